Source: an optimization exercise on an open RTL-to-GDS flow (aim: small area). Production flows keep margins and buffers that such runs may drop.
RTL that was checked went through simulation tests only; none was proved equivalent to the original.
Order is by start time. A run may have started before the one above it ended, and the first run may already hold edits.
The series may have gaps, and a smaller design here may also do less where the tests do not look.
Only the layout flow was run in runs 2, 3, 6 and 7; the RTL was not checked for function there.

--- flow/design.v ---
module segdriver(decimal_in, seg);
	output [6:0] seg;
	input [3:0] decimal_in;
	wire [15:0] m = 16'd1 << decimal_in;
	assign seg[0] = |(m & 16'b0010100000010010);
	assign seg[1] = |(m & 16'b1101100001100000);
	assign seg[2] = |(m & 16'b1101000000000100);
	assign seg[3] = |(m & 16'b1000011010010010);
	assign seg[4] = |(m & 16'b0000001010111010);
	assign seg[5] = |(m & 16'b0010000010001110);
	assign seg[6] = |(m & 16'b0001000010000011);
endmodule
module lcd(CLOCK_50, RESET, KEY0, ASCIIData, writeData,
	LCD_ON, LCD_BLON, LCD_EN, LCD_RS, LCD_DATA, LCD_RW);
input CLOCK_50;
input RESET;
input KEY0;
input [6:0] ASCIIData;
input writeData;
output LCD_ON;
output LCD_BLON;
output LCD_EN;
output LCD_RS;
output LCD_RW;
output [7:0] LCD_DATA;
assign LCD_ON = 1'b1;
assign LCD_BLON = 1'b1;
assign LCD_RW = 1'b0;
localparam COUNT = 2'b00, PEND2 = 2'b01, PARK = 2'b10, PEND1 = 2'b11;
reg [1:0] mode;
reg [19:0] C;
reg [1:0] state;
reg [2:0] idx;
reg hi;
reg [3:0] lo;
reg prevWriteData;
reg [7:0] data;
reg rs;
reg F;       
reg done;    
wire run = mode[1] & ~RESET;
wire [19:0] Cstep = {C[18:0], ~(C[19] ^ C[16])};
wire cEq1  = (C == 20'h00001);
wire cEq3  = (C == 20'h00007);
wire cEq21 = (C == 20'hFFFF1);
wire porEnd = (C == 20'hC0007);
wire delayEnd = (C == 20'h56C7C);
assign LCD_EN = F & (C[3] | C[4]);
assign LCD_RS = rs;
assign LCD_DATA = data;
wire wr = writeData & ~prevWriteData;
wire isChar = (ASCIIData >= 7'h20) && (ASCIIData != 7'h7F);
wire loadInst = (idx != 3'd5);
wire load = wr | loadInst;
wire exit1 = ~F | (cEq1 & done);
reg [7:0] instData;
always @* begin
	case (idx)
		3'd0: instData = 8'h38;
		3'd1: instData = 8'h0F;
		3'd2: instData = 8'h01;
		3'd3: instData = 8'h06;
		3'd4: instData = 8'h80;
		default: instData = 8'h00;
	endcase
end
always @(posedge CLOCK_50) begin
	if (RESET) begin
		mode <= COUNT;
		C <= 20'd0;
	end
	else case (mode)
		COUNT: begin
			if (porEnd) begin
				mode <= KEY0 ? PARK : PEND1;
				C <= 20'd0;
			end
			else
				C <= Cstep;
		end
		PEND2: begin
			mode <= COUNT;
			C <= 20'h00003;
		end
		default: begin
			if (mode == PEND1)
				mode <= PEND2;
			else if (!KEY0)
				mode <= PEND1;
			case (state)
				2'd0: C <= load ? Cstep : 20'd0;
				2'd1: C <= exit1 ? 20'h00003 : Cstep;
				2'd2: C <= delayEnd ? 20'd0 : Cstep;
				2'd3: C <= 20'd0;
			endcase
		end
	endcase
end
always @(posedge CLOCK_50) begin
	if (!run) begin
		state <= 2'd0;
		idx <= 3'd0;
		hi <= 1'b0;
		lo <= 4'd0;
		prevWriteData <= 1'b0;
		data <= 8'd0;
		rs <= 1'b0;
		F <= 1'b0;
		done <= 1'b0;
	end
	else begin
		prevWriteData <= writeData;
		if (F && cEq21) begin
			F <= 1'b0;
			done <= 1'b1;
		end
		case (state)
		2'd0: begin
			if (wr) begin
				if (isChar) begin
					data <= {1'b0, ASCIIData};
					rs <= 1'b1;
					if (lo != 4'hF) lo <= lo + 4'd1;
				end
				else begin
					rs <= 1'b0;
					case (ASCIIData)
					7'h11: begin
						hi <= 1'b0;
						data <= {4'b1000, lo};
					end
					7'h12: begin
						hi <= 1'b1;
						data <= {4'b1100, lo};
					end
					7'h13: begin
						if (lo != 4'h0) begin
							lo <= lo - 4'd1;
							data <= {1'b1, hi, 2'b00, lo - 4'd1};
						end
						else
							data <= {1'b1, hi, 2'b00, lo};
					end
					7'h14: begin
						if (lo != 4'hF) begin
							lo <= lo + 4'd1;
							data <= {1'b1, hi, 2'b00, lo + 4'd1};
						end
						else
							data <= {1'b1, hi, 2'b00, lo};
					end
					7'h0D: begin
						hi <= 1'b1;
						lo <= 4'd0;
						data <= 8'hC0;
					end
					7'h1B: begin
						hi <= 1'b0;
						lo <= 4'd0;
						data <= 8'h01;
					end
					default: data <= 8'h00;
					endcase
				end
			end
			else if (loadInst) begin
				data <= instData;
				rs <= 1'b0;
			end
			if (load) begin
				state <= 2'd1;
				F <= 1'b1;
			end
		end
		2'd1: if (exit1) state <= 2'd2;
		2'd2: if (delayEnd) state <= 2'd3;
		2'd3: begin
			if (idx != 3'd5) idx <= idx + 3'd1;
			state <= 2'd0;
		end
		endcase
	end
end
endmodule
module ps2(CLOCK_50, RESET, PS2_CLK, PS2_DAT, LCD_ON, LCD_BLON, LCD_EN,
	LCD_RS, LCD_DATA, LCD_RW, HEX0, HEX1, HEX4, HEX5, GPIO_1, LEDR, KEY);
input CLOCK_50, RESET, PS2_CLK, PS2_DAT;
input [1:0] KEY;
output wire [6:0] HEX0;
output wire [6:0] HEX1;
output wire [6:0] HEX4;
output wire [6:0] HEX5;
output [1:0] GPIO_1;
output [1:0] LEDR;
output LCD_ON;
output LCD_BLON;
output LCD_EN;
output LCD_RS;
output LCD_RW;
output [7:0] LCD_DATA;
reg [2:0] ps2ClkSync;
reg [1:0] ps2DatSync;
always @(posedge CLOCK_50) begin
	ps2ClkSync <= {ps2ClkSync[1:0], PS2_CLK};
	ps2DatSync <= {ps2DatSync[0], PS2_DAT};
end
wire ps2ClkRise = ps2ClkSync[1] & ~ps2ClkSync[2];
wire ps2Dat = ps2DatSync[1];
reg [22:0] porLfsr;
reg resetNeg;
always @(posedge CLOCK_50) begin
	if (RESET) begin
		porLfsr <= 23'd0;
		resetNeg <= 1'b0;
	end
	else begin
		porLfsr <= {porLfsr[21:0], ~(porLfsr[22] ^ porLfsr[17])};
		resetNeg <= resetNeg | (porLfsr == 23'h5FA021);
	end
end
reg [7:0] PS2Data;    
reg prevF0;           
reg [3:0] rxState;    
reg shiftOn;
reg writeData;
reg [6:0] ASCIIData;
wire shiftCode = (PS2Data == 8'h12) || (PS2Data == 8'h59);
wire isF0 = (PS2Data == 8'hF0);
wire brk = isF0 | prevF0;
reg [6:0] a;
wire sh = shiftOn;
always @* begin
	a = 7'h00;
	if (!PS2Data[7])
	case (PS2Data[6:0])
		7'h0E: a = sh ? 7'h7E : 7'h60;
		7'h15: a = sh ? 7'h51 : 7'h71;
		7'h16: a = sh ? 7'h21 : 7'h31;
		7'h1A: a = sh ? 7'h5A : 7'h7A;
		7'h1B: a = sh ? 7'h53 : 7'h73;
		7'h1C: a = sh ? 7'h41 : 7'h61;
		7'h1D: a = sh ? 7'h57 : 7'h77;
		7'h1E: a = sh ? 7'h40 : 7'h32;
		7'h21: a = sh ? 7'h43 : 7'h63;
		7'h22: a = sh ? 7'h58 : 7'h78;
		7'h23: a = sh ? 7'h44 : 7'h64;
		7'h24: a = sh ? 7'h45 : 7'h65;
		7'h25: a = sh ? 7'h24 : 7'h34;
		7'h26: a = sh ? 7'h23 : 7'h33;
		7'h29: a = 7'h20;
		7'h2A: a = sh ? 7'h56 : 7'h76;
		7'h2B: a = sh ? 7'h46 : 7'h66;
		7'h2C: a = sh ? 7'h54 : 7'h74;
		7'h2D: a = sh ? 7'h52 : 7'h72;
		7'h2E: a = sh ? 7'h25 : 7'h35;
		7'h31: a = sh ? 7'h4E : 7'h6E;
		7'h32: a = sh ? 7'h42 : 7'h62;
		7'h33: a = sh ? 7'h48 : 7'h68;
		7'h34: a = sh ? 7'h47 : 7'h67;
		7'h35: a = sh ? 7'h59 : 7'h79;
		7'h36: a = sh ? 7'h5E : 7'h36;
		7'h3A: a = sh ? 7'h4D : 7'h6D;
		7'h3B: a = sh ? 7'h4A : 7'h6A;
		7'h3C: a = sh ? 7'h55 : 7'h75;
		7'h3D: a = sh ? 7'h26 : 7'h37;
		7'h3E: a = sh ? 7'h2A : 7'h38;
		7'h41: a = sh ? 7'h3C : 7'h2C;
		7'h42: a = sh ? 7'h4B : 7'h6B;
		7'h43: a = sh ? 7'h49 : 7'h69;
		7'h44: a = sh ? 7'h4F : 7'h6F;
		7'h45: a = sh ? 7'h29 : 7'h30;
		7'h46: a = sh ? 7'h28 : 7'h39;
		7'h49: a = sh ? 7'h3E : 7'h2E;
		7'h4A: a = sh ? 7'h3F : 7'h2F;
		7'h4B: a = sh ? 7'h4C : 7'h6C;
		7'h4C: a = sh ? 7'h3A : 7'h3B;
		7'h4D: a = sh ? 7'h50 : 7'h70;
		7'h4E: a = sh ? 7'h5F : 7'h2D;
		7'h52: a = sh ? 7'h22 : 7'h27;
		7'h54: a = sh ? 7'h7B : 7'h5B;
		7'h55: a = sh ? 7'h2B : 7'h3D;
		7'h5A: a = 7'h0D;
		7'h5B: a = sh ? 7'h7D : 7'h5D;
		7'h5D: a = sh ? 7'h7C : 7'h60;
		7'h66: a = 7'h08;
		7'h6B: a = 7'h13;
		7'h71: a = 7'h7F;
		7'h72: a = 7'h12;
		7'h74: a = 7'h14;
		7'h75: a = 7'h11;
		7'h76: a = 7'h1B;
		default: a = 7'h00;
	endcase
end
always @(posedge CLOCK_50) begin
	if (RESET || !resetNeg) begin
		rxState <= 4'd0;
		shiftOn <= 1'b0;
		writeData <= 1'b0;
		PS2Data <= 8'd0;
		prevF0 <= 1'b0;
		ASCIIData <= 7'd0;
	end
	else if (ps2ClkRise) begin
		if (rxState == 4'd0) begin
			if (!ps2Dat) begin
				writeData <= 1'b0;
				rxState <= 4'd1;
			end
		end
		else if (rxState != 4'd9) begin
			PS2Data <= {ps2Dat, PS2Data[7:1]};
			rxState <= rxState + 4'd1;
		end
		else begin
			prevF0 <= isF0;
			rxState <= 4'd0;
			if (brk) begin
				if (shiftCode)
					shiftOn <= 1'b0;
			end
			else if (shiftCode)
				shiftOn <= 1'b1;
			else begin
				ASCIIData <= a;
				writeData <= 1'b1;
			end
		end
	end
end
assign GPIO_1[0] = PS2_DAT;
assign GPIO_1[1] = PS2_CLK;
assign LEDR[0] = shiftOn;
assign LEDR[1] = 1'b0;
segdriver make0(PS2Data[3:0], HEX0);
segdriver make1(PS2Data[7:4], HEX1);
segdriver ascii0(ASCIIData[3:0], HEX4);
segdriver ascii1({1'b0, ASCIIData[6:4]}, HEX5);
lcd lcd16x2(.CLOCK_50(CLOCK_50), .RESET(RESET), .KEY0(KEY[0]),
	.ASCIIData(ASCIIData), .writeData(writeData),
	.LCD_ON(LCD_ON), .LCD_BLON(LCD_BLON), .LCD_EN(LCD_EN),
	.LCD_RS(LCD_RS), .LCD_DATA(LCD_DATA), .LCD_RW(LCD_RW));
endmodule
--- flow/run.sh ---
#!/bin/bash
# synth_recipe.tcl (not shown) runs the flow's synth.tcl, then flattens the netlist and writes it again
# the make line also repeats each setting of config.mk as NAME=value (left out here)
make -C /OpenROAD-flow-scripts/flow DESIGN_CONFIG=/design/flow/config.mk WORK_HOME=/design/flow/orfs CLKGATE_MAP_FILE= SYNTH_SCRIPT=/design/flow/synth_recipe.tcl finish
--- flow/config.mk ---
export PLATFORM = sky130hd
export DESIGN_NAME = ps2
export DESIGN_NICKNAME = ps2
export VERILOG_FILES = /design/flow/design.v
export SDC_FILE = /design/flow/constraint.sdc
export NUM_CORES = 4
export LEC_CHECK = 0
export ABC_AREA = 1
export CAP_MARGIN = 20
export CORE_MARGIN = 2
export CORE_UTILIZATION = 40
export SLEW_MARGIN = 20
--- flow/constraint.sdc ---
create_clock -name core_clock -period 20.0 [get_ports {CLOCK_50}]
set_input_delay 4.0000 -clock core_clock [delete_from_list [all_inputs] [get_ports {CLOCK_50}]]
set_output_delay 4.0000 -clock core_clock [all_outputs]
set_load 0.01 [all_outputs]
==> summary.txt, run 1 <==
Outcome - no timing/DRC/antenna violations
Final setup vio count - 0
Mapped Area - 0.00600 mm²
DR WL/cell - 13.8 µm
Netlist cell types - 42
Layout cells sized above 1 - 0.0433
Register area share after synthesis - 0.317
Worst-path cell chain - clkdlybuf4s50_1 > clkdlybuf4s50_1
Worst-case clock buffer depth - 2
Critical path peak fanout - 2
IO Pins - 51
Slew Limit Fails - 0
Core footprint - 0.0146 mm²
Worst Reg-to-Reg Cells - 8
CP most frequent cell - clkdlybuf4s50_1
Final Skew - 0.00624 ns
GPL Wtd Cong - 0.973
Hold_buf cts - 0
Starting DRT DRC Count - 692
Ys Warns - 2
Layout area overhead - 14.3%
Setup CP Type - input port to primary output
Die span in y - 126 µm
Antenna viol nets, final - 0
Wire length on met2 - 7.53 mm
Max-cap viol count - 0
Post-layout net count - 1034
Rows - 44
Routed wire length - 16.6 mm
All-layer global routing usage - 0.210
Setup bufs post-CTS - 0
Placed inst area - 0.00654 mm²
Clock root buffer - clkbuf_16
Post-cts repair resize count - 0
Initial Utilization - 0.411
CTS Buf Count - 9
Synth top area share - 0.317
Post-synth top cells - nand2_1, nor2_1, inv_1
Crit start category - input port
RSZ-0062 raised after global routing - false
Clk slew on worst S/H paths - 0.06 ns
Initial antenna violation count - 0
Tmin final - 9.01 ns
Ys async rst share - 0
First-pass GRT wire length - 27.9 mm
Worst Setup End Kind - primary output
Overflow after GRT - 0
Pin count of the biggest net entering global routing - 34
HP Class - register to register
Delay-heaviest family, CP - buffers and inverters
Critical path arrival - 5.01 ns
Syn_area_per_cell - 6.10 µm²
Drt pass-1 iters - 5
M1 wire length - 7.69 mm
Vias per cell - 5.27
Die area - 0.0160 mm²
Post-DP HPWL - 12.8 mm
WP data required - 16.00 ns
DRC viols - 0
Via count - 6328
Final cycle utilization of the critical path - 0.451
Count leader, synth - nand2_1
WP depth - 2
Vias in the first global route - 5696
Post-synthesis cell count - 984
Clock Latency Late Sink - 0.34 ns
CP peak stage delay - 0.54 ns
Peak Freq - 111 MHz
CTS tree - done
Slew HR - 0.364
Final core utilization - 0.470
Setup TNS - 0 ns
Cell area after layout - 0.00686 mm²
WHS Path Cells - 0
Met3 wire len - 981 µm
Antenna Cells - 0
Chip width - 126 µm
Max Used Layer - met4
Slowest-stage cell, CP - clkdlybuf4s50_1
Worst Tran Pin Value - 0.953 ns
Depth of the CTS H-tree - 3
Port bufs - 45
Synthesis-stage register bit count - 95
Final Hold Vio Count - 0
Clk sink count - 95
Area leader, netlist - dfxtp_1
Post-synth EDFFs - 0
Synth area leaders - dfxtp_1, nand2_1, nor2_1
Ys flop type - dfxtp_1
CP bufs+invs - 2
worst paths after layout:
kind / from / to / slack [ns]
worst max-delay path: PS2_DAT / GPIO_1[0] / 10.99
worst min-delay path: ps2ClkSync[0] / ps2ClkSync[1] / 0.33
worst max register to register: shiftOn / ASCIIData[2] / 17.59
worst min register to register: ps2ClkSync[0] / ps2ClkSync[1] / 0.33
layout by cell type, fill, tap and decap left out, types with 2 or more instances in the layout:
master	synthesis	final
a211oi_1	2	2
a21oi_1	76	76
a31oi_1	7	7
bufinv_16	0	2
clkbuf_1	16	2
clkbuf_16	0	9
clkdlybuf4s50_1	0	45
conb_1	2	4
dfxtp_1	95	95
ha_1	15	15
inv_1	113	113
inv_2	9	9
nand2_1	233	233
nand3_1	50	50
nand3b_1	4	4
nand4_1	30	30
nor2_1	176	176
nor2_2	12	12
nor3_1	17	17
nor4_1	8	8
o2111ai_1	3	3
o211ai_1	7	7
o21ai_0	64	64
o21ai_1	2	2
o221ai_1	2	2
o22ai_1	4	4
or2_2	4	4
xor2_1	4	4
per-stage QoR:
| step | hold WS [ns] | instances | worst slack [ns] |
|---|---|---|---|
| finish | 0.326 | 1201 | 10.99 |
| CTS | 0.330 | 1201 | 10.98 |
| floorplan | 0.310 | 986 | 11.88 |
| detailed placement | 0.315 | 1186 | 10.98 |
| global route | 0.347 | 1201 | 10.97 |
| global placement | 0.311 | 1186 | 10.99 |
state kept, by name, indices dropped and copies added (netlist names), 3 cells and up:
name and count:
porLfsr 23, PS2Data 8, lcd16x2.data 8, rxState 4, lcd16x2.lo 4, lcd16x2.idx 3
ps2ClkSync 3, lcd16x2.C 20, ASCIIData 7
layer usage:
layer | GRT usage | up-vias
li1 | - | 3263
met1 | 0.287 | 2819
met2 | 0.334 | 203
met3 | 0.0405 | 43
met4 | 0.0698 | 0
met5 | 0 | -
cell families (layout without fill, tap and decap cells):
logic type      Yosys count  in the layout  share of synthesized area
xor+xnor                  5              5                    0.00730
flops                    95             95                      0.317
other cells               2              4                    0.00125
simple gates            539            539                      0.380
fa+ha+maj                15             15                     0.0313
buf+inv                 153            184                      0.102
compound gates          175            175                      0.161
final cells by class:
cell class                      instances  area, µm²
Multi-Input combinational cell        738       3490
Tap cell                              184        230
Clock inverter                          3       67.6
Inverter                              123        462
Timing Repair Buffer                   46        458
Clock buffer                           12        246
Fill cell                            1566       7730
Sequential cell                        95       1900
Power of run 1 is not shown: the default activity estimate is doubtful for this run.
==> run 2: changes to the inputs <==
==> flow/design.v (replaced) <==
module segdriver(decimal_in, seg);
	output [6:0] seg;
	input [3:0] decimal_in;
	wire [15:0] m = 16'd1 << decimal_in;
	assign seg[0] = |(m & 16'b0010100000010010);
	assign seg[1] = |(m & 16'b1101100001100000);
	assign seg[2] = |(m & 16'b1101000000000100);
	assign seg[3] = |(m & 16'b1000011010010010);
	assign seg[4] = |(m & 16'b0000001010111010);
	assign seg[5] = |(m & 16'b0010000010001110);
	assign seg[6] = |(m & 16'b0001000010000011);
endmodule
module lcd(CLOCK_50, RESET, KEY0, ASCIIData, writeData,
	LCD_ON, LCD_BLON, LCD_EN, LCD_RS, LCD_DATA, LCD_RW);
input CLOCK_50;
input RESET;
input KEY0;
input [6:0] ASCIIData;
input writeData;
output LCD_ON;
output LCD_BLON;
output LCD_EN;
output LCD_RS;
output LCD_RW;
output [7:0] LCD_DATA;
assign LCD_ON = 1'b1;
assign LCD_BLON = 1'b1;
assign LCD_RW = 1'b0;
localparam COUNT = 2'b00, PEND2 = 2'b01, PARK = 2'b10, PEND1 = 2'b11;
reg [1:0] mode;
reg [19:0] C;
reg [1:0] state;
reg [2:0] idx;
reg hi;
reg [3:0] lo;
reg prevWriteData;
reg [7:0] data;
reg rs;
reg F;       
wire run = mode[1] & ~RESET;
wire [19:0] Cstep = {~C[18:0], ~(C[19] ^ C[16])};
wire cEq1  = C[1] & C[3];
wire cEq21 = ~C[0] & ~C[2];
wire porEnd = (C == 20'hBFFFD);
wire delayEnd = (C == 20'h3242B);
assign LCD_EN = F & ~C[3] & (C[2] | ~C[0]);
assign LCD_RS = rs;
assign LCD_DATA = data;
wire wr = writeData & ~prevWriteData;
wire isChar = (ASCIIData >= 7'h20) && (ASCIIData != 7'h7F);
wire loadInst = (idx != 3'd5);
wire load = wr | loadInst;
wire exit1 = ~F | (cEq1 & (idx != 3'd0));
wire isUp = (ASCIIData == 7'h11);
wire isDown = (ASCIIData == 7'h12);
wire isLeft = (ASCIIData == 7'h13);
wire isRight = (ASCIIData == 7'h14);
wire isEnter = (ASCIIData == 7'h0D);
wire isEsc = (ASCIIData == 7'h1B);
wire isAddr = isUp | isDown | isLeft | isRight | isEnter;
wire incLo = (isChar | isRight) & (lo != 4'hF);
wire decLo = isLeft & (lo != 4'h0);
wire [3:0] newLo = (isEnter | isEsc) ? 4'h0 : incLo ? lo + 4'd1 : decLo ? lo - 4'd1 : lo;
wire newHi = (isDown | isEnter) ? 1'b1 : (isUp | isEsc) ? 1'b0 : hi;
reg [7:0] instData;
always @* begin
	case (idx)
		3'd0: instData = 8'h38;
		3'd1: instData = 8'h0F;
		3'd2: instData = 8'h01;
		3'd3: instData = 8'h06;
		3'd4: instData = 8'h80;
		default: instData = 8'h00;
	endcase
end
always @(posedge CLOCK_50) begin
	if (RESET) begin
		mode <= COUNT;
		C <= 20'd0;
	end
	else case (mode)
		COUNT: begin
			if (porEnd) begin
				mode <= KEY0 ? PARK : PEND1;
				C <= 20'd0;
			end
			else
				C <= Cstep;
		end
		PEND2: begin
			mode <= COUNT;
			C <= 20'h00001;
		end
		default: begin
			if (mode == PEND1)
				mode <= PEND2;
			else if (!KEY0)
				mode <= PEND1;
			case (state)
				2'd0: C <= load ? Cstep : 20'd0;
				2'd1: C <= exit1 ? 20'h00001 : Cstep;
				2'd2: C <= delayEnd ? 20'd0 : Cstep;
				2'd3: C <= 20'd0;
			endcase
		end
	endcase
end
always @(posedge CLOCK_50) begin
	if (!run) begin
		state <= 2'd0;
		idx <= 3'd0;
		hi <= 1'b0;
		lo <= 4'd0;
		prevWriteData <= 1'b0;
		data <= 8'd0;
		rs <= 1'b0;
		F <= 1'b0;
	end
	else begin
		prevWriteData <= writeData;
		if (F && cEq21)
			F <= 1'b0;
		case (state)
		2'd0: begin
			if (wr) begin
				hi <= newHi;
				lo <= newLo;
				rs <= isChar;
				data <= isChar ? {1'b0, ASCIIData} :
					isAddr ? {1'b1, newHi, 2'b00, newLo} :
					{7'd0, isEsc};
			end
			else if (loadInst) begin
				data <= instData;
				rs <= 1'b0;
			end
			if (load) begin
				state <= 2'd1;
				F <= 1'b1;
			end
		end
		2'd1: if (exit1) state <= 2'd2;
		2'd2: if (delayEnd) state <= 2'd3;
		2'd3: begin
			if (idx != 3'd5) idx <= idx + 3'd1;
			state <= 2'd0;
		end
		endcase
	end
end
endmodule
module ps2(CLOCK_50, RESET, PS2_CLK, PS2_DAT, LCD_ON, LCD_BLON, LCD_EN,
	LCD_RS, LCD_DATA, LCD_RW, HEX0, HEX1, HEX4, HEX5, GPIO_1, LEDR, KEY);
input CLOCK_50, RESET, PS2_CLK, PS2_DAT;
input [1:0] KEY;
output wire [6:0] HEX0;
output wire [6:0] HEX1;
output wire [6:0] HEX4;
output wire [6:0] HEX5;
output [1:0] GPIO_1;
output [1:0] LEDR;
output LCD_ON;
output LCD_BLON;
output LCD_EN;
output LCD_RS;
output LCD_RW;
output [7:0] LCD_DATA;
reg [2:0] ps2ClkSync;
reg [1:0] ps2DatSync;
always @(posedge CLOCK_50) begin
	ps2ClkSync <= {ps2ClkSync[1:0], PS2_CLK};
	ps2DatSync <= {ps2DatSync[0], PS2_DAT};
end
wire ps2ClkRise = ps2ClkSync[1] & ~ps2ClkSync[2];
wire ps2Dat = ps2DatSync[1];
reg [22:0] porLfsr;
reg resetNeg;
always @(posedge CLOCK_50) begin
	if (RESET) begin
		porLfsr <= 23'd0;
		resetNeg <= 1'b0;
	end
	else begin
		porLfsr <= {~porLfsr[21:0], ~(porLfsr[22] ^ porLfsr[17])};
		resetNeg <= resetNeg | (porLfsr == 23'h35601F);
	end
end
reg [7:0] PS2Data;    
reg prevF0;           
reg [3:0] rxState;    
reg shiftOn;
reg writeData;
reg [6:0] ASCIIData;
wire shiftCode = (PS2Data == 8'h12) || (PS2Data == 8'h59);
wire isF0 = (PS2Data == 8'hF0);
wire brk = isF0 | prevF0;
wire [6:0] a;
asciirom rom(.sh(shiftOn), .code(PS2Data), .q(a));
always @(posedge CLOCK_50) begin
	if (RESET || !resetNeg) begin
		rxState <= 4'd0;
		shiftOn <= 1'b0;
		writeData <= 1'b0;
		PS2Data <= 8'd0;
		prevF0 <= 1'b0;
		ASCIIData <= 7'd0;
	end
	else if (ps2ClkRise) begin
		if (rxState == 4'd0) begin
			if (!ps2Dat) begin
				writeData <= 1'b0;
				rxState <= 4'd1;
			end
		end
		else if (rxState != 4'd9) begin
			PS2Data <= {ps2Dat, PS2Data[7:1]};
			rxState <= rxState + 4'd1;
		end
		else begin
			prevF0 <= isF0;
			rxState <= 4'd0;
			if (brk) begin
				if (shiftCode)
					shiftOn <= 1'b0;
			end
			else if (shiftCode)
				shiftOn <= 1'b1;
			else begin
				ASCIIData <= a;
				writeData <= 1'b1;
			end
		end
	end
end
assign GPIO_1[0] = PS2_DAT;
assign GPIO_1[1] = PS2_CLK;
assign LEDR[0] = shiftOn;
assign LEDR[1] = 1'b0;
segdriver make0(PS2Data[3:0], HEX0);
segdriver make1(PS2Data[7:4], HEX1);
segdriver ascii0(ASCIIData[3:0], HEX4);
segdriver ascii1({1'b0, ASCIIData[6:4]}, HEX5);
lcd lcd16x2(.CLOCK_50(CLOCK_50), .RESET(RESET), .KEY0(KEY[0]),
	.ASCIIData(ASCIIData), .writeData(writeData),
	.LCD_ON(LCD_ON), .LCD_BLON(LCD_BLON), .LCD_EN(LCD_EN),
	.LCD_RS(LCD_RS), .LCD_DATA(LCD_DATA), .LCD_RW(LCD_RW));
endmodule
module asciirom(sh, code, q);
input sh;
input [7:0] code;
output [6:0] q;
wire c7=code[7], c6=code[6], c5=code[5], c4=code[4], c3=code[3], c2=code[2], c1=code[1], c0=code[0];
wire q6, q5, q4, q3, q2, q1, q0;
assign q = {q6, q5, q4, q3, q2, q1, q0};
wire n17, n18, n19, n20, n21, n22, n23, n24, n25, n26, n27, n28, n29, n30, n31, n32, n33, n34, n35, n36, n37, n38, n39, n40, n41, n42, n43, n44, n45, n46, n47, n48, n49, n50, n51, n52, n53, n54, n55, n56, n57, n58, n59, n60, n61, n62, n63, n64, n65, n66, n67, n68, n69, n70, n71, n72, n73, n74, n75, n76, n77, n78, n79, n80, n81, n82, n83, n84, n85, n86, n87, n88, n89, n90, n91, n92, n93, n94, n95, n96, n97, n98, n99, n100, n101, n102, n103, n104, n105, n106, n107, n108, n109, n110, n111, n112, n113, n114, n115, n116, n118, n119, n120, n121, n122, n124, n125, n126, n127, n128, n129, n130, n131, n132, n133, n134, n135, n136, n137, n138, n139, n140, n141, n142, n143, n144, n145, n146, n147, n148, n149, n150, n151, n152, n153, n155, n156, n157, n158, n159, n160, n161, n162, n163, n164, n165, n166, n167, n169, n170, n171, n172, n173, n174, n175, n176, n177, n178, n179, n180, n181, n182, n183, n184, n185, n186, n188, n189, n190, n191, n192, n193, n194, n195, n196, n197, n198, n199, n200, n201, n202, n203, n204, n205, n207, n208, n209, n210, n211, n212, n213, n214, n215, n216, n217, n218;
assign n17 = c2 & c0;
  assign n18 = ~c5 & ~c3;
  assign n19 = c0 & ~n18;
  assign n20 = ~c1 & ~n19;
  assign n21 = c1 & c0;
  assign n22 = c5 & ~c4;
  assign n23 = ~n21 & n22;
  assign n24 = c4 & c3;
  assign n25 = c6 & ~n24;
  assign n26 = ~n21 & n25;
  assign n27 = ~n22 & ~n26;
  assign n28 = ~n23 & ~n27;
  assign n29 = ~n20 & n28;
  assign n30 = c6 & ~c5;
  assign n31 = ~c6 & c5;
  assign n32 = ~n30 & ~n31;
  assign n33 = ~n21 & ~n32;
  assign n34 = ~c6 & ~c2;
  assign n35 = ~c4 & n34;
  assign n36 = c3 & c1;
  assign n37 = c4 & c2;
  assign n38 = n36 & ~n37;
  assign n39 = ~n35 & n38;
  assign n40 = n33 & n39;
  assign n41 = ~c4 & ~c2;
  assign n42 = n36 & ~n41;
  assign n43 = ~c3 & n19;
  assign n44 = ~n42 & ~n43;
  assign n45 = ~c5 & ~c4;
  assign n46 = c5 & c1;
  assign n47 = ~c2 & ~n46;
  assign n48 = ~n45 & ~n47;
  assign n49 = n44 & ~n48;
  assign n50 = ~c6 & ~n49;
  assign n51 = c2 & n28;
  assign n52 = ~n50 & ~n51;
  assign n53 = ~n40 & ~n52;
  assign n54 = ~n29 & ~n53;
  assign n55 = c4 & ~n54;
  assign n56 = ~c1 & n55;
  assign n57 = ~c6 & ~c1;
  assign n58 = c2 & n57;
  assign n59 = n21 & n35;
  assign n60 = ~n58 & ~n59;
  assign n61 = ~n40 & n60;
  assign n62 = ~n56 & n61;
  assign n63 = ~c4 & ~c3;
  assign n64 = ~n24 & ~n63;
  assign n65 = c5 & ~n64;
  assign n66 = ~n62 & ~n65;
  assign n67 = n17 & ~n66;
  assign n68 = ~n17 & n18;
  assign n69 = ~n62 & n68;
  assign n70 = n50 & ~n69;
  assign n71 = ~n67 & n70;
  assign n72 = c5 & c4;
  assign n73 = ~c3 & n72;
  assign n74 = ~n34 & ~n73;
  assign n75 = sh & c3;
  assign n76 = n45 & n75;
  assign n77 = n74 & ~n76;
  assign n78 = ~c0 & ~n77;
  assign n79 = ~c4 & c2;
  assign n80 = ~c5 & n24;
  assign n81 = ~n79 & ~n80;
  assign n82 = n78 & ~n81;
  assign n83 = ~n72 & ~n82;
  assign n84 = ~n44 & ~n83;
  assign n85 = c3 & c0;
  assign n86 = ~n63 & ~n85;
  assign n87 = ~c2 & ~n86;
  assign n88 = ~c3 & ~c0;
  assign n89 = ~n85 & ~n88;
  assign n90 = ~c1 & ~n89;
  assign n91 = ~n87 & ~n90;
  assign n92 = ~n84 & n91;
  assign n93 = ~c2 & ~c1;
  assign n94 = n30 & ~n93;
  assign n95 = ~n92 & n94;
  assign n96 = ~c4 & n95;
  assign n97 = ~n71 & ~n96;
  assign n98 = c4 & ~c2;
  assign n99 = ~c0 & ~n79;
  assign n100 = ~n98 & ~n99;
  assign n101 = n33 & n100;
  assign n102 = n97 & ~n101;
  assign n103 = ~n30 & ~n57;
  assign n104 = ~n80 & n103;
  assign n105 = n74 & n104;
  assign n106 = sh & ~n105;
  assign n107 = ~n97 & n106;
  assign n108 = ~n102 & ~n107;
  assign n109 = c2 & n108;
  assign n110 = c1 & ~n45;
  assign n111 = n109 & n110;
  assign n112 = c5 & ~n62;
  assign n113 = ~c2 & n112;
  assign n114 = ~n95 & ~n113;
  assign n115 = ~n71 & n114;
  assign n116 = ~c7 & ~n115;
  assign q6 = ~n111 & n116;
  assign n118 = sh & n95;
  assign n119 = n29 & n47;
  assign n120 = ~n118 & ~n119;
  assign n121 = n102 & n120;
  assign n122 = ~c7 & ~n107;
  assign q5 = ~n121 & n122;
  assign n124 = ~n22 & n34;
  assign n125 = n78 & ~n124;
  assign n126 = sh & n108;
  assign n127 = ~n52 & n126;
  assign n128 = c6 & n79;
  assign n129 = ~c5 & ~n128;
  assign n130 = ~n88 & ~n129;
  assign n131 = ~c2 & ~n130;
  assign n132 = n29 & ~n131;
  assign n133 = c5 & ~n132;
  assign n134 = n39 & ~n91;
  assign n135 = ~n72 & ~n134;
  assign n136 = ~n45 & ~n135;
  assign n137 = ~n133 & n136;
  assign n138 = n79 & n88;
  assign n139 = c1 & ~n138;
  assign n140 = ~n105 & ~n139;
  assign n141 = ~n82 & ~n140;
  assign n142 = ~n137 & n141;
  assign n143 = ~n111 & n142;
  assign n144 = ~n127 & ~n143;
  assign n145 = ~n125 & ~n144;
  assign n146 = ~c6 & ~n17;
  assign n147 = n55 & ~n146;
  assign n148 = n93 & n130;
  assign n149 = ~c1 & ~n130;
  assign n150 = ~n126 & n149;
  assign n151 = ~n148 & ~n150;
  assign n152 = ~n147 & ~n151;
  assign n153 = ~c7 & ~n152;
  assign q4 = ~n145 & n153;
  assign n155 = ~c2 & ~n36;
  assign n156 = n102 & n155;
  assign n157 = ~n17 & ~n37;
  assign n158 = ~n56 & ~n157;
  assign n159 = ~n126 & n158;
  assign n160 = n30 & ~n159;
  assign n161 = n46 & ~n98;
  assign n162 = n88 & n161;
  assign n163 = ~n109 & n162;
  assign n164 = ~n160 & ~n163;
  assign n165 = ~n156 & ~n164;
  assign n166 = n84 & ~n115;
  assign n167 = ~n165 & ~n166;
  assign q3 = ~c7 & ~n167;
  assign n169 = ~c3 & ~c1;
  assign n170 = ~sh & ~c0;
  assign n171 = ~n169 & ~n170;
  assign n172 = ~n93 & ~n171;
  assign n173 = n167 & n172;
  assign n174 = ~n102 & n149;
  assign n175 = ~n145 & n174;
  assign n176 = ~n36 & ~n175;
  assign n177 = ~n173 & n176;
  assign n178 = n160 & ~n177;
  assign n179 = n17 & n64;
  assign n180 = n112 & ~n179;
  assign n181 = n78 & ~n131;
  assign n182 = n56 & n85;
  assign n183 = ~n181 & ~n182;
  assign n184 = n50 & ~n183;
  assign n185 = ~n180 & ~n184;
  assign n186 = ~n178 & n185;
  assign q2 = ~c7 & ~n186;
  assign n188 = c0 & n62;
  assign n189 = ~sh & c4;
  assign n190 = ~n88 & n189;
  assign n191 = ~c1 & ~n190;
  assign n192 = c1 & n190;
  assign n193 = ~n191 & ~n192;
  assign n194 = ~n57 & ~n193;
  assign n195 = c5 & n194;
  assign n196 = ~n46 & ~n85;
  assign n197 = ~n78 & n196;
  assign n198 = ~n194 & n197;
  assign n199 = ~n195 & ~n198;
  assign n200 = ~n188 & n199;
  assign n201 = c2 & ~n200;
  assign n202 = ~n21 & ~n161;
  assign n203 = n155 & ~n202;
  assign n204 = ~c7 & ~n203;
  assign n205 = ~n54 & n204;
  assign q1 = ~n201 & n205;
  assign n207 = n160 & n172;
  assign n208 = n126 & n184;
  assign n209 = n97 & ~n184;
  assign n210 = n46 & ~n79;
  assign n211 = ~n37 & ~n63;
  assign n212 = ~n36 & ~n211;
  assign n213 = ~n210 & n212;
  assign n214 = ~n209 & n213;
  assign n215 = ~n208 & n214;
  assign n216 = ~n40 & ~n137;
  assign n217 = ~n215 & n216;
  assign n218 = ~n207 & n217;
  assign q0 = ~c7 & ~n218;
endmodule
==> run 2 against run 1 <==
  * Still clean on timing, DRC and antenna
  * Global-route usage shrank 1.9 points
  * Highest routed layer unchanged
  * Critical endpoint is now GPIO_1[1]
  * Flip-flop and latch count shrank 1
  * Synthesized cell count shrank 23%
  * Critical path depth is the same
  * Sequential share of layout area grew 2.8 points
  * Non-clock buffer count is the same
  * Maximum frequency is essentially flat
  * Largest cell class unchanged
==> summary.txt, run 2 <==
Outcome - no timing/DRC/antenna violations
Number of flip-flops in the largest register - 23 (unchanged)
Hold Startpoint - ps2ClkSync[0]
Layout cells sized above 1 - 0.0741 (+0.0309)
Post-cts repair resize count - 0 (unchanged)
Worst Tran Pin Value - 0.847 ns (-0.106 ns)
Routed wire length - 13.4 mm (-19%)
Gr busiest metal - met2
Largest Register - porLfsr
Core footprint - 0.0131 mm² (-9.9%)
HP Class - register to register
Worst-case clock buffer depth - 2 (unchanged)
Worst-path cell chain - clkdlybuf4s50_1 > clkdlybuf4s50_1
Overflow after GRT - 0 (unchanged)
Worst Reg-to-Reg Cells - 20 (+12)
IO Pins - 51 (unchanged)
CP peak stage delay - 0.54 ns (about the same)
Met1 GRT Util - 0.261 (-0.0256)
Biggest regs - porLfsr x23, lcd16x2.C x20
Mapped Area - 0.00532 mm² (-11%)
GPL Wtd Cong - 0.908 (-6.7%)
All-layer global routing usage - 0.191 (-0.0194)
Synthesis-stage register bit count - 94 (-1.1%)
Post-synth EDFFs - 0 (unchanged)
Met2 Use GR - 0.314 (-0.0202)
Slew Limit Fails - 0 (unchanged)
Vias in the first global route - 4872 (-14%)
Synth area leaders - dfxtp_1, nand2_1, nor2_1
Critical path peak fanout - 2 (unchanged)
Crit start category - input port
Ys async rst share - 0 (unchanged)
R2R Path Start - PS2Data[1]
Antenna Cells - 0 (unchanged)
Drt pass-1 iters - 5 (unchanged)
WP data required - 16.00 ns (about the same)
Die span in y - 119 µm (-5.6%)
Clock root buffer - clkbuf_16
WHS Path Cells - 0 (unchanged)
Slew HR - 0.433 (+0.0690)
Register area share after synthesis - 0.354 (+0.0366)
Slowest-stage cell, CP - clkdlybuf4s50_1
Setup TNS - 0 ns (unchanged)
Final setup vio count - 0 (unchanged)
Chip width - 119 µm (-5.6%)
Critical path arrival - 5.01 ns (about the same)
Peak Freq - 111 MHz (about the same)
Worst R2R End - ASCIIData[2]
CP most frequent cell - clkdlybuf4s50_1
Synth top area share - 0.354 (+0.0366)
Hold endpoint - ps2ClkSync[1]
Tmin final - 9.01 ns (-0.00480 ns)
Final Skew - 0.00496 ns (-0.00128 ns)
Area leader, netlist - dfxtp_1
Vias per cell - 5.23 (-0.69%)
Clock Latency Late Sink - 0.33 ns (about the same)
Via count - 5086 (-20%)
Final Hold Vio Count - 0 (unchanged)
Ys Warns - 2 (unchanged)
Max-cap viol count - 0 (unchanged)
Worst Setup End Kind - primary output
Delay-heaviest family, CP - buffers and inverters
Most common cell after layout, fill and taps aside - nand2_1
CP bufs+invs - 2 (unchanged)
Antenna viol nets, final - 0 (unchanged)
Worst R2R Setup Slack - 16.85 ns (-0.74 ns)
Final cycle utilization of the critical path - 0.450 (about the same)
Initial Utilization - 0.405 (-0.00610)
DRC viols - 0 (unchanged)
Post-DP HPWL - 10.3 mm (-19%)
Post-synth top cells - nand2_1, nor2_1, inv_1
DR WL/cell - 13.8 µm (-0.15%)
CTS Buf Count - 9 (unchanged)
M3 GR Usage - 0.0220 (-0.0185)
Starting DRT DRC Count - 345 (-50%)
Syn_area_per_cell - 6.98 µm² (+15%)
RSZ-0062 raised after global routing - false
Clk slew on worst S/H paths - 0.06 ns (about the same)
Netlist cell types - 57 (+36%)
Ys flop type - dfxtp_1
CTS tree - done
Pin count of the biggest net entering global routing - 45 (+32%)
Setup CP Type - input port to primary output
Depth of the CTS H-tree - 3 (unchanged)
Die area - 0.0142 mm² (-11%)
Initial antenna violation count - 0 (unchanged)
First-pass GRT wire length - 22.7 mm (-19%)
Commonest non-fill, non-tap cells in the layout - nand2_1, nor2_1, inv_1
Count leader, synth - nand2_1
Clk sink count - 94 (-1.1%)
Port bufs - 45 (unchanged)
Post-layout net count - 816 (-21%)
Setup bufs post-CTS - 0 (unchanged)
Post-synthesis cell count - 762 (-23%)
Hold_buf cts - 0 (unchanged)
Rows - 42 (-4.5%)
Layout area overhead - 15.8%
-- run 2: area by class of cell --
type | count | area [µm²]
clock buffers | 12 | 267
clock inverters | 4 | 53.8
fillers | 1367 | 6980
inverters | 105 | 399
multi-input cells | 535 | 2880
flip-flops and latches | 94 | 1880
well taps | 176 | 220
repair buffers | 46 | 458
-- run 2: logic make-up (layout without fill, tap and decap cells) --
family / Yosys count / count (layout) / share of synthesized area
multiplexers: 1 / 1 / 0.00188
XOR/XNOR: 4 / 4 / 0.00658
other: 2 / 4 / 0.00141
flip-flops: 94 / 94 / 0.354
buffers and inverters: 135 / 167 / 0.107
AO/OA/AOI/OAI: 155 / 155 / 0.173
AND/OR/NAND/NOR: 352 / 352 / 0.312
adder cells (fa/ha/maj): 19 / 19 / 0.0447
-- run 2: how the worst max path moves through the flow --
| stage | from | to | cells after the start |
|---|---|---|---|
| after global routing | PS2_CLK | GPIO_1[1] | 2 |
| after global placement | PS2_CLK | GPIO_1[1] | 2 |
| final | PS2_CLK | GPIO_1[1] | 2 |
| after CTS | PS2_CLK | GPIO_1[1] | 2 |
| after floorplan | PS2_DAT | GPIO_1[0] | 1 |
| after detailed placement | PS2_DAT | GPIO_1[0] | 2 |
-- run 2: through the flow --
stage / hold slack [ns] / util / cells / area (µm²) / worst slack [ns]
finish: 0.328 / 0.469 / 972 / 6160 / 10.99
global route: 0.344 / 0.469 / 972 / 6160 / 10.96
CTS: 0.327 / 0.469 / 972 / 6160 / 10.98
floorplan: 0.310 / - / 764 / 5330 / 11.88
global placement: 0.312 / 0.444 / 956 / 5840 / 11.00
detailed placement: 0.312 / 0.444 / 956 / 5840 / 10.99
-- run 2: metal layers --
| metal | share of wire | vias up |
|---|---|---|
| met2 | 0.47 | 117 |
| li1 | - | 2574 |
| met5 | 0 | - |
| met4 | 0.015 | 0 |
| met3 | 0.035 | 17 |
| met1 | 0.48 | 2378 |
Power of run 2 is not shown: the default activity estimate is doubtful for this run.
==> run 3: changes to the inputs <==
--- a/flow/design.v
+++ b/flow/design.v
@@ -38,7 +38,6 @@
 reg rs;
 reg F;       
 wire run = mode[1] & ~RESET;
-wire [19:0] Cstep = {~C[18:0], ~(C[19] ^ C[16])};
 wire cEq1  = C[1] & C[3];
 wire cEq21 = ~C[0] & ~C[2];
 wire porEnd = (C == 20'hBFFFD);
@@ -73,36 +72,20 @@
 		default: instData = 8'h00;
 	endcase
 end
+wire cZero = RESET |
+	(mode == COUNT && porEnd) |
+	(mode[1] && ((state == 2'd0 && !load) || (state == 2'd2 && delayEnd) || state == 2'd3));
+wire cTwo = (mode == PEND2) | (mode[1] && state == 2'd1 && exit1);
+wire cForce = cZero | cTwo;
 always @(posedge CLOCK_50) begin
-	if (RESET) begin
+	C <= {~(C[18:0] | {19{cForce}}), ~cZero & (cTwo | ~(C[19] ^ C[16]))};
+	if (RESET)
 		mode <= COUNT;
-		C <= 20'd0;
-	end
 	else case (mode)
-		COUNT: begin
-			if (porEnd) begin
-				mode <= KEY0 ? PARK : PEND1;
-				C <= 20'd0;
-			end
-			else
-				C <= Cstep;
-		end
-		PEND2: begin
-			mode <= COUNT;
-			C <= 20'h00001;
-		end
-		default: begin
-			if (mode == PEND1)
-				mode <= PEND2;
-			else if (!KEY0)
-				mode <= PEND1;
-			case (state)
-				2'd0: C <= load ? Cstep : 20'd0;
-				2'd1: C <= exit1 ? 20'h00001 : Cstep;
-				2'd2: C <= delayEnd ? 20'd0 : Cstep;
-				2'd3: C <= 20'd0;
-			endcase
-		end
+		COUNT: if (porEnd) mode <= KEY0 ? PARK : PEND1;
+		PARK: if (!KEY0) mode <= PEND1;
+		PEND1: mode <= PEND2;
+		PEND2: mode <= COUNT;
 	endcase
 end
 always @(posedge CLOCK_50) begin
@@ -175,61 +158,56 @@
 wire ps2Dat = ps2DatSync[1];
 reg [22:0] porLfsr;
 reg resetNeg;
-always @(posedge CLOCK_50) begin
-	if (RESET) begin
-		porLfsr <= 23'd0;
-		resetNeg <= 1'b0;
-	end
-	else begin
-		porLfsr <= {~porLfsr[21:0], ~(porLfsr[22] ^ porLfsr[17])};
-		resetNeg <= resetNeg | (porLfsr == 23'h35601F);
-	end
-end
 reg [7:0] PS2Data;    
-reg prevF0;           
-reg [3:0] rxState;    
 reg shiftOn;
 reg writeData;
 reg [6:0] ASCIIData;
+localparam [4:0] RXK = 5'h00;
+wire [4:0] rxBits = porLfsr[5:1] ^ RXK;
+wire prevF0 = rxBits[4];         
+wire [3:0] rxState = rxBits[3:0];  
 wire shiftCode = (PS2Data == 8'h12) || (PS2Data == 8'h59);
 wire isF0 = (PS2Data == 8'hF0);
 wire brk = isF0 | prevF0;
 wire [6:0] a;
 asciirom rom(.sh(shiftOn), .code(PS2Data), .q(a));
+wire idle = (rxState == 4'd0);
+wire last = (rxState == 4'd9);
+wire startBit = ps2ClkRise & idle & ~ps2Dat;
+wire shiftIn = ps2ClkRise & ~idle & ~last;
+wire proc = ps2ClkRise & last;
+wire key = proc & ~brk & ~shiftCode;
+wire [4:0] rxNext = {proc ? isF0 : prevF0,
+	proc ? 4'd0 : (startBit | shiftIn) ? rxState + 4'd1 : rxState};
+always @(posedge CLOCK_50) begin
+	if (RESET) begin
+		porLfsr <= 23'd0;
+		resetNeg <= 1'b0;
+	end
+	else begin
+		porLfsr <= {~porLfsr[21:5], resetNeg ? rxNext ^ RXK : ~porLfsr[4:0],
+			~(porLfsr[22] ^ porLfsr[17])};
+		resetNeg <= resetNeg | (porLfsr == 23'h35601F);
+	end
+end
 always @(posedge CLOCK_50) begin
 	if (RESET || !resetNeg) begin
-		rxState <= 4'd0;
 		shiftOn <= 1'b0;
 		writeData <= 1'b0;
 		PS2Data <= 8'd0;
-		prevF0 <= 1'b0;
 		ASCIIData <= 7'd0;
 	end
-	else if (ps2ClkRise) begin
-		if (rxState == 4'd0) begin
-			if (!ps2Dat) begin
-				writeData <= 1'b0;
-				rxState <= 4'd1;
-			end
-		end
-		else if (rxState != 4'd9) begin
+	else begin
+		if (shiftIn)
 			PS2Data <= {ps2Dat, PS2Data[7:1]};
-			rxState <= rxState + 4'd1;
-		end
-		else begin
-			prevF0 <= isF0;
-			rxState <= 4'd0;
-			if (brk) begin
-				if (shiftCode)
-					shiftOn <= 1'b0;
-			end
-			else if (shiftCode)
-				shiftOn <= 1'b1;
-			else begin
-				ASCIIData <= a;
-				writeData <= 1'b1;
-			end
-		end
+		if (proc & shiftCode)
+			shiftOn <= ~brk;
+		if (startBit)
+			writeData <= 1'b0;
+		else if (key)
+			writeData <= 1'b1;
+		if (key)
+			ASCIIData <= a;
 	end
 end
 assign GPIO_1[0] = PS2_DAT;
==> flow/flow/run.sh (new file) <==
#!/bin/bash
# Standard layout, with plain buf_1 cells as the port buffers.
set -euo pipefail
export BUFFER_PORTS_ARGS="-buffer_cell sky130_fd_sc_hd__buf_1"
bash standard.sh finish > layout.log 2>&1
==> flow/standard.sh (new file) <==
#!/bin/bash
# synth_recipe.tcl (not shown) runs the flow's synth.tcl, then flattens the netlist and writes it again
# the make line also repeats each setting of config.mk as NAME=value (left out here)
make -C /OpenROAD-flow-scripts/flow DESIGN_CONFIG=/design/flow/config.mk WORK_HOME=/design/flow/orfs CLKGATE_MAP_FILE= SYNTH_SCRIPT=/design/flow/synth_recipe.tcl "${@:-finish}"
--- a/flow/config.mk
+++ b/flow/config.mk
@@ -8,5 +8,6 @@
 export ABC_AREA = 1
 export CAP_MARGIN = 20
 export CORE_MARGIN = 2
-export CORE_UTILIZATION = 40
+export CORE_UTILIZATION = 60
+export CTS_BUF_LIST = sky130_fd_sc_hd__clkbuf_8
 export SLEW_MARGIN = 20
removed: flow/run.sh
==> run 3 against run 2 <==
  * Critical endpoint unchanged
  * Non-clock buffer count rose by 1
  * Clock skew rose by 0.0055 ns
  * Utilization rose by 20 points
  * Still clean
  * First-iteration DRC count rose by 10%
  * Die area fell by 35%
==> summary.txt, run 3 <==
Peak Freq - 121 MHz (+9.1%)
Post-layout net count - 808 (-0.98%)
Slew Limit Fails - 0 (unchanged)
WP depth - 2 (unchanged)
Hold Startpoint - ps2DatSync[0]
Worst R2R End - ASCIIData[2]
Hold_buf cts - 0 (unchanged)
Crit start category - input port
Initial Utilization - 0.621 (+0.216)
Netlist cell types - 52 (-8.8%)
CP most frequent cell - buf_1
WP data required - 16.00 ns (about the same)
Count leader, synth - nor2_1
Biggest regs - porLfsr x23, lcd16x2.C x20
Post-synth EDFFs - 0 (unchanged)
Critical path arrival - 4.26 ns (-0.75 ns)
Ys Warns - 2 (unchanged)
Commonest non-fill, non-tap cells in the layout - nor2_1, inv_1, nand2_1
Post-cts repair resize count - 0 (unchanged)
Post-Layout Cell Count - 894 (-8.0%)
Slew HR - 0.367 (-0.0661)
RSZ-0062 raised after global routing - false
Delay-heaviest family, CP - buffers and inverters
Synth area leaders - dfxtp_1, nor2_1, inv_1
Core footprint - 0.00822 mm² (-37%)
Antenna Cells - 0 (unchanged)
Synthesis-stage register bit count - 89 (-5.3%)
Critical path peak fanout - 2 (unchanged)
Pin count of the biggest net entering global routing - 26 (-42%)
CP peak stage delay - 0.16 ns (-0.38 ns)
Setup bufs post-CTS - 0 (unchanged)
Slowest-stage cell, CP - buf_1
CP bufs+invs - 2 (unchanged)
Initial antenna violation count - 0 (unchanged)
Register area share after synthesis - 0.349 (-0.00461)
Worst Reg-to-Reg Cells - 22 (+10%)
Setup TNS - 0 ns (unchanged)
Antenna viol nets, final - 0 (unchanged)
Final cycle utilization of the critical path - 0.413 (-0.0376)
CTS Buf Count - 9 (unchanged)
Clk slew on worst S/H paths - 0.09 ns (+0.03 ns)
Number of flip-flops in the largest register - 23 (unchanged)
Post-DP HPWL - 9.56 mm (-7.1%)
Die area - 0.00926 mm² (-35%)
DRC viols - 0 (unchanged)
Mapped Area - 0.00510 mm² (-4.1%)
IO Pins - 51 (unchanged)
Worst-case clock buffer depth - 2 (unchanged)
Most common cell after layout, fill and taps aside - nor2_1
Ys async rst share - 0 (unchanged)
Vias per cell - 5.67 (+8.3%)
All-layer global routing usage - 0.280 (+0.0893)
Depth of the CTS H-tree - 3 (unchanged)
Max-cap viol count - 0 (unchanged)
Final Hold Vio Count - 0 (unchanged)
Die span in y - 96.2 µm (-19%)
Ys flop type - dfxtp_1
Synth top area share - 0.349 (-0.00461)
Syn_area_per_cell - 6.82 µm² (-2.4%)
Hold endpoint - ps2DatSync[1]
Chip width - 96.2 µm (-19%)
R2R Path Start - PS2Data[4]
First-pass GRT wire length - 20.4 mm (-9.8%)
Worst Setup End Kind - primary output
Clock root buffer - clkbuf_8
Largest Register - porLfsr
Port bufs - 45 (unchanged)
Placed Cells - 878 (-8.2%)
WHS Path Cells - 0 (unchanged)
Fillcell total - 774 (-43%)
Layout area overhead - 7.94%
Setup CP Type - input port to primary output
Outcome - no timing/DRC/antenna violations
Post-synth top cells - nor2_1, inv_1, nand2_1
Starting DRT DRC Count - 380 (+10%)
Post-synthesis cell count - 749 (-1.7%)
HP Class - register to register
DR WL/cell - 14.0 µm (+1.4%)
Area leader, netlist - dfxtp_1
Vias in the first global route - 4534 (-6.9%)
Rows - 33 (-21%)
Worst Tran Pin Value - 0.946 ns (+0.0988 ns)
Overflow after GRT - 0 (unchanged)
Worst-path cell chain - buf_1 > buf_1
CTS tree - done
Routed wire length - 12.5 mm (-6.8%)
GPL Wtd Cong - 1.02 (+12%)
Final setup vio count - 0 (unchanged)
Clock Latency Late Sink - 0.36 ns (+0.03 ns)
Clk sink count - 89 (-5.3%)
Layout cells sized above 1 - 0.0824 (+0.00826)
Worst R2R Setup Slack - 16.92 ns (+0.07 ns)
Tmin final - 8.26 ns (-0.751 ns)
Final Skew - 0.0104 ns (+0.00547 ns)
Drt pass-1 iters - 5 (unchanged)
Via count - 5066 (-0.39%)
run 3: cell count changes after synthesis, sizes merged, moves of 4 or more:
cell,delta
nor4,+5
nor2,+12
dfxtp,-5
inv,+13
nand3,-8
nor3,-13
a21oi,+5
nand2,-11
nand4,-4
run 3: per-layer routing:
metal | vias up | track usage | part of all wire
li1 | 2536 | - | -
met1 | 2314 | 0.375 | 0.45
met2 | 183 | 0.457 | 0.46
met3 | 33 | 0.0337 | 0.064
met4 | 0 | 0.113 | 0.024
met5 | - | 0 | 0
run 3: through the flow:
step	worst slack [ns]	instance area [µm²]	utilization	hold slack, ns
final	11.74	5510	0.671	0.333
after global routing	11.71	5510	0.671	0.346
after CTS	11.74	5510	0.670	0.335
after detailed placement	11.74	5280	0.643	0.313
after global placement	11.74	5280	0.643	0.312
after floorplan	11.88	5110	-	0.310
run 3: kinds of logic (layout without fill, tap and decap cells):
family	count (synthesis)	after routing	share of synthesized area
XOR/XNOR	2	2	0.00343
AND/OR/NAND/NOR	332	332	0.294
other	2	4	0.00147
adder cells (fa/ha/maj)	18	18	0.0441
buffers and inverters	143	181	0.116
AO/OA/AOI/OAI	163	163	0.192
flip-flops	89	89	0.349
run 3: worst max path at each step:
stage             from   endpoint  slack, ns
6_report       PS2_CLK  GPIO_1[1]      11.74
5_1_grt        PS2_CLK  GPIO_1[1]      11.71
4_1_cts        PS2_CLK  GPIO_1[1]      11.74
3_5_place_dp   PS2_CLK  GPIO_1[1]      11.74
3_3_place_gp   PS2_DAT  GPIO_1[0]      11.74
2_1_floorplan  PS2_DAT  GPIO_1[0]      11.88
run 3: layout make-up:
cell class	count	area [µm²]	share of cell area
flip-flops and latches	89	1780	0.323
clock inverters	7	98.8	0.0179
repair buffers	47	184	0.0334
well taps	105	131	0.0238
clock buffers	9	124	0.0225
multi-input cells	519	2740	0.498
inverters	118	447	0.0811
Power of run 3 is not shown: the default activity estimate is doubtful for this run.
==> run 4: changes to the inputs <==
==> flow/design.v (replaced) <==
module segdriver(decimal_in, seg);
	output [6:0] seg;
	input [3:0] decimal_in;
	wire [15:0] m = 16'd1 << decimal_in;
	assign seg[0] = |(m & 16'b0010100000010010);
	assign seg[1] = |(m & 16'b1101100001100000);
	assign seg[2] = |(m & 16'b1101000000000100);
	assign seg[3] = |(m & 16'b1000011010010010);
	assign seg[4] = |(m & 16'b0000001010111010);
	assign seg[5] = |(m & 16'b0010000010001110);
	assign seg[6] = |(m & 16'b0001000010000011);
endmodule
module lcd(CLOCK_50, RESET, KEY0, ASCIIData, writeData,
	LCD_ON, LCD_BLON, LCD_EN, LCD_RS, LCD_DATA, LCD_RW);
input CLOCK_50;
input RESET;
input KEY0;
input [6:0] ASCIIData;
input writeData;
output LCD_ON;
output LCD_BLON;
output LCD_EN;
output LCD_RS;
output LCD_RW;
output [7:0] LCD_DATA;
assign LCD_ON = 1'b1;
assign LCD_BLON = 1'b1;
assign LCD_RW = 1'b0;
localparam COUNT = 2'b00, PEND2 = 2'b01, PARK = 2'b10, PEND1 = 2'b11;
reg [1:0] mode;
reg [19:0] C;
reg [1:0] state;
reg [2:0] idx;
reg hi;
reg [3:0] lo;
reg prevWriteData;
reg [7:0] data;
reg rs;
reg F;       
wire run = mode[1] & ~RESET;
wire cEq1  = C[1] & C[3];
wire cEq21 = ~C[0] & ~C[2];
wire porEnd = (C == 20'hBFFFD);
wire delayEnd = (C == 20'h3242B);
assign LCD_EN = F & ~C[3] & (C[2] | ~C[0]);
assign LCD_RS = rs;
assign LCD_DATA = data;
wire wr = writeData & ~prevWriteData;
wire isChar = (ASCIIData >= 7'h20) && (ASCIIData != 7'h7F);
wire loadInst = (idx != 3'd5);
wire load = wr | loadInst;
wire exit1 = ~F | (cEq1 & (idx != 3'd0));
wire isUp = (ASCIIData == 7'h11);
wire isDown = (ASCIIData == 7'h12);
wire isLeft = (ASCIIData == 7'h13);
wire isRight = (ASCIIData == 7'h14);
wire isEnter = (ASCIIData == 7'h0D);
wire isEsc = (ASCIIData == 7'h1B);
wire isAddr = isUp | isDown | isLeft | isRight | isEnter;
wire incLo = (isChar | isRight) & (lo != 4'hF);
wire decLo = isLeft & (lo != 4'h0);
wire [3:0] newLo = (isEnter | isEsc) ? 4'h0 : incLo ? lo + 4'd1 : decLo ? lo - 4'd1 : lo;
wire newHi = (isDown | isEnter) ? 1'b1 : (isUp | isEsc) ? 1'b0 : hi;
reg [7:0] instData;
always @* begin
	case (idx)
		3'd0: instData = 8'h38;
		3'd1: instData = 8'h0F;
		3'd2: instData = 8'h01;
		3'd3: instData = 8'h06;
		3'd4: instData = 8'h80;
		default: instData = 8'h00;
	endcase
end
wire cZero = RESET |
	(mode == COUNT && porEnd) |
	(mode[1] && ((state == 2'd0 && !load) || (state == 2'd2 && delayEnd) || state == 2'd3));
wire cTwo = (mode == PEND2) | (mode[1] && state == 2'd1 && exit1);
wire cForce = cZero | cTwo;
always @(posedge CLOCK_50) begin
	C <= {~(C[18:0] | {19{cForce}}), ~cZero & (cTwo | ~(C[19] ^ C[16]))};
	if (RESET)
		mode <= COUNT;
	else case (mode)
		COUNT: if (porEnd) mode <= KEY0 ? PARK : PEND1;
		PARK: if (!KEY0) mode <= PEND1;
		PEND1: mode <= PEND2;
		PEND2: mode <= COUNT;
	endcase
end
always @(posedge CLOCK_50) begin
	if (!run) begin
		state <= 2'd0;
		idx <= 3'd0;
		hi <= 1'b0;
		lo <= 4'd0;
		prevWriteData <= 1'b0;
		data <= 8'd0;
		rs <= 1'b0;
		F <= 1'b0;
	end
	else begin
		prevWriteData <= writeData;
		if (F && cEq21)
			F <= 1'b0;
		case (state)
		2'd0: begin
			if (wr) begin
				hi <= newHi;
				lo <= newLo;
				rs <= isChar;
				data <= isChar ? {1'b0, ASCIIData} :
					isAddr ? {1'b1, newHi, 2'b00, newLo} :
					{7'd0, isEsc};
			end
			else if (loadInst) begin
				data <= instData;
				rs <= 1'b0;
			end
			if (load) begin
				state <= 2'd1;
				F <= 1'b1;
			end
		end
		2'd1: if (exit1) state <= 2'd2;
		2'd2: if (delayEnd) state <= 2'd3;
		2'd3: begin
			if (idx != 3'd5) idx <= idx + 3'd1;
			state <= 2'd0;
		end
		endcase
	end
end
endmodule
module ps2(CLOCK_50, RESET, PS2_CLK, PS2_DAT, LCD_ON, LCD_BLON, LCD_EN,
	LCD_RS, LCD_DATA, LCD_RW, HEX0, HEX1, HEX4, HEX5, GPIO_1, LEDR, KEY);
input CLOCK_50, RESET, PS2_CLK, PS2_DAT;
input [1:0] KEY;
output wire [6:0] HEX0;
output wire [6:0] HEX1;
output wire [6:0] HEX4;
output wire [6:0] HEX5;
output [1:0] GPIO_1;
output [1:0] LEDR;
output LCD_ON;
output LCD_BLON;
output LCD_EN;
output LCD_RS;
output LCD_RW;
output [7:0] LCD_DATA;
reg [2:0] ps2ClkSync;
reg [1:0] ps2DatSync;
always @(posedge CLOCK_50) begin
	ps2ClkSync <= {ps2ClkSync[1:0], PS2_CLK};
	ps2DatSync <= {ps2DatSync[0], PS2_DAT};
end
wire ps2ClkRise = ps2ClkSync[1] & ~ps2ClkSync[2];
wire ps2Dat = ps2DatSync[1];
reg [22:0] porLfsr;
reg resetNeg;
reg [7:0] PS2Data;    
reg shiftOn;
reg writeData;
reg [6:0] ASCIIData;
localparam [4:0] RXK = 5'h00;
wire [4:0] rxBits = porLfsr[5:1] ^ RXK;
wire prevF0 = rxBits[4];         
wire [3:0] rxState = rxBits[3:0];  
wire shiftCode = (PS2Data == 8'h12) || (PS2Data == 8'h59);
wire isF0 = (PS2Data == 8'hF0);
wire brk = isF0 | prevF0;
wire [6:0] a;
asciirom rom(.sh(shiftOn), .code(PS2Data), .q(a));
wire idle = (rxState == 4'd0);
wire last = (rxState == 4'd9);
wire startBit = ps2ClkRise & idle & ~ps2Dat;
wire shiftIn = ps2ClkRise & ~idle & ~last;
wire proc = ps2ClkRise & last;
wire key = proc & ~brk & ~shiftCode;
wire [4:0] rxNext = {proc ? isF0 : prevF0,
	proc ? 4'd0 : (startBit | shiftIn) ? rxState + 4'd1 : rxState};
always @(posedge CLOCK_50) begin
	if (RESET) begin
		porLfsr <= 23'd0;
		resetNeg <= 1'b0;
	end
	else begin
		porLfsr <= {~porLfsr[21:5], resetNeg ? rxNext ^ RXK : ~porLfsr[4:0],
			~(porLfsr[22] ^ porLfsr[17])};
		resetNeg <= resetNeg | (porLfsr == 23'h35601F);
	end
end
always @(posedge CLOCK_50) begin
	if (RESET || !resetNeg) begin
		shiftOn <= 1'b0;
		writeData <= 1'b0;
		PS2Data <= 8'd0;
		ASCIIData <= 7'd0;
	end
	else begin
		if (shiftIn)
			PS2Data <= {ps2Dat, PS2Data[7:1]};
		if (proc & shiftCode)
			shiftOn <= ~brk;
		if (startBit)
			writeData <= 1'b0;
		else if (key)
			writeData <= 1'b1;
		if (key)
			ASCIIData <= a;
	end
end
assign GPIO_1[0] = PS2_DAT;
assign GPIO_1[1] = PS2_CLK;
assign LEDR[0] = shiftOn;
assign LEDR[1] = 1'b0;
segdriver make0(PS2Data[3:0], HEX0);
segdriver make1(PS2Data[7:4], HEX1);
segdriver ascii0(ASCIIData[3:0], HEX4);
segdriver ascii1({1'b0, ASCIIData[6:4]}, HEX5);
lcd lcd16x2(.CLOCK_50(CLOCK_50), .RESET(RESET), .KEY0(KEY[0]),
	.ASCIIData(ASCIIData), .writeData(writeData),
	.LCD_ON(LCD_ON), .LCD_BLON(LCD_BLON), .LCD_EN(LCD_EN),
	.LCD_RS(LCD_RS), .LCD_DATA(LCD_DATA), .LCD_RW(LCD_RW));
endmodule
module asciirom(sh, code, q);
input sh;
input [7:0] code;
output [6:0] q;
wire c7=code[7], c6=code[6], c5=code[5], c4=code[4], c3=code[3], c2=code[2], c1=code[1], c0=code[0];
wire q6, q5, q4, q3, q2, q1, q0;
assign q = {q6, q5, q4, q3, q2, q1, q0};
wire n17, n18, n19, n20, n21, n22, n23, n24, n25, n26, n27, n28, n29, n30, n31, n32, n33, n34, n35, n36, n37, n38, n39, n40, n41, n42, n43, n44, n45, n46, n47, n48, n49, n50, n51, n52, n53, n54, n55, n56, n57, n58, n59, n60, n61, n62, n63, n64, n65, n66, n67, n68, n69, n70, n71, n72, n74, n75, n76, n77, n78, n79, n80, n81, n82, n83, n84, n85, n86, n87, n88, n89, n90, n91, n92, n93, n94, n95, n96, n97, n98, n99, n100, n101, n102, n103, n104, n105, n106, n107, n108, n109, n110, n111, n112, n113, n114, n115, n116, n117, n118, n119, n120, n121, n122, n123, n124, n125, n126, n127, n129, n130, n131, n132, n133, n134, n135, n136, n137, n138, n139, n140, n141, n142, n143, n144, n146, n147, n148, n149, n150, n151, n152, n153, n154, n155, n156, n157, n158, n159, n160, n161, n162, n163, n164, n165, n166, n168, n169, n170, n171, n172, n173, n174, n175, n176, n177, n178, n179, n180, n181, n182, n183, n185, n186, n187, n188, n189, n190, n191, n192, n193, n194, n195, n196, n197, n198, n199, n201, n202, n203, n204, n205, n206, n207, n208, n209, n210, n211, n212;
assign n17 = c4 & ~c2;
  assign n18 = ~c3 & c0;
  assign n19 = c3 & ~c0;
  assign n20 = ~n18 & ~n19;
  assign n21 = c2 & ~n20;
  assign n22 = c4 & c2;
  assign n23 = c5 & c4;
  assign n24 = n18 & n23;
  assign n25 = ~n22 & ~n24;
  assign n26 = ~n21 & n25;
  assign n27 = ~c1 & ~n26;
  assign n28 = n17 & n27;
  assign n29 = c6 & ~c5;
  assign n30 = c1 & ~c0;
  assign n31 = c2 & c0;
  assign n32 = ~c3 & ~n31;
  assign n33 = c2 & ~c1;
  assign n34 = ~c2 & c1;
  assign n35 = ~n33 & ~n34;
  assign n36 = ~c4 & ~n35;
  assign n37 = ~n32 & ~n36;
  assign n38 = ~c5 & ~n37;
  assign n39 = n30 & ~n38;
  assign n40 = ~c5 & ~c4;
  assign n41 = sh & n40;
  assign n42 = ~c6 & ~c2;
  assign n43 = c4 & ~c3;
  assign n44 = ~n42 & n43;
  assign n45 = ~n23 & n42;
  assign n46 = ~n44 & ~n45;
  assign n47 = ~n41 & n46;
  assign n48 = n39 & ~n47;
  assign n49 = ~n18 & n33;
  assign n50 = n34 & ~n43;
  assign n51 = ~n49 & ~n50;
  assign n52 = ~n19 & ~n23;
  assign n53 = ~n51 & n52;
  assign n54 = ~n48 & ~n53;
  assign n55 = n29 & ~n54;
  assign n56 = c4 & c1;
  assign n57 = ~sh & n56;
  assign n58 = ~c1 & c0;
  assign n59 = ~c3 & n58;
  assign n60 = ~n30 & ~n59;
  assign n61 = c4 & c0;
  assign n62 = n60 & ~n61;
  assign n63 = c5 & ~n43;
  assign n64 = ~n62 & n63;
  assign n65 = ~n57 & ~n64;
  assign n66 = c2 & ~n65;
  assign n67 = n35 & n60;
  assign n68 = ~c6 & ~n67;
  assign n69 = ~n38 & n68;
  assign n70 = ~n66 & n69;
  assign n71 = ~n55 & ~n70;
  assign n72 = ~n28 & n71;
  assign q6 = ~c7 & ~n72;
  assign n74 = c6 & c4;
  assign n75 = ~sh & ~n74;
  assign n76 = ~n30 & ~n58;
  assign n77 = ~sh & n76;
  assign n78 = n74 & ~n77;
  assign n79 = ~n75 & ~n78;
  assign n80 = ~n71 & n79;
  assign n81 = ~c6 & c2;
  assign n82 = ~c3 & ~n35;
  assign n83 = ~n81 & ~n82;
  assign n84 = c4 & n83;
  assign n85 = ~n33 & n76;
  assign n86 = ~n84 & ~n85;
  assign n87 = n71 & ~n86;
  assign n88 = ~c6 & c5;
  assign n89 = ~n29 & ~n88;
  assign n90 = ~n69 & n89;
  assign n91 = ~n87 & ~n90;
  assign n92 = ~n80 & n91;
  assign n93 = c6 & ~n28;
  assign n94 = c4 & ~c1;
  assign n95 = c2 & ~n94;
  assign n96 = n29 & ~n95;
  assign n97 = c2 & n48;
  assign n98 = ~n96 & ~n97;
  assign n99 = sh & n92;
  assign n100 = ~n38 & ~n99;
  assign n101 = ~n83 & ~n100;
  assign n102 = ~c6 & ~n40;
  assign n103 = ~n43 & ~n102;
  assign n104 = ~c6 & ~c3;
  assign n105 = c5 & ~n104;
  assign n106 = ~c0 & ~n105;
  assign n107 = ~n103 & ~n106;
  assign n108 = n100 & ~n107;
  assign n109 = n33 & ~n108;
  assign n110 = ~n101 & n109;
  assign n111 = ~c4 & n58;
  assign n112 = c3 & c1;
  assign n113 = ~n111 & ~n112;
  assign n114 = ~n110 & n113;
  assign n115 = ~n98 & ~n114;
  assign n116 = c4 & ~n76;
  assign n117 = ~n83 & n116;
  assign n118 = ~n48 & ~n117;
  assign n119 = c2 & ~n76;
  assign n120 = ~n18 & ~n119;
  assign n121 = n86 & n120;
  assign n122 = ~n69 & ~n121;
  assign n123 = ~n118 & n122;
  assign n124 = ~c6 & ~n123;
  assign n125 = ~n115 & n124;
  assign n126 = ~n93 & ~n125;
  assign n127 = ~n92 & ~n126;
  assign q5 = ~c7 & ~n127;
  assign n129 = n99 & n115;
  assign n130 = c5 & n112;
  assign n131 = ~n43 & ~n130;
  assign n132 = c6 & ~n131;
  assign n133 = ~n56 & ~n132;
  assign n134 = ~n28 & ~n53;
  assign n135 = ~n133 & ~n134;
  assign n136 = ~c4 & ~c3;
  assign n137 = n29 & n136;
  assign n138 = ~n102 & ~n137;
  assign n139 = ~sh & n119;
  assign n140 = ~n138 & n139;
  assign n141 = ~n48 & ~n140;
  assign n142 = ~n135 & n141;
  assign n143 = ~n110 & n142;
  assign n144 = ~n129 & n143;
  assign q4 = ~c7 & ~n144;
  assign n146 = ~c6 & ~n66;
  assign n147 = ~n122 & ~n146;
  assign n148 = ~c3 & ~n17;
  assign n149 = n39 & n148;
  assign n150 = ~n147 & n149;
  assign n151 = ~n53 & ~n86;
  assign n152 = c4 & n130;
  assign n153 = ~n24 & ~n152;
  assign n154 = ~n151 & n153;
  assign n155 = n69 & ~n154;
  assign n156 = ~c3 & n33;
  assign n157 = ~n139 & n156;
  assign n158 = ~c2 & ~n82;
  assign n159 = ~c4 & ~n31;
  assign n160 = ~n158 & n159;
  assign n161 = ~n157 & ~n160;
  assign n162 = n29 & ~n161;
  assign n163 = ~n28 & ~n162;
  assign n164 = ~n155 & n163;
  assign n165 = ~n150 & n164;
  assign n166 = ~n115 & n165;
  assign q3 = ~c7 & ~n166;
  assign n168 = n31 & n43;
  assign n169 = n44 & n69;
  assign n170 = ~n112 & ~n156;
  assign n171 = ~n22 & ~n89;
  assign n172 = ~n170 & n171;
  assign n173 = ~n169 & ~n172;
  assign n174 = ~c0 & ~n173;
  assign n175 = ~c4 & n34;
  assign n176 = ~n27 & ~n175;
  assign n177 = n107 & ~n176;
  assign n178 = ~c0 & n57;
  assign n179 = n96 & n178;
  assign n180 = ~n177 & ~n179;
  assign n181 = ~n174 & n180;
  assign n182 = ~n168 & ~n181;
  assign n183 = ~n115 & ~n182;
  assign q2 = ~c7 & ~n183;
  assign n185 = ~n19 & ~n82;
  assign n186 = c4 & n99;
  assign n187 = ~n43 & ~n186;
  assign n188 = ~c0 & ~n187;
  assign n189 = ~n185 & ~n188;
  assign n190 = n69 & ~n189;
  assign n191 = ~c5 & n147;
  assign n192 = ~n190 & ~n191;
  assign n193 = ~n135 & ~n186;
  assign n194 = c4 & c3;
  assign n195 = ~n193 & ~n194;
  assign n196 = ~n48 & ~n195;
  assign n197 = n192 & n196;
  assign n198 = n48 & n53;
  assign n199 = ~c7 & ~n198;
  assign q1 = ~n197 & n199;
  assign n201 = n136 & ~n192;
  assign n202 = ~n174 & ~n201;
  assign n203 = ~n48 & ~n202;
  assign n204 = n81 & n94;
  assign n205 = n100 & n204;
  assign n206 = sh & ~c0;
  assign n207 = n162 & ~n206;
  assign n208 = ~n135 & ~n179;
  assign n209 = ~n207 & n208;
  assign n210 = ~n123 & n209;
  assign n211 = ~n205 & n210;
  assign n212 = ~n203 & n211;
  assign q0 = ~c7 & ~n212;
endmodule
==> run 4 against run 3 <==
  * Still clean on timing, DRC and antenna
  * Clock skew is essentially flat
  * Synthesized cell count shrank 2.8%
  * Via count shrank 2.8%
  * Sequential share of layout area grew 1.1 points
  * Register-to-register slack gained 0.12 ns
  * Worst hold slack lost 0.0038 ns
  * Non-clock buffer count is the same
  * Count of clock-buffer cells in the layout is the same
  * Final cell count shrank 2.5%
  * Routed wire length shrank 5.3%
  * Critical path depth is the same
  * Global-route usage shrank 0.63 points
  * Critical endpoint unchanged
  * Largest cell class unchanged
  * Highest routed layer unchanged
==> summary.txt, run 4 <==
Worst-path cell chain - buf_1 > buf_1
Overflow after GRT - 0 (unchanged)
Worst Tran Pin Value - 0.897 ns (-0.0490 ns)
Worst R2R Setup Slack - 17.04 ns (+0.12 ns)
Delay-heaviest family, CP - buffers and inverters
Ys async rst share - 0 (unchanged)
R2R Path Start - PS2Data[3]
Pre-CTS setup slack - 11.76 ns (+0.0189 ns)
Worst Reg-to-Reg Cells - 23 (+4.5%)
Outcome - no timing/DRC/antenna violations
Area leader, netlist - dfxtp_1
Synth Area in Compound Gates - 0.188 (-0.00427)
Worst R2R End - ASCIIData[0]
CP peak stage delay - 0.15 ns (about the same)
Initial antenna violation count - 0 (unchanged)
RSZ-0062 raised after global routing - false
Ys flop type - dfxtp_1
Routed wire length - 11.9 mm (-5.3%)
Depth of the CTS H-tree - 3 (unchanged)
DR WL/cell - 13.6 µm (-2.9%)
Count leader, synth - nand2_1
Register area share after synthesis - 0.359 (+0.0101)
Slowest-stage cell, CP - buf_1
Crit start category - input port
Peak Freq - 121 MHz (+0.23%)
Slew HR - 0.400 (+0.0328)
Post-cts repair resize count - 0 (unchanged)
Via count - 4922 (-2.8%)
Setup CP Type - input port to primary output
Number of flip-flops in the largest register - 23 (unchanged)
Post-synthesis adder-cell area fraction - 0.0580 (+0.0139)
CP most frequent cell - buf_1
GPL Wtd Cong - 0.990 (-2.9%)
Final Hold Vio Count - 0 (unchanged)
Post-synthesis cell count - 728 (-2.8%)
Synth Area in Simple Gates - 0.285 (-0.00938)
Max-cap viol count - 0 (unchanged)
HP Class - register to register
Clock root buffer - clkbuf_8
CTS tree - done
First-pass GRT wire length - 19.8 mm (-3.1%)
Critical path arrival - 4.24 ns (-0.02 ns)
Core footprint - 0.00813 mm² (-1.0%)
Clk slew on worst S/H paths - 0.09 ns (about the same)
Synth area leaders - dfxtp_1, nand2_1, nor2_1
Mapped Area - 0.00496 mm² (-2.8%)
Post-layout net count - 791 (-2.1%)
Vias in the first global route - 4405 (-2.8%)
Critical path peak fanout - 2 (unchanged)
Post-route setup slack - 11.76 ns (+0.0192 ns)
Synthesis-stage register bit count - 89 (unchanged)
Synth top area share - 0.359 (+0.0101)
Initial Utilization - 0.610 (-0.0114)
Ys Warns - 2 (unchanged)
Die area - 0.00901 mm² (-2.7%)
Hold Startpoint - ps2DatSync[0]
Final setup vio count - 0 (unchanged)
Slew Limit Fails - 0 (unchanged)
Largest Register - porLfsr
Setup TNS - 0 ns (unchanged)
Commonest non-fill, non-tap cells in the layout - nand2_1, nor2_1, inv_1
Tmin final - 8.24 ns (-0.0192 ns)
Final Skew - 0.0106 ns (+0.000137 ns)
All-layer global routing usage - 0.274 (-0.00629)
DRC viols - 0 (unchanged)
Port bufs - 45 (unchanged)
Most common cell after layout, fill and taps aside - nand2_1
Worst Setup End Kind - primary output
WP data required - 16.00 ns (about the same)
Worst-case clock buffer depth - 2 (unchanged)
Post-synth top cells - nand2_1, nor2_1, inv_1
Post-DP HPWL - 8.93 mm (-6.6%)
CTS Buf Count - 9 (unchanged)
WHS Path Cells - 0 (unchanged)
Largest family of logic cells by synthesized area - simple AND/OR/NAND/NOR gates
IO Pins - 51 (unchanged)
Syn_area_per_cell - 6.81 µm² (about the same)
Drt pass-1 iters - 5 (unchanged)
Clk sink count - 89 (unchanged)
CP bufs+invs - 2 (unchanged)
Layout cells sized above 1 - 0.0561 (-0.0263)
Antenna viol nets, final - 0 (unchanged)
Chip width - 94.9 µm (-1.4%)
Starting DRT DRC Count - 403 (+6.1%)
Die span in y - 94.9 µm (-1.4%)
Layout area overhead - 7.54%
Clock Latency Late Sink - 0.36 ns (about the same)
Rows - 33 (unchanged)
Final cycle utilization of the critical path - 0.412 (-0.000960)
Setup bufs post-CTS - 0 (unchanged)
Post-synth EDFFs - 0 (unchanged)
Biggest regs - porLfsr x23, lcd16x2.C x20
Pin count of the biggest net entering global routing - 27 (+3.8%)
Mux cell area share after synthesis - 0 (unchanged)
Hold endpoint - ps2DatSync[1]
Antenna Cells - 0 (unchanged)
Post-synthesis xor/xnor area fraction - 0.00530 (+0.00186)
Netlist cell types - 49 (-5.8%)
Vias per cell - 5.64 (-0.39%)
Hold_buf cts - 0 (unchanged)
==> run 4: cell types whose count changed after synthesis, moves of 4 or more <==
cell,change
nand3_1,+7
inv_1,-10
inv_2,-4
nor2_1,-17
nand2_1,+11
ha_1,+5
nand2_2,-8
==> run 4: area by class of cell <==
| type | instances | area (µm²) |
|---|---|---|
| inverter | 102 | 383 |
| tap | 105 | 131 |
| sequential | 89 | 1780 |
| clock inverter | 7 | 58.8 |
| clock buffer | 9 | 124 |
| timing repair buffer | 47 | 184 |
| multi-input combinational | 513 | 2670 |
| fill | 745 | 2800 |
==> run 4: routing by layer <==
| layer | part of all wire | up-vias | GRT usage |
|---|---|---|---|
| li1 | - | 2471 | - |
| met1 | 0.45 | 2260 | 0.369 |
| met2 | 0.47 | 175 | 0.445 |
| met3 | 0.072 | 16 | 0.0519 |
| met4 | 0.013 | 0 | 0.0845 |
| met5 | 0 | - | 0 |
==> run 4: worst max path at each step <==
stage | from | to | slack (ns) | cells after the start
finish | PS2_CLK | GPIO_1[1] | 11.76 | 2
global route | PS2_DAT | GPIO_1[0] | 11.72 | 2
CTS | PS2_DAT | GPIO_1[0] | 11.76 | 2
detailed placement | PS2_DAT | GPIO_1[0] | 11.76 | 2
global placement | PS2_DAT | GPIO_1[0] | 11.77 | 2
floorplan | PS2_DAT | GPIO_1[0] | 11.88 | 1
==> run 4: logic make-up after synthesis <==
group,count (synthesis)
and+or+nand+nor,324
buffers and inverters,128
DFF,89
other,2
AOI/OAI and AO/OA,159
xor gates and xnor gates,3
adders and majority gates,23
==> run 4: through the flow <==
stage | hold slack (ns) | utilization | area, µm² | std cells
2_1_floorplan | 0.310 | - | 4970 | 730
3_3_place_gp | 0.311 | 0.633 | 5150 | 856
3_5_place_dp | 0.314 | 0.633 | 5150 | 856
4_1_cts | 0.334 | 0.656 | 5340 | 872
5_1_grt | 0.343 | 0.656 | 5340 | 872
6_report | 0.329 | 0.656 | 5340 | 872
Power of run 4 is not shown: the default activity estimate is doubtful for this run.
==> run 5: changes to the inputs <==
==> flow/flow/run.sh (replaced) <==
#!/bin/bash
# Standard layout, except:
#  * synthesis is the standard script with a stronger ABC mapping script
#    (flow/map.abc) in place of ORFS's abc_area.script; registers are
#    mapped before ABC runs, so they are the standard synthesis's;
#  * the port buffers are plain buf_1 cells.
set -euo pipefail
here=$(pwd)
sed 's|log_cmd abc {\*}$abc_args|log_cmd abc -script '"$here"'/flow/map.abc {*}[lrange $abc_args 2 end]|' \
	"$FLOW_HOME/scripts/synth.tcl" > flow_synth.tcl
grep -q 'flow/map.abc' flow_synth.tcl
sed "s|source \$::env(SCRIPTS_DIR)/synth.tcl|source $here/flow_synth.tcl|" synth_recipe.tcl > flow_synth_recipe.tcl
grep -q 'flow_synth.tcl' flow_synth_recipe.tcl
export BUFFER_PORTS_ARGS="-buffer_cell sky130_fd_sc_hd__buf_1"
bash standard.sh SYNTH_SCRIPT="$here/flow_synth_recipe.tcl" synth > synth.log 2>&1
bash standard.sh SYNTH_SCRIPT="$here/flow_synth_recipe.tcl" finish > layout.log 2>&1
==> flow/flow/map.abc (new file) <==
strash
&get -n
&deepsyn -T 180
&put
dch
map -a
mfs2 -a
strash
dch
map -a
topo
==> run 5 against run 4 <==
  * Design area is 6.1% lower
  * Maximum frequency is 0.11% higher
  * Clock skew fell by 0.0013 ns
  * Highest routed layer unchanged
  * Synthesized cell count down 13%
  * Die area shrank 8.1%
  * Synthesized area is 8.4% lower
  * Final cell count is 9.5% lower
  * Register-to-register slack got worse by 1.1 ns
  * Critical endpoint unchanged
  * Global-route usage rose by 0.74 points
  * Critical path type unchanged
==> summary.txt, run 5 <==
Rows - 31 (-6.1%)
Chip width - 91.0 µm (-4.1%)
Worst-path cell chain - buf_1 > buf_1
Ys flop type - dfxtp_1
Most common cell after layout, fill and taps aside - nor2_1
Area of the multi-input gates - 0.00234 mm² (-12%)
Area leader, netlist - dfxtp_1
CP bufs+invs - 2 (unchanged)
R2R Path Start - PS2Data[4]
Die area - 0.00828 mm² (-8.1%)
Pin count of the biggest net entering global routing - 23 (-15%)
Pre-CTS setup slack - 11.77 ns (+0.00700 ns)
Clock Latency Late Sink - 0.35 ns (about the same)
Initial antenna violation count - 0 (unchanged)
Post-synth top cells - nor2_1, clkinv_1, dfxtp_1
Count leader, synth - nor2_1
Vias in the first global route - 4314 (-2.1%)
HP Class - register to register
Critical path arrival - 4.23 ns (about the same)
Fillcell total - 677 (-9.1%)
Setup bufs post-CTS - 0 (unchanged)
Slew HR - 0.401 (+0.00116)
First-pass GRT wire length - 19.4 mm (-1.8%)
Clock root buffer - clkbuf_8
Antenna viol nets, final - 0 (unchanged)
Drt pass-1 iters - 5 (unchanged)
Core footprint - 0.00729 mm² (-10%)
Clk slew on worst S/H paths - 0.07 ns (-0.02 ns)
M1 wire length - 4.91 mm (-7.5%)
Synth top area share - 0.392 (+0.0331)
Via count - 4570 (-7.2%)
Depth of the CTS H-tree - 3 (unchanged)
Clk sink count - 89 (unchanged)
Antenna Cells - 0 (unchanged)
Post-route setup slack - 11.77 ns (+0.00900 ns)
Worst Setup End Kind - primary output
Register area share after synthesis - 0.392 (+0.0331)
Worst-case clock buffer depth - 2 (unchanged)
Starting DRT DRC Count - 274 (-32%)
CTS Buf Count - 9 (unchanged)
Final cycle utilization of the critical path - 0.411 (-0.000450)
Crit start category - input port
Setup CP Type - input port to primary output
Port bufs - 45 (unchanged)
Largest Register - porLfsr
Post-DP HPWL - 8.59 mm (-3.7%)
Post-synthesis cell count - 634 (-13%)
Syn_area_per_cell - 7.16 µm² (+5.1%)
Register area - 0.00178 mm² (unchanged)
CP peak stage delay - 0.15 ns (about the same)
Final Hold Vio Count - 0 (unchanged)
Initial Utilization - 0.623 (+0.0129)
Slowest-stage cell, CP - buf_1
Max-cap viol count - 0 (unchanged)
Peak Freq - 122 MHz (+0.11%)
DR WL/cell - 14.6 µm (+7.0%)
Placed Cells - 773 (-9.7%)
Delay-heaviest family, CP - buffers and inverters
Critical path peak fanout - 2 (unchanged)
Post-Layout Cell Count - 789 (-9.5%)
Ys Warns - 2 (unchanged)
Hold slack final - 0.332 ns (+0.00281 ns)
Met3 wire len - 824 µm (-3.3%)
Netlist cell types - 33 (-33%)
Outcome - no timing/DRC/antenna violations
DRC viols - 0 (unchanged)
Hold Startpoint - ps2ClkSync[0]
GPL Wtd Cong - 0.974 (-1.6%)
Ys async rst share - 0 (unchanged)
Mapped Area - 0.00454 mm² (-8.4%)
Synthesis-stage register bit count - 89 (unchanged)
Slew Limit Fails - 0 (unchanged)
All-layer global routing usage - 0.281 (+0.00743)
Layout area overhead - 10.3%
Tmin final - 8.23 ns (-0.00900 ns)
Biggest regs - porLfsr x23, lcd16x2.C x20
Number of flip-flops in the largest register - 23 (unchanged)
Layout cells sized above 1 - 0.0261 (-0.0300)
Overflow after GRT - 0 (unchanged)
RSZ-0062 raised after global routing - false
Wire length on met2 - 5.44 mm (-2.1%)
Worst Tran Pin Value - 0.899 ns (+0.00158 ns)
Worst Reg-to-Reg Cells - 17 (-26%)
Routed wire length - 11.5 mm (-3.2%)
Synth area leaders - dfxtp_1, nor2_1, clkinv_1
Max Used Layer - met4
Die span in y - 91.0 µm (-4.1%)
Commonest non-fill, non-tap cells in the layout - nor2_1, clkinv_1, dfxtp_1
Vias per cell - 5.79 (+2.6%)
Worst R2R End - ASCIIData[5]
CTS tree - done
WP data required - 16.00 ns (about the same)
CP most frequent cell - buf_1
Post-cts repair resize count - 0 (unchanged)
Post-synth EDFFs - 0 (unchanged)
IO Pins - 51 (unchanged)
Final setup vio count - 0 (unchanged)
WP depth - 2 (unchanged)
Hold endpoint - ps2ClkSync[1]
WHS Path Cells - 0 (unchanged)
Final Skew - 0.00931 ns (-0.00126 ns)
Post-layout net count - 714 (-9.7%)
Worst R2R Setup Slack - 15.92 ns (-1.12 ns)
Hold_buf cts - 0 (unchanged)
Setup TNS - 0 ns (unchanged)
## run 5: cell types whose count changed in the layout (fill, tap and decap cells not counted), sizes merged, moves of 18 or more
cell    before  now
nand3       38   14
inv        105    2
nand2      126   74
clkinv       3  101
o22ai        5   25
a21oi       58   40
## run 5: cells by family (layout without fill, tap and decap cells)
logic type,count (synthesis),after routing,share of synthesized area
and+or+nand+nor,252,252,0.231
DFF,89,89,0.392
buffers and inverters,107,161,0.0942
other,2,4,0.00165
AOI/OAI and AO/OA,154,154,0.204
muxes,1,1,0.00220
xor gates and xnor gates,6,6,0.0116
adders and majority gates,23,23,0.0634
## run 5: per-stage QoR
step	cell area (µm²)	util
final	5010	0.687
after global routing	5010	0.687
after CTS	5010	0.687
after detailed placement	4790	0.657
after global placement	4790	0.657
after floorplan	4550	-
## run 5: worst max-delay path by stage
stage / from / end
after CTS: PS2_CLK / GPIO_1[1]
after floorplan: PS2_DAT / GPIO_1[0]
after global routing: PS2_DAT / GPIO_1[0]
final: PS2_CLK / GPIO_1[1]
after detailed placement: PS2_CLK / GPIO_1[1]
after global placement: PS2_DAT / GPIO_1[0]
## run 5: final cells by class
cell class / count / share of cell area
multi-input cells: 440 / 0.467
flip-flops and latches: 89 / 0.356
inverters: 100 / 0.0749
repair buffers: 45 / 0.0337
clock buffers: 10 / 0.0275
well taps: 99 / 0.0247
clock inverters: 6 / 0.0167
## run 5: routing by layer
| layer | GRT usage | vias to the layer above |
|---|---|---|
| met5 | 0 | - |
| met4 | 0.104 | 0 |
| met3 | 0.0506 | 33 |
| met2 | 0.485 | 202 |
| met1 | 0.351 | 2062 |
| li1 | - | 2273 |
Power of run 5 is not shown: the default activity estimate is doubtful for this run.
==> run 6: changes to the inputs <==
--- a/flow/design.v
+++ b/flow/design.v
@@ -57,9 +57,12 @@
 wire isEnter = (ASCIIData == 7'h0D);
 wire isEsc = (ASCIIData == 7'h1B);
 wire isAddr = isUp | isDown | isLeft | isRight | isEnter;
-wire incLo = (isChar | isRight) & (lo != 4'hF);
-wire decLo = isLeft & (lo != 4'h0);
-wire [3:0] newLo = (isEnter | isEsc) ? 4'h0 : incLo ? lo + 4'd1 : decLo ? lo - 4'd1 : lo;
+wire [3:0] cu = {lo[2] & lo[1] & lo[0], lo[1] & lo[0], lo[0], 1'b1};
+wire [3:0] cd = {~lo[2] & ~lo[1] & ~lo[0], ~lo[1] & ~lo[0], ~lo[0], 1'b1};
+wire incLo = (isChar | isRight) & ~(cu[3] & lo[3]);
+wire decLo = isLeft & ~(cd[3] & ~lo[3]);
+wire [3:0] tgl = ({4{incLo}} & cu) | ({4{decLo}} & cd);
+wire [3:0] newLo = (isEnter | isEsc) ? 4'h0 : lo ^ tgl;
 wire newHi = (isDown | isEnter) ? 1'b1 : (isUp | isEsc) ? 1'b0 : hi;
 reg [7:0] instData;
 always @* begin
==> run 6 against run 5 <==
  * Critical path type unchanged
  * Highest routed layer unchanged
  * Non-clock buffer count unchanged
  * Routed wire length down 0.38%
  * Setup slack worse by 0.024 ns
  * Critical path depth unchanged
  * Utilization down 0.57 points
  * Still clean on timing, DRC and antenna
  * Critical endpoint is now GPIO_1[0]
  * Flip-flop and latch count unchanged
==> summary.txt, run 6 <==
Final cycle utilization of the critical path - 0.413 (+0.00121)
Antenna viol nets, final - 0 (unchanged)
Peak Freq - 121 MHz (-0.29%)
Crit. Startpoint - PS2_DAT
Core footprint - 0.00729 mm² (unchanged)
Biggest regs - porLfsr x23, lcd16x2.C x20
Initial antenna violation count - 0 (unchanged)
Post-DP HPWL - 8.60 mm (about the same)
CP bufs+invs - 2 (unchanged)
Commonest non-fill, non-tap cells in the layout - nor2_1, clkinv_1, dfxtp_1
Clk sink count - 89 (unchanged)
Clk slew on worst S/H paths - 0.09 ns (+0.02 ns)
Depth of the CTS H-tree - 3 (unchanged)
Delay-heaviest family, CP - buffers and inverters
CP peak stage delay - 0.16 ns (about the same)
Pin count of the biggest net entering global routing - 23 (unchanged)
Netlist cell types - 37 (+12%)
DR WL/cell - 14.3 µm (-1.5%)
Crit start category - input port
Post-cts repair resize count - 0 (unchanged)
Clock root buffer - clkbuf_8
DRC viols - 0 (unchanged)
Register area share after synthesis - 0.393 (+0.000433)
Most common cell after layout, fill and taps aside - nor2_1
Post-synth top cells - nor2_1, clkinv_1, dfxtp_1
Overflow after GRT - 0 (unchanged)
Antenna Cells - 0 (unchanged)
Layout area overhead - 9.54%
Critical path arrival - 4.25 ns (+0.02 ns)
Mapped Area - 0.00454 mm² (-0.11%)
Synthesis-stage register bit count - 89 (unchanged)
Via count - 4549 (-0.46%)
Port bufs - 45 (unchanged)
Largest Register - porLfsr
Worst Tran Pin Value - 0.859 ns (-0.0398 ns)
Post-synth EDFFs - 0 (unchanged)
Ys Warns - 2 (unchanged)
Ys async rst share - 0 (unchanged)
WP data required - 16.00 ns (about the same)
Routed wire length - 11.4 mm (-0.38%)
Final setup vio count - 0 (unchanged)
Hold Startpoint - ps2DatSync[0]
Die span in y - 91.0 µm (about the same)
Critical path peak fanout - 2 (unchanged)
Chip width - 91.0 µm (about the same)
Number of flip-flops in the largest register - 23 (unchanged)
Final Skew - 0.00728 ns (-0.00203 ns)
GPL Wtd Cong - 0.986 (+1.2%)
HP Class - register to register
Starting DRT DRC Count - 253 (-7.7%)
Slew HR - 0.427 (+0.0265)
Drt pass-1 iters - 6 (+1)
All-layer global routing usage - 0.280 (-0.00126)
Layout cells sized above 1 - 0.0300 (+0.00396)
Rows - 31 (unchanged)
Slew Limit Fails - 0 (unchanged)
Count leader, synth - nor2_1
Post-synthesis cell count - 643 (+1.4%)
CTS tree - done
R2R Path Start - PS2Data[2]
Placed inst area - 0.00478 mm² (-0.10%)
Final Hold Vio Count - 0 (unchanged)
Cell area after layout - 0.00497 mm² (-0.82%)
Setup bufs post-CTS - 0 (unchanged)
Hold_buf cts - 0 (unchanged)
Setup CP Type - input port to primary output
Max-cap viol count - 0 (unchanged)
Synth top area share - 0.393 (+0.000433)
Setup TNS - 0 ns (unchanged)
Ys flop type - dfxtp_1
CP most frequent cell - buf_1
IO Pins - 51 (unchanged)
Slowest-stage cell, CP - buf_1
First-pass GRT wire length - 19.0 mm (-2.1%)
Outcome - no timing/DRC/antenna violations
Synth area leaders - dfxtp_1, nor2_1, clkinv_1
Vias in the first global route - 4170 (-3.3%)
Worst Setup End Kind - primary output
Fillcell total - 674 (-0.44%)
Post-layout net count - 721 (+0.98%)
Initial Utilization - 0.622 (-0.000686)
Clock Latency Late Sink - 0.36 ns (about the same)
Die area - 0.00827 mm² (-0.11%)
Tmin final - 8.25 ns (+0.0242 ns)
CTS Buf Count - 9 (unchanged)
Syn_area_per_cell - 7.06 µm² (-1.5%)
Area leader, netlist - dfxtp_1
Vias per cell - 5.70 (-1.6%)
Worst-path cell chain - buf_1 > buf_1
RSZ-0062 raised after global routing - false
Worst-case clock buffer depth - 2 (unchanged)
-- run 6: changes by cell type after synthesis, moves of 3 or more --
| cell | before | now |
|---|---|---|
| nor2_1 | 119 | 133 |
| clkinv_1 | 100 | 108 |
| nand2_1 | 74 | 66 |
| a21oi_1 | 40 | 47 |
| nor3_1 | 23 | 18 |
| a22oi_1 | 6 | 2 |
| and3_2 | 0 | 3 |
| o311ai_0 | 3 | 0 |
| xor2_1 | 6 | 3 |
-- run 6: final cells by class --
class	count	area [µm²]	area share
timing repair buffer	45	169	0.0340
inverter	108	405	0.0816
sequential	89	1780	0.359
tap	99	124	0.0249
clock inverter	7	61.3	0.0123
multi-input combinational	441	2300	0.464
clock buffer	9	124	0.0249
-- run 6: worst paths after layout --
path	to	slack, ns	depth (start not counted)
max	GPIO_1[0]	11.75	2
min	ps2DatSync[1]	0.34	0
max reg2reg	ASCIIData[3]	15.57	17
min reg2reg	ps2DatSync[1]	0.34	0
-- run 6: kinds of logic (layout without fill, tap and decap cells) --
family / Yosys count / after routing / share of synthesized area
AO/OA/AOI/OAI: 154 / 154 / 0.200
multiplexers: 1 / 1 / 0.00221
XOR/XNOR: 4 / 4 / 0.00772
buffers and inverters: 115 / 169 / 0.101
AND/OR/NAND/NOR: 257 / 257 / 0.237
flip-flops: 89 / 89 / 0.393
other: 2 / 4 / 0.00166
adder cells (fa/ha/maj): 21 / 21 / 0.0579
-- run 6: routing by layer --
layer	wire (µm)	track usage	part of all wire	vias up
li1	-	-	-	2264
met1	4990	0.353	0.44	2046
met2	5370	0.475	0.47	206
met3	789	0.0456	0.069	33
met4	293	0.119	0.026	0
met5	0	0	0	-
-- run 6: stage by stage --
step	worst slack, ns	std cells	hold WS, ns	utilization
2_1_floorplan	11.88	645	0.310	-
5_1_grt	11.74	798	0.352	0.682
3_3_place_gp	11.76	782	0.318	0.656
3_5_place_dp	11.75	782	0.320	0.656
6_report	11.75	798	0.339	0.682
4_1_cts	11.74	798	0.343	0.682
Power of run 6 is not shown: the default activity estimate is doubtful for this run.
==> run 7: changes to the inputs <==
--- a/flow/flow/run.sh
+++ b/flow/flow/run.sh
@@ -12,5 +12,6 @@
 sed "s|source \$::env(SCRIPTS_DIR)/synth.tcl|source $here/flow_synth.tcl|" synth_recipe.tcl > flow_synth_recipe.tcl
 grep -q 'flow_synth.tcl' flow_synth_recipe.tcl
 export BUFFER_PORTS_ARGS="-buffer_cell sky130_fd_sc_hd__buf_1"
+export CTS_ARGS="-sink_clustering_enable -repair_clock_nets -buf_list sky130_fd_sc_hd__clkbuf_8 -dont_use_dummy_load"
 bash standard.sh SYNTH_SCRIPT="$here/flow_synth_recipe.tcl" synth > synth.log 2>&1
 bash standard.sh SYNTH_SCRIPT="$here/flow_synth_recipe.tcl" finish > layout.log 2>&1
==> run 7 against run 6 <==
  * Global-route usage fell by 0.075 points
  * Non-clock buffer count did not move
  * Via count fell by 1.1%
  * Still clean
  * First-iteration DRC count fell by 11%
  * Sequential share of layout area rose by 0.45 points
  * Critical path depth did not move
  * Count of clock-buffer cells in the layout did not move
==> summary.txt, run 7 <==
Worst R2R End - ASCIIData[3]
RSZ-0062 raised after global routing - false
Peak Freq - 121 MHz (about the same)
Area leader, netlist - dfxtp_1
WHS Path Cells - 0 (unchanged)
Post-route setup slack - 11.75 ns (+0.000400 ns)
Worst Reg-to-Reg Cells - 17 (unchanged)
Ys Warns - 2 (unchanged)
Synth area leaders - dfxtp_1, nor2_1, clkinv_1
Post-synthesis cell count - 643 (unchanged)
Pre-CTS setup slack - 11.75 ns (unchanged)
Final setup vio count - 0 (unchanged)
Antenna viol nets, final - 0 (unchanged)
Outcome - no timing/DRC/antenna violations
Count leader, synth - nor2_1
Crit start category - input port
Fillcell total - 686 (+1.8%)
Area of the multi-input gates - 0.00230 mm² (unchanged)
Port bufs - 45 (unchanged)
Initial Utilization - 0.622 (unchanged)
Worst-case clock buffer depth - 2 (unchanged)
Worst-path cell chain - buf_1 > buf_1
Starting DRT DRC Count - 225 (-11%)
Final cycle utilization of the critical path - 0.413 (about the same)
Synth top area share - 0.393 (unchanged)
CP peak stage delay - 0.16 ns (about the same)
Most common cell after layout, fill and taps aside - nor2_1
Register area - 0.00178 mm² (unchanged)
R2R Path Start - PS2Data[2]
Synthesis-stage register bit count - 89 (unchanged)
Die area - 0.00827 mm² (unchanged)
Hold_buf cts - 0 (unchanged)
Final Skew - 0.0238 ns (+0.0165 ns)
Setup CP Type - input port to primary output
Number of flip-flops in the largest register - 23 (unchanged)
Layout area overhead - 8.19%
Post-DP HPWL - 8.60 mm (unchanged)
Layout cells sized above 1 - 0.0202 (-0.00981)
Largest Register - porLfsr
Tmin final - 8.25 ns (-0.000400 ns)
Worst R2R Setup Slack - 15.49 ns (-0.08 ns)
Post-layout net count - 721 (unchanged)
Syn_area_per_cell - 7.06 µm² (unchanged)
IO Pins - 51 (unchanged)
Critical path peak fanout - 2 (unchanged)
Clock root buffer - clkbuf_8
Delay-heaviest family, CP - buffers and inverters
Overflow after GRT - 0 (unchanged)
Setup TNS - 0 ns (unchanged)
Commonest non-fill, non-tap cells in the layout - nor2_1, clkinv_1, dfxtp_1
Vias per cell - 5.69 (-0.25%)
Worst Setup End Kind - primary output
Slew HR - 0.423 (-0.00392)
Post-synth top cells - nor2_1, clkinv_1, dfxtp_1
DRC viols - 0 (unchanged)
Antenna Cells - 0 (unchanged)
Post-Layout Cell Count - 791 (-0.88%)
HP Class - register to register
Drt pass-1 iters - 5 (-1)
Hold endpoint - ps2DatSync[1]
Clk slew on worst S/H paths - 0.07 ns (-0.02 ns)
DR WL/cell - 14.4 µm (+0.27%)
Slowest-stage cell, CP - buf_1
CP most frequent cell - buf_1
Register area share after synthesis - 0.393 (unchanged)
Biggest regs - porLfsr x23, lcd16x2.C x20
Pin count of the biggest net entering global routing - 23 (unchanged)
GPL Wtd Cong - 0.986 (unchanged)
Core footprint - 0.00729 mm² (unchanged)
Die span in y - 91.0 µm (unchanged)
Slew Limit Fails - 0 (unchanged)
CTS Buf Count - 9 (unchanged)
CTS tree - done
Clock Latency Late Sink - 0.35 ns (about the same)
Rows - 31 (unchanged)
Clk sink count - 89 (unchanged)
Netlist cell types - 37 (unchanged)
All-layer global routing usage - 0.279 (-0.000755)
Ys flop type - dfxtp_1
Vias in the first global route - 4206 (+0.86%)
CP bufs+invs - 2 (unchanged)
Initial antenna violation count - 0 (unchanged)
Via count - 4498 (-1.1%)
Hold Startpoint - ps2DatSync[0]
Hold slack final - 0.335 ns (-0.00368 ns)
Ys async rst share - 0 (unchanged)
WP data required - 16.00 ns (about the same)
Max-cap viol count - 0 (unchanged)
Depth of the CTS H-tree - 3 (unchanged)
First-pass GRT wire length - 19.0 mm (-0.15%)
Chip width - 91.0 µm (unchanged)
Setup bufs post-CTS - 0 (unchanged)
Placed Cells - 782 (unchanged)
Final Hold Vio Count - 0 (unchanged)
Worst Tran Pin Value - 0.865 ns (+0.00588 ns)
Post-synth EDFFs - 0 (unchanged)
Post-cts repair resize count - 0 (unchanged)
Critical path arrival - 4.25 ns (about the same)
Mapped Area - 0.00454 mm² (unchanged)
Routed wire length - 11.4 mm (-0.61%)
[run 7: stage by stage]
stage | utilization | area, µm²
finish | 0.673 | 4910
detailed placement | 0.656 | 4780
global placement | 0.656 | 4780
CTS | 0.673 | 4910
floorplan | - | 4540
global route | 0.673 | 4910
[run 7: how the worst max path moves through the flow]
stage             from        end  slack (ns)  cells past startpoint
6_report       PS2_DAT  GPIO_1[0]       11.75                      2
4_1_cts        PS2_DAT  GPIO_1[0]       11.74                      2
5_1_grt        PS2_DAT  GPIO_1[0]       11.74                      2
2_1_floorplan  PS2_DAT  GPIO_1[0]       11.88                      1
3_5_place_dp   PS2_DAT  GPIO_1[0]       11.75                      2
3_3_place_gp   PS2_DAT  GPIO_1[0]       11.76                      2
[run 7: kinds of logic after synthesis]
logic type	after synthesis	synth area share
adder cells (fa/ha/maj)	21	0.0579
AO/OA/AOI/OAI	154	0.200
AND/OR/NAND/NOR	257	0.237
XOR/XNOR	4	0.00772
buffers and inverters	115	0.101
other	2	0.00166
flip-flops	89	0.393
multiplexers	1	0.00221
[run 7: per-layer routing]
metal  global-route usage  up-vias  routed length, µm
met2                0.473      187               5360
met3               0.0564       35                792
met4                0.117        0                312
met5                    0        -                  0
li1                     -     2257                  -
met1                0.346     2019               4910
[run 7: final cells by class]
class                      instances  share of cell area
multi-input combinational        441               0.470
sequential                        89               0.363
inverter                         108              0.0826
timing repair buffer              45              0.0344
clock buffer                       9              0.0252
tap                               99              0.0252
Power of run 7 is not shown: the default activity estimate is doubtful for this run.
==> run 8: changes to the inputs <==
--- a/flow/design.v
+++ b/flow/design.v
@@ -161,14 +161,14 @@
 wire ps2Dat = ps2DatSync[1];
 reg [22:0] porLfsr;
 reg resetNeg;
-reg [7:0] PS2Data;    
-reg shiftOn;
-reg writeData;
-reg [6:0] ASCIIData;
-localparam [4:0] RXK = 5'h00;
-wire [4:0] rxBits = porLfsr[5:1] ^ RXK;
-wire prevF0 = rxBits[4];         
-wire [3:0] rxState = rxBits[3:0];  
+wire [21:0] rx = porLfsr[22:1];
+wire porEnd = (porLfsr == 23'h35601F);
+wire writeData = rx[21];
+wire shiftOn = rx[20];
+wire [6:0] ASCIIData = rx[19:13];
+wire [7:0] PS2Data = rx[12:5];    
+wire prevF0 = rx[4];              
+wire [3:0] rxState = rx[3:0];     
 wire shiftCode = (PS2Data == 8'h12) || (PS2Data == 8'h59);
 wire isF0 = (PS2Data == 8'hF0);
 wire brk = isF0 | prevF0;
@@ -180,7 +180,12 @@
 wire shiftIn = ps2ClkRise & ~idle & ~last;
 wire proc = ps2ClkRise & last;
 wire key = proc & ~brk & ~shiftCode;
-wire [4:0] rxNext = {proc ? isF0 : prevF0,
+wire [21:0] rxNext = {
+	startBit ? 1'b0 : key ? 1'b1 : writeData,
+	(proc & shiftCode) ? ~brk : shiftOn,
+	key ? a : ASCIIData,
+	shiftIn ? {ps2Dat, PS2Data[7:1]} : PS2Data,
+	proc ? isF0 : prevF0,
 	proc ? 4'd0 : (startBit | shiftIn) ? rxState + 4'd1 : rxState};
 always @(posedge CLOCK_50) begin
 	if (RESET) begin
@@ -188,41 +193,23 @@
 		resetNeg <= 1'b0;
 	end
 	else begin
-		porLfsr <= {~porLfsr[21:5], resetNeg ? rxNext ^ RXK : ~porLfsr[4:0],
+		porLfsr <= {resetNeg ? rxNext : porEnd ? 22'd0 : ~porLfsr[21:0],
 			~(porLfsr[22] ^ porLfsr[17])};
-		resetNeg <= resetNeg | (porLfsr == 23'h35601F);
-	end
-end
-always @(posedge CLOCK_50) begin
-	if (RESET || !resetNeg) begin
-		shiftOn <= 1'b0;
-		writeData <= 1'b0;
-		PS2Data <= 8'd0;
-		ASCIIData <= 7'd0;
-	end
-	else begin
-		if (shiftIn)
-			PS2Data <= {ps2Dat, PS2Data[7:1]};
-		if (proc & shiftCode)
-			shiftOn <= ~brk;
-		if (startBit)
-			writeData <= 1'b0;
-		else if (key)
-			writeData <= 1'b1;
-		if (key)
-			ASCIIData <= a;
+		resetNeg <= resetNeg | porEnd;
 	end
 end
+wire [7:0] PS2DataOut = PS2Data & {8{resetNeg}};
+wire [6:0] ASCIIDataOut = ASCIIData & {7{resetNeg}};
 assign GPIO_1[0] = PS2_DAT;
 assign GPIO_1[1] = PS2_CLK;
-assign LEDR[0] = shiftOn;
+assign LEDR[0] = shiftOn & resetNeg;
 assign LEDR[1] = 1'b0;
-segdriver make0(PS2Data[3:0], HEX0);
-segdriver make1(PS2Data[7:4], HEX1);
-segdriver ascii0(ASCIIData[3:0], HEX4);
-segdriver ascii1({1'b0, ASCIIData[6:4]}, HEX5);
+segdriver make0(PS2DataOut[3:0], HEX0);
+segdriver make1(PS2DataOut[7:4], HEX1);
+segdriver ascii0(ASCIIDataOut[3:0], HEX4);
+segdriver ascii1({1'b0, ASCIIDataOut[6:4]}, HEX5);
 lcd lcd16x2(.CLOCK_50(CLOCK_50), .RESET(RESET), .KEY0(KEY[0]),
-	.ASCIIData(ASCIIData), .writeData(writeData),
+	.ASCIIData(ASCIIData), .writeData(writeData & resetNeg),
 	.LCD_ON(LCD_ON), .LCD_BLON(LCD_BLON), .LCD_EN(LCD_EN),
 	.LCD_RS(LCD_RS), .LCD_DATA(LCD_DATA), .LCD_RW(LCD_RW));
 endmodule
--- a/flow/flow/run.sh
+++ b/flow/flow/run.sh
@@ -3,7 +3,8 @@
 #  * synthesis is the standard script with a stronger ABC mapping script
 #    (flow/map.abc) in place of ORFS's abc_area.script; registers are
 #    mapped before ABC runs, so they are the standard synthesis's;
-#  * the port buffers are plain buf_1 cells.
+#  * the port buffers are plain buf_1 cells;
+#  * clock tree synthesis uses clkbuf_8 cells and no dummy loads.
 set -euo pipefail
 here=$(pwd)
 sed 's|log_cmd abc {\*}$abc_args|log_cmd abc -script '"$here"'/flow/map.abc {*}[lrange $abc_args 2 end]|' \
--- a/flow/config.mk
+++ b/flow/config.mk
@@ -9,5 +9,4 @@
 export CAP_MARGIN = 20
 export CORE_MARGIN = 2
 export CORE_UTILIZATION = 60
-export CTS_BUF_LIST = sky130_fd_sc_hd__clkbuf_8
 export SLEW_MARGIN = 20
==> run 8 against run 7 <==
  * Still clean
  * First-iteration DRC count is 85% higher
  * Via count is 5.6% higher
  * Worst hold slack improved by 0.0031 ns
  * Critical path depth stayed put
  * Synthesized area is 5.7% lower
  * Critical path type unchanged
  * Critical endpoint unchanged
==> summary.txt, run 8 <==
Worst R2R End - porLfsr[18]
DR WL/cell - 15.5 µm (+7.7%)
Setup TNS - 0 ns (unchanged)
Slew Limit Fails - 0 (unchanged)
Initial Utilization - 0.626 (+0.00402)
Final Skew - 0.0240 ns (+0.000144 ns)
Netlist cell types - 37 (unchanged)
Vias in the first global route - 4119 (-2.1%)
Slowest-stage cell, CP - buf_1
Final setup vio count - 0 (unchanged)
Critical path peak fanout - 2 (unchanged)
IO Pins - 51 (unchanged)
Most common cell after layout, fill and taps aside - nor2_1
Post-layout net count - 719 (-0.28%)
Placed inst area - 0.00454 mm² (-5.2%)
Ys async rst share - 0 (unchanged)
Final Hold Vio Count - 0 (unchanged)
Setup bufs post-CTS - 0 (unchanged)
GPL Wtd Cong - 0.998 (+1.3%)
Die span in y - 88.4 µm (-2.8%)
CTS tree - done
Worst Tran Pin Value - 0.733 ns (-0.132 ns)
WHS Path Cells - 0 (unchanged)
CP most frequent cell - buf_1
Layout cells sized above 1 - 0.0188 (-0.00142)
Worst-case clock buffer depth - 2 (unchanged)
Post-cts repair resize count - 0 (unchanged)
Depth of the CTS H-tree - 3 (unchanged)
Outcome - no timing/DRC/antenna violations
Routed wire length - 12.2 mm (+7.1%)
Overflow after GRT - 0 (unchanged)
Antenna Cells - 0 (unchanged)
Core footprint - 0.00683 mm² (-6.3%)
Worst R2R Setup Slack - 15.03 ns (-0.46 ns)
Setup CP Type - input port to primary output
Final cycle utilization of the critical path - 0.412 (-0.00112)
Area leader, netlist - dfxtp_1
RSZ-0062 raised after global routing - false
Clk slew on worst S/H paths - 0.07 ns (about the same)
Cell area after layout - 0.00466 mm² (-5.0%)
All-layer global routing usage - 0.318 (+0.0387)
Layout area overhead - 8.95%
Number of flip-flops in the largest register - 23 (unchanged)
Delay-heaviest family, CP - buffers and inverters
WP data required - 16.00 ns (about the same)
Slew HR - 0.509 (+0.0853)
Tmin final - 8.23 ns (-0.0224 ns)
Pre-CTS setup slack - 11.76 ns (+0.0121 ns)
Chip width - 88.4 µm (-2.8%)
Ys Warns - 2 (unchanged)
Critical path arrival - 4.23 ns (-0.02 ns)
Post-synth top cells - nor2_1, clkinv_1, nand2_1
Post-synthesis cell count - 640 (-0.47%)
CP bufs+invs - 2 (unchanged)
Worst Reg-to-Reg Cells - 20 (+3)
First-pass GRT wire length - 19.4 mm (+2.0%)
Post-synth EDFFs - 0 (unchanged)
Synth area leaders - dfxtp_1, nor2_1, clkinv_1
Synthesis-stage register bit count - 72 (-19%)
Pin count of the biggest net entering global routing - 22 (-4.3%)
Hold endpoint - ps2ClkSync[1]
Count leader, synth - nor2_1
Worst-path cell chain - buf_1 > buf_1
Port bufs - 45 (unchanged)
CTS Buf Count - 9 (unchanged)
Drt pass-1 iters - 5 (unchanged)
R2R Path Start - porLfsr[8]
Biggest regs - porLfsr x23, lcd16x2.C x20, lcd16x2.data x8
Post-route setup slack - 11.77 ns (+0.0224 ns)
Largest Register - porLfsr
Crit start category - input port
Synth top area share - 0.337 (-0.0558)
CP peak stage delay - 0.15 ns (about the same)
Commonest non-fill, non-tap cells in the layout - nor2_1, clkinv_1, nand2_1
Hold_buf cts - 0 (unchanged)
Register area share after synthesis - 0.337 (-0.0558)
DRC viols - 0 (unchanged)
Clk sink count - 72 (-19%)
Antenna viol nets, final - 0 (unchanged)
Peak Freq - 122 MHz (+0.27%)
Syn_area_per_cell - 6.68 µm² (-5.3%)
Worst Setup End Kind - primary output
Max-cap viol count - 0 (unchanged)
HP Class - register to register
Initial antenna violation count - 0 (unchanged)
WP depth - 2 (unchanged)
Hold Startpoint - ps2ClkSync[0]
Clock Latency Late Sink - 0.35 ns (about the same)
Vias per cell - 6.04 (+6.2%)
Ys flop type - dfxtp_1
Clock root buffer - clkbuf_8
Via count - 4751 (+5.6%)
Mapped Area - 0.00428 mm² (-5.7%)
Post-DP HPWL - 9.21 mm (+7.1%)
Starting DRT DRC Count - 417 (+85%)
Rows - 30 (-3.2%)
Die area - 0.00782 mm² (-5.5%)
==> run 8: cell count changes in the layout (fill, tap and decap cells not counted), moves of 4 or more <==
cell	before	now
a21oi_1	47	56
a22oi_1	2	6
a31oi_1	4	12
clkinv_1	108	92
dfxtp_1	89	72
nand2_1	66	83
nand3_1	15	20
nor2_1	133	124
nor3_1	18	22
o21ai_0	46	53
o221ai_1	2	10
o22ai_1	26	13
==> run 8: final cells by class <==
cell class | count | area, µm²
fill | 627 | 2170
tap | 96 | 120
sequential | 72 | 1440
timing repair buffer | 46 | 176
clock buffer | 9 | 124
inverter | 92 | 345
multi-input combinational | 472 | 2450
==> run 8: per-layer routing <==
metal	GRT usage	routed length (µm)	part of all wire	vias to the layer above
met3	0.0606	1200	0.099	30
met4	0.125	255	0.021	0
met2	0.483	5390	0.44	264
met5	0	0	0	-
li1	-	-	-	2312
met1	0.448	5330	0.44	2145
==> run 8: stage by stage <==
stage	utilization	instances	hold slack, ns
global route	0.682	787	0.344
detailed placement	0.664	778	0.316
CTS	0.682	787	0.337
global placement	0.664	778	0.319
finish	0.682	787	0.338
floorplan	-	642	0.310
==> run 8: worst max-delay path by stage <==
stage,startpoint,end
6_report,PS2_DAT,GPIO_1[0]
5_1_grt,PS2_CLK,GPIO_1[1]
4_1_cts,PS2_DAT,GPIO_1[0]
3_5_place_dp,PS2_DAT,GPIO_1[0]
3_3_place_gp,PS2_DAT,GPIO_1[0]
2_1_floorplan,PS2_DAT,GPIO_1[0]
==> run 8: kinds of logic (layout without fill, tap and decap cells) <==
| family | after synthesis | count (layout) | synth area share |
|---|---|---|---|
| adder cells (fa/ha/maj) | 20 | 20 | 0.0585 |
| flip-flops | 72 | 72 | 0.337 |
| AO/OA/AOI/OAI | 176 | 176 | 0.245 |
| other | 2 | 4 | 0.00176 |
| AND/OR/NAND/NOR | 270 | 270 | 0.263 |
| XOR/XNOR | 2 | 2 | 0.00410 |
| buffers and inverters | 98 | 147 | 0.0913 |
Power of run 8 is not shown: the default activity estimate is doubtful for this run.
==> run 9: changes to the inputs <==
--- a/flow/config.mk
+++ b/flow/config.mk
@@ -8,5 +8,5 @@
 export ABC_AREA = 1
 export CAP_MARGIN = 20
 export CORE_MARGIN = 2
-export CORE_UTILIZATION = 60
+export CORE_UTILIZATION = 75
 export SLEW_MARGIN = 20
==> run 9 against run 8 <==
  * Count of clock-buffer cells in the layout unchanged
  * Register-to-register slack improved by 0.05 ns
  * Final cell count decreased by 3.0%
  * Utilization increased by 16 points
  * Maximum frequency about the same
  * Clock skew increased by 0.0099 ns
  * Global-route usage increased by 7.4 points
  * Critical path depth unchanged
  * Setup slack improved by 0.0032 ns
  * Critical endpoint unchanged
  * Highest routed layer unchanged
==> summary.txt, run 9 <==
Worst Setup End Kind - primary output
Largest Register - porLfsr
WP data required - 16.00 ns (about the same)
Vias per cell - 6.53 (+8.2%)
CTS Buf Count - 9 (unchanged)
Final Hold Vio Count - 0 (unchanged)
Mapped Area - 0.00428 mm² (unchanged)
Slew Limit Fails - 0 (unchanged)
Final Skew - 0.0338 ns (+0.00986 ns)
Starting DRT DRC Count - 910 (+120%)
Synth top area share - 0.337 (unchanged)
RSZ-0062 raised after global routing - false
Netlist cell types - 37 (unchanged)
Area leader, netlist - dfxtp_1
Post-synth top cells - nor2_1, clkinv_1, nand2_1
Hold Startpoint - ps2DatSync[0]
Clock Latency Late Sink - 0.36 ns (about the same)
Worst-path cell chain - buf_1 > buf_1
Critical path arrival - 4.23 ns (about the same)
Initial antenna violation count - 0 (unchanged)
Syn_area_per_cell - 6.68 µm² (unchanged)
Post-synthesis cell count - 640 (unchanged)
Register area - 0.00144 mm² (unchanged)
IO Pins - 51 (unchanged)
Clock root buffer - clkbuf_8
Worst Reg-to-Reg Cells - 20 (unchanged)
Number of flip-flops in the largest register - 23 (unchanged)
Antenna viol nets, final - 0 (unchanged)
Chip width - 79.5 µm (-10%)
Vias in the first global route - 4454 (+8.1%)
Worst R2R Setup Slack - 15.08 ns (+0.05 ns)
Register area share after synthesis - 0.337 (unchanged)
Outcome - no timing/DRC/antenna violations
Peak Freq - 122 MHz (about the same)
Hold_buf cts - 0 (unchanged)
Ys flop type - dfxtp_1
Ys Warns - 2 (unchanged)
Commonest non-fill, non-tap cells in the layout - nor2_1, clkinv_1, nand2_1
DR WL/cell - 16.2 µm (+4.8%)
Hold slack final - 0.337 ns (-0.000703 ns)
Routed wire length - 12.4 mm (+1.6%)
HP Class - register to register
Worst Tran Pin Value - 0.749 ns (+0.0170 ns)
Rows - 27 (-10%)
Slowest-stage cell, CP - buf_1
Ys async rst share - 0 (unchanged)
Setup TNS - 0 ns (unchanged)
Via count - 4985 (+4.9%)
Delay-heaviest family, CP - buffers and inverters
CP bufs+invs - 2 (unchanged)
Setup CP Type - input port to primary output
Post-DP HPWL - 8.84 mm (-4.0%)
First-pass GRT wire length - 19.8 mm (+1.9%)
Synth area leaders - dfxtp_1, nor2_1, clkinv_1
Clk sink count - 72 (unchanged)
Post-layout net count - 719 (unchanged)
Slew HR - 0.498 (-0.0105)
Hold endpoint - ps2DatSync[1]
Biggest regs - porLfsr x23, lcd16x2.C x20, lcd16x2.data x8
Crit. Startpoint - PS2_DAT
WHS Path Cells - 0 (unchanged)
Count leader, synth - nor2_1
Crit start category - input port
Worst R2R End - porLfsr[18]
Max-cap viol count - 0 (unchanged)
CP peak stage delay - 0.15 ns (about the same)
Drt pass-1 iters - 12 (+7)
CTS tree - done
Post-cts repair resize count - 0 (unchanged)
Final setup vio count - 0 (unchanged)
Setup bufs post-CTS - 0 (unchanged)
CP most frequent cell - buf_1
Critical path peak fanout - 2 (unchanged)
Clk slew on worst S/H paths - 0.07 ns (about the same)
Most common cell after layout, fill and taps aside - nor2_1
Tmin final - 8.23 ns (-0.00320 ns)
DRC viols - 0 (unchanged)
Synthesis-stage register bit count - 72 (unchanged)
Overflow after GRT - 0 (unchanged)
Antenna Cells - 0 (unchanged)
All-layer global routing usage - 0.392 (+0.0743)
Layout cells sized above 1 - 0.0188 (unchanged)
Pin count of the biggest net entering global routing - 22 (unchanged)
Port bufs - 45 (unchanged)
Area of the multi-input gates - 0.00245 mm² (unchanged)
Initial Utilization - 0.777 (+0.151)
Post-synth EDFFs - 0 (unchanged)
Core footprint - 0.00551 mm² (-19%)
Layout area overhead - 8.25%
Fillcell total - 375 (-40%)
Worst-case clock buffer depth - 2 (unchanged)
Final cycle utilization of the critical path - 0.411 (about the same)
Depth of the CTS H-tree - 3 (unchanged)
R2R Path Start - porLfsr[10]
Die span in y - 79.5 µm (-10%)
GPL Wtd Cong - 1.16 (+16%)
Die area - 0.00632 mm² (-19%)
run 9: worst max-delay path by stage:
| stage | end | depth (start not counted) |
|---|---|---|
| floorplan | GPIO_1[0] | 1 |
| finish | GPIO_1[0] | 2 |
| detailed placement | GPIO_1[0] | 2 |
| CTS | GPIO_1[0] | 2 |
| global route | GPIO_1[1] | 2 |
| global placement | GPIO_1[0] | 2 |
run 9: cell type report:
class,instances,area share
Sequential cell,72,0.311
Tap cell,72,0.0195
Timing Repair Buffer,46,0.0381
Multi-Input combinational cell,472,0.530
Inverter,92,0.0746
Clock buffer,9,0.0267
run 9: cell families (layout without fill, tap and decap cells):
logic type / after synthesis / after routing / share of synthesized area
simple gates: 270 / 270 / 0.263
compound gates: 176 / 176 / 0.245
buf+inv: 98 / 147 / 0.0913
flops: 72 / 72 / 0.337
fa+ha+maj: 20 / 20 / 0.0585
other cells: 2 / 4 / 0.00176
xor+xnor: 2 / 2 / 0.00410
run 9: metrics by stage:
step	instance area, µm²	instances	util	setup WS [ns]
floorplan	4290	642	-	11.88
global placement	4500	753	0.817	11.77
detailed placement	4510	754	0.818	11.77
CTS	4630	763	0.841	11.77
global route	4630	763	0.841	11.74
finish	4630	763	0.841	11.77
run 9: routing by layer:
layer | global-route usage | wire, µm
met3 | 0.0973 | 1520
met1 | 0.500 | 4900
met4 | 0.167 | 402
met5 | 0 | 0
met2 | 0.630 | 5560
Power of run 9 is not shown: the default activity estimate is doubtful for this run.
==> run 10: changes to the inputs <==
--- a/flow/flow/run.sh
+++ b/flow/flow/run.sh
@@ -13,6 +13,6 @@
 sed "s|source \$::env(SCRIPTS_DIR)/synth.tcl|source $here/flow_synth.tcl|" synth_recipe.tcl > flow_synth_recipe.tcl
 grep -q 'flow_synth.tcl' flow_synth_recipe.tcl
 export BUFFER_PORTS_ARGS="-buffer_cell sky130_fd_sc_hd__buf_1"
-export CTS_ARGS="-sink_clustering_enable -repair_clock_nets -buf_list sky130_fd_sc_hd__clkbuf_8 -dont_use_dummy_load"
+export CTS_ARGS="-sink_clustering_enable -repair_clock_nets -buf_list {sky130_fd_sc_hd__clkbuf_4 sky130_fd_sc_hd__clkbuf_8} -dont_use_dummy_load"
 bash standard.sh SYNTH_SCRIPT="$here/flow_synth_recipe.tcl" synth > synth.log 2>&1
 bash standard.sh SYNTH_SCRIPT="$here/flow_synth_recipe.tcl" finish > layout.log 2>&1
--- a/flow/config.mk
+++ b/flow/config.mk
@@ -8,5 +8,5 @@
 export ABC_AREA = 1
 export CAP_MARGIN = 20
 export CORE_MARGIN = 2
-export CORE_UTILIZATION = 75
+export CORE_UTILIZATION = 70
 export SLEW_MARGIN = 20
==> run 10 against run 9 <==
  * Non-clock buffer count up 2
  * Clock skew down 0.0080 ns
  * Maximum frequency down 0.10%
  * Utilization fell by 5.6 points
  * Sequential share of layout area is 0.13 points lower
  * Synthesized area unchanged
==> summary.txt, run 10 <==
Outcome - no timing/DRC/antenna violations
Overflow after GRT - 0 (unchanged)
HP Class - register to register
Post-cts repair resize count - 0 (unchanged)
Critical path arrival - 4.24 ns (about the same)
Antenna viol nets, final - 0 (unchanged)
Most common cell after layout, fill and taps aside - nor2_1
IO Pins - 51 (unchanged)
Register area share after synthesis - 0.337 (unchanged)
Setup CP Type - input port to primary output
Chip width - 82.2 µm (+3.3%)
Syn_area_per_cell - 6.68 µm² (unchanged)
CP peak stage delay - 0.16 ns (about the same)
Area leader, netlist - dfxtp_1
Post-synthesis cell count - 640 (unchanged)
Crit start category - input port
Synth top area share - 0.337 (unchanged)
Ys Warns - 2 (unchanged)
Delay-heaviest family, CP - buffers and inverters
Antenna Cells - 0 (unchanged)
Port bufs - 45 (unchanged)
Initial antenna violation count - 0 (unchanged)
Synthesis-stage register bit count - 72 (unchanged)
WP data required - 16.00 ns (about the same)
Layout cells sized above 1 - 0.0216 (+0.00283)
Clk sink count - 72 (unchanged)
Number of flip-flops in the largest register - 23 (unchanged)
Core footprint - 0.00592 mm² (+7.5%)
First-pass GRT wire length - 19.9 mm (+0.77%)
CTS tree - done
CP most frequent cell - buf_1
Starting DRT DRC Count - 653 (-28%)
DR WL/cell - 16.9 µm (+4.1%)
Worst Setup End Kind - primary output
Mapped Area - 0.00428 mm² (unchanged)
GPL Wtd Cong - 1.07 (-7.8%)
Slew Limit Fails - 0 (unchanged)
Worst Tran Pin Value - 0.741 ns (-0.00818 ns)
Ys flop type - dfxtp_1
Count leader, synth - nor2_1
Worst-case clock buffer depth - 2 (unchanged)
Worst-path cell chain - buf_1 > buf_1
Biggest regs - porLfsr x23, lcd16x2.C x20, lcd16x2.data x8
Synth area leaders - dfxtp_1, nor2_1, clkinv_1
Setup bufs post-CTS - 0 (unchanged)
Layout area overhead - 8.69%
CTS Buf Count - 9 (unchanged)
Tmin final - 8.24 ns (+0.00840 ns)
CP bufs+invs - 2 (unchanged)
Initial Utilization - 0.723 (-0.0543)
Ys async rst share - 0 (unchanged)
Commonest non-fill, non-tap cells in the layout - nor2_1, clkinv_1, nand2_1
Clk slew on worst S/H paths - 0.07 ns (about the same)
Final cycle utilization of the critical path - 0.412 (+0.000420)
Pin count of the biggest net entering global routing - 22 (unchanged)
Die area - 0.00675 mm² (+6.8%)
RSZ-0062 raised after global routing - false
Clock Latency Late Sink - 0.35 ns (about the same)
Slowest-stage cell, CP - buf_1
Die span in y - 82.2 µm (+3.3%)
Netlist cell types - 37 (unchanged)
Depth of the CTS H-tree - 3 (unchanged)
Vias per cell - 6.60 (+0.94%)
Final setup vio count - 0 (unchanged)
Post-layout net count - 721 (+0.28%)
Routed wire length - 13.0 mm (+4.8%)
DRC viols - 0 (unchanged)
Final Skew - 0.0258 ns (-0.00799 ns)
Clock root buffer - clkbuf_8
Post-synth top cells - nor2_1, clkinv_1, nand2_1
Via count - 5065 (+1.6%)
Max-cap viol count - 0 (unchanged)
Peak Freq - 121 MHz (-0.10%)
Vias in the first global route - 4375 (-1.8%)
Slew HR - 0.503 (+0.00460)
Fillcell total - 424 (+13%)
All-layer global routing usage - 0.382 (-0.00982)
Critical path peak fanout - 2 (unchanged)
Drt pass-1 iters - 9 (-3)
Post-DP HPWL - 9.53 mm (+7.8%)
Setup TNS - 0 ns (unchanged)
Hold_buf cts - 0 (unchanged)
Rows - 28 (+3.7%)
Final Hold Vio Count - 0 (unchanged)
Post-synth EDFFs - 0 (unchanged)
Largest Register - porLfsr
## run 10: cell types whose count changed in the layout (fill, tap and decap cells not counted), sizes merged
| cell | delta |
|---|---|
| buf | +2 |
## run 10: cell type report
cell class | instances | area, µm² | share of cell area
Sequential cell | 72 | 1440 | 0.310
Clock buffer | 9 | 124 | 0.0266
Timing Repair Buffer | 48 | 191 | 0.0412
Multi-Input combinational cell | 472 | 2450 | 0.528
Inverter | 92 | 345 | 0.0743
Tap cell | 75 | 93.8 | 0.0202
## run 10: per-layer routing
| layer | part of all wire | vias up | global-route usage |
|---|---|---|---|
| li1 | - | 2316 | - |
| met3 | 0.14 | 73 | 0.127 |
| met2 | 0.45 | 456 | 0.611 |
| met5 | 0 | - | 0 |
| met4 | 0.029 | 0 | 0.155 |
| met1 | 0.38 | 2220 | 0.476 |
## run 10: cells by family (layout without fill, tap and decap cells)
kind of cell               after synthesis  after routing  share of synthesized area
AOI/OAI and AO/OA                      176            176                      0.245
xor gates and xnor gates                 2              2                    0.00410
adders and majority gates               20             20                     0.0585
buffers and inverters                   98            149                     0.0913
DFF                                     72             72                      0.337
other                                    2              4                    0.00176
and+or+nand+nor                        270            270                      0.263
## run 10: metrics by stage
step	utilization	instances	setup slack, ns	hold WS, ns	instance area (µm²)
3_3_place_gp	0.763	758	11.76	0.318	4520
3_5_place_dp	0.764	759	11.76	0.316	4530
5_1_grt	0.785	768	11.75	0.344	4650
6_report	0.785	768	11.76	0.333	4650
2_1_floorplan	-	642	11.88	0.310	4290
4_1_cts	0.785	768	11.76	0.338	4650
## run 10: path summary, 6_finish.rpt
check | from | slack [ns] | endpoint | cells past startpoint
max | PS2_CLK | 11.76 | GPIO_1[1] | 2
min | ps2ClkSync[0] | 0.33 | ps2ClkSync[1] | 0
max reg2reg | porLfsr[8] | 15.01 | porLfsr[18] | 20
min reg2reg | ps2ClkSync[0] | 0.33 | ps2ClkSync[1] | 0
## run 10: worst reg2reg max path, cell delays in order (launching register included)
cell and delay [ns]:
dfxtp_1 0.65, clkinv_1 0.55, nor2_1 0.29, nor2_1 0.12, o21ai_0 0.50, nand2_1 0.15, a21oi_1 0.48, o21ai_0 0.14
o21ai_0 0.19, o21ai_0 0.16, a21oi_1 0.24, nand2_1 0.17, nand2_1 0.12, nor2_1 0.05, nor3_1 0.24, clkinv_1 0.10
a21oi_1 0.24, clkinv_1 0.14, o2111ai_1 0.19, nand2_1 0.08, o221ai_1 0.08
Power of run 10 is not shown: the default activity estimate is doubtful for this run.
==> run 11: changes to the inputs <==
--- a/flow/design.v
+++ b/flow/design.v
@@ -30,7 +30,7 @@
 reg [1:0] mode;
 reg [19:0] C;
 reg [1:0] state;
-reg [2:0] idx;
+reg [2:0] idx;     
 reg hi;
 reg [3:0] lo;
 reg prevWriteData;
@@ -47,9 +47,9 @@
 assign LCD_DATA = data;
 wire wr = writeData & ~prevWriteData;
 wire isChar = (ASCIIData >= 7'h20) && (ASCIIData != 7'h7F);
-wire loadInst = (idx != 3'd5);
+wire loadInst = (idx != 3'b100);
 wire load = wr | loadInst;
-wire exit1 = ~F | (cEq1 & (idx != 3'd0));
+wire exit1 = ~F | (cEq1 & (idx != 3'b000));
 wire isUp = (ASCIIData == 7'h11);
 wire isDown = (ASCIIData == 7'h12);
 wire isLeft = (ASCIIData == 7'h13);
@@ -67,11 +67,11 @@
 reg [7:0] instData;
 always @* begin
 	case (idx)
-		3'd0: instData = 8'h38;
-		3'd1: instData = 8'h0F;
-		3'd2: instData = 8'h01;
-		3'd3: instData = 8'h06;
-		3'd4: instData = 8'h80;
+		3'b000: instData = 8'h38;
+		3'b001: instData = 8'h0F;
+		3'b011: instData = 8'h01;
+		3'b111: instData = 8'h06;
+		3'b110: instData = 8'h80;
 		default: instData = 8'h00;
 	endcase
 end
@@ -128,7 +128,7 @@
 		2'd1: if (exit1) state <= 2'd2;
 		2'd2: if (delayEnd) state <= 2'd3;
 		2'd3: begin
-			if (idx != 3'd5) idx <= idx + 3'd1;
+			if (loadInst) idx <= {idx[1:0], ~idx[2]};
 			state <= 2'd0;
 		end
 		endcase
--- a/flow/flow/run.sh
+++ b/flow/flow/run.sh
@@ -13,6 +13,6 @@
 sed "s|source \$::env(SCRIPTS_DIR)/synth.tcl|source $here/flow_synth.tcl|" synth_recipe.tcl > flow_synth_recipe.tcl
 grep -q 'flow_synth.tcl' flow_synth_recipe.tcl
 export BUFFER_PORTS_ARGS="-buffer_cell sky130_fd_sc_hd__buf_1"
-export CTS_ARGS="-sink_clustering_enable -repair_clock_nets -buf_list {sky130_fd_sc_hd__clkbuf_4 sky130_fd_sc_hd__clkbuf_8} -dont_use_dummy_load"
+export CTS_ARGS="-sink_clustering_enable -repair_clock_nets -buf_list sky130_fd_sc_hd__clkbuf_8 -dont_use_dummy_load"
 bash standard.sh SYNTH_SCRIPT="$here/flow_synth_recipe.tcl" synth > synth.log 2>&1
 bash standard.sh SYNTH_SCRIPT="$here/flow_synth_recipe.tcl" finish > layout.log 2>&1
--- a/flow/config.mk
+++ b/flow/config.mk
@@ -8,5 +8,5 @@
 export ABC_AREA = 1
 export CAP_MARGIN = 20
 export CORE_MARGIN = 2
-export CORE_UTILIZATION = 70
+export CORE_UTILIZATION = 60
 export SLEW_MARGIN = 20
==> run 11 against run 10 <==
  * Utilization decreased by 11 points
  * Sequential share of layout area increased by 0.82 points
  * Final cell count decreased by 2.6%
  * Global-route usage decreased by 7.1 points
  * Non-clock buffer count decreased by 2
  * Flip-flop and latch count unchanged
  * Highest routed layer unchanged
==> summary.txt, run 11 <==
Netlist cell types - 34 (-8.1%)
Worst Tran Pin Value - 0.787 ns (+0.0454 ns)
Count leader, synth - nor2_1
Largest Register - porLfsr
GPL Wtd Cong - 0.970 (-9.1%)
Layout area overhead - 8.71% (about the same)
Antenna viol nets, final - 0 (unchanged)
Vias per cell - 6.19 (-6.2%)
Via count - 4628 (-8.6%)
Ys async rst share - 0 (unchanged)
Chip width - 87.3 µm (+6.3%)
Antenna Cells - 0 (unchanged)
Register area share after synthesis - 0.346 (+0.00901)
CP bufs+invs - 2 (unchanged)
Layout cells sized above 1 - 0.0180 (-0.00368)
Final cycle utilization of the critical path - 0.412 (about the same)
First-pass GRT wire length - 18.9 mm (-5.0%)
IO Pins - 51 (unchanged)
Post-cts repair resize count - 0 (unchanged)
Routed wire length - 11.7 mm (-9.6%)
Hold slack final - 0.338 ns (+0.00436 ns)
Initial antenna violation count - 0 (unchanged)
Post-synthesis cell count - 617 (-3.6%)
Slew HR - 0.472 (-0.0305)
Final Hold Vio Count - 0 (unchanged)
Ys flop type - dfxtp_1
Depth of the CTS H-tree - 3 (unchanged)
Worst R2R Setup Slack - 15.53 ns (+0.52 ns)
Worst-path cell chain - buf_1 > buf_1
Worst Setup End Kind - primary output
Slowest-stage cell, CP - buf_1
Rows - 30 (+7.1%)
Clk slew on worst S/H paths - 0.07 ns (about the same)
Die span in y - 87.3 µm (+6.3%)
Pin count of the biggest net entering global routing - 24 (+9.1%)
Vias in the first global route - 4153 (-5.1%)
Outcome - no timing/DRC/antenna violations
Commonest non-fill, non-tap cells in the layout - nor2_1, clkinv_1, nand2_1
Synthesis-stage register bit count - 72 (unchanged)
Starting DRT DRC Count - 364 (-44%)
Synth area leaders - dfxtp_1, nor2_1, clkinv_1
Hold Startpoint - ps2DatSync[0]
Setup TNS - 0 ns (unchanged)
DRC viols - 0 (unchanged)
CP most frequent cell - buf_1
Port bufs - 45 (unchanged)
Mapped Area - 0.00417 mm² (-2.6%)
CTS Buf Count - 9 (unchanged)
Placed inst area - 0.00441 mm² (-2.7%)
Critical path arrival - 4.24 ns (about the same)
Delay-heaviest family, CP - buffers and inverters
Post-synth top cells - nor2_1, clkinv_1, nand2_1
Synth top area share - 0.346 (+0.00901)
DR WL/cell - 15.7 µm (-7.2%)
Biggest regs - porLfsr x23, lcd16x2.C x20, lcd16x2.data x8
Cell area after layout - 0.00453 mm² (-2.6%)
Syn_area_per_cell - 6.75 µm² (+1.0%)
WHS Path Cells - 0 (unchanged)
Hold endpoint - ps2DatSync[1]
Worst-case clock buffer depth - 2 (unchanged)
Area leader, netlist - dfxtp_1
CTS tree - done
Ys Warns - 2 (unchanged)
Drt pass-1 iters - 5 (-4)
Most common cell after layout, fill and taps aside - nor2_1
Slew Limit Fails - 0 (unchanged)
Worst Reg-to-Reg Cells - 21 (+5.0%)
Core footprint - 0.00676 mm² (+14%)
Final Skew - 0.0176 ns (-0.00823 ns)
All-layer global routing usage - 0.311 (-0.0714)
Clock root buffer - clkbuf_8
Worst R2R End - porLfsr[14]
Overflow after GRT - 0 (unchanged)
Setup bufs post-CTS - 0 (unchanged)
R2R Path Start - porLfsr[10]
Die area - 0.00763 mm² (+13%)
Peak Freq - 121 MHz (about the same)
Number of flip-flops in the largest register - 23 (unchanged)
WP data required - 16.00 ns (about the same)
Tmin final - 8.24 ns (+0.00230 ns)
Setup CP Type - input port to primary output
Crit start category - input port
CP peak stage delay - 0.15 ns (about the same)
Post-layout net count - 691 (-4.2%)
Max-cap viol count - 0 (unchanged)
Critical path peak fanout - 2 (unchanged)
Initial Utilization - 0.617 (-0.106)
HP Class - register to register
Post-DP HPWL - 8.65 mm (-9.3%)
Clk sink count - 72 (unchanged)
Clock Latency Late Sink - 0.35 ns (about the same)
Hold_buf cts - 0 (unchanged)
RSZ-0062 raised after global routing - false
Final setup vio count - 0 (unchanged)
Post-synth EDFFs - 0 (unchanged)
==> run 11: cell count changes after synthesis, moves of 5 or more <==
cell / previous run / this run
nand3_1: 20 / 27
ha_1: 20 / 15
a22oi_1: 6 / 15
nor2_1: 124 / 114
o21ai_0: 53 / 47
o22ai_1: 13 / 6
nand2_1: 83 / 73
==> run 11: logic make-up after synthesis <==
family / share of synthesized area
adder cells (fa/ha/maj): 0.0450
other: 0.00180
buffers and inverters: 0.0937
XOR/XNOR: 0.00420
AO/OA/AOI/OAI: 0.248
AND/OR/NAND/NOR: 0.262
flip-flops: 0.346
==> run 11: per-stage QoR <==
step,instances,worst slack (ns),util
final,748,11.76,0.670
after detailed placement,739,11.75,0.652
after CTS,748,11.75,0.670
after global routing,748,11.75,0.670
after floorplan,619,11.88,-
after global placement,739,11.76,0.652
==> run 11: routing by layer <==
metal,global-route usage,part of all wire,vias up,routed length (µm)
li1,-,-,2239,-
met1,0.395,0.44,2142,5110
met2,0.504,0.47,215,5480
met3,0.0521,0.068,32,798
met4,0.162,0.029,0,339
met5,0,0,-,0
==> run 11: layout make-up <==
| class | count | area [µm²] |
|---|---|---|
| clock buffers | 9 | 124 |
| fillers | 608 | 2230 |
| inverters | 92 | 345 |
| multi-input cells | 449 | 2340 |
| flip-flops and latches | 72 | 1440 |
| well taps | 80 | 100 |
| repair buffers | 46 | 176 |
==> run 11: how the worst max path moves through the flow <==
stage / from / end / slack (ns) / depth (start not counted)
after CTS: PS2_DAT / GPIO_1[0] / 11.75 / 2
after floorplan: PS2_DAT / GPIO_1[0] / 11.88 / 1
after global routing: PS2_DAT / GPIO_1[0] / 11.75 / 2
final: PS2_DAT / GPIO_1[0] / 11.76 / 2
after detailed placement: PS2_DAT / GPIO_1[0] / 11.75 / 2
after global placement: PS2_DAT / GPIO_1[0] / 11.76 / 2
Power of run 11 is not shown: the default activity estimate is doubtful for this run.

-- static timing again, ports no longer ideal --
How much do the figures lean on ideal ports? The routed layouts below were timed once more, with nothing changed but the port constraints. Step 1 assumes that a clkbuf_16 drives the clock port and a buf_2 every other input. Step 2 times the ports against the registers' clock, not the clock port: input delays grow and output delays shrink by t, the midpoint of the rising clock arrivals with the driver on. Slacks: ideal / step 1 / step 2; pairs: ideal / step 1.
| run | t (ns) | setup slack, ns | worst setup path at the end | cell pins on the clock port's net |
|---|---|---|---|---|
| run 1 | 0.378 | 10.987 / 10.964 / 10.964 | input to output | 1 |
| run 2 | 0.364 | 10.991 / 10.967 / 10.967 | input to output | 1 |
| run 3 | 0.386 | 11.743 / 11.720 / 11.720 | input to output | 1 |
| run 4 | 0.382 | 11.762 / 11.736 / 11.736 | input to output | 1 |
| run 5 | 0.377 | 11.771 / 11.749 / 11.749 | input to output | 1 |
| run 6 | 0.391 | 11.747 / 11.722 / 11.722 | input to output | 1 |
| run 7 | 0.370 | 11.747 / 11.722 / 11.722 | input to output | 1 |
| run 8 | 0.366 | 11.770 / 11.746 / 11.746 | input to output | 1 |
| run 9 | 0.376 | 11.773 / 11.749 / 11.749 | input to output | 1 |
| run 10 | 0.369 | 11.764 / 11.739 / 11.739 | input to output | 1 |
| run 11 | 0.370 | 11.762 / 11.736 / 11.736 | input to output | 1 |
After both steps setup and hold are still met in every run listed.
